This is an optimization exercise on Yosys and OpenROAD, whose aim is small area, a short achievable clock period and few clock cycles per item, not a production implementation. At most, simulation tests tie the RTL to the original design; equivalence was not proved. Order is by start time. A run may have started before the one above it ended, and the first run may already hold edits. The series may have gaps, and a smaller design here may also do less where the tests do not look. The RTL of runs 2 to 4 was laid out without a check of its function.

File: design/flow/run.sh
#!/bin/bash
# synth_recipe.tcl (not shown) runs the flow's synth.tcl, then flattens the netlist and writes it again
# the make line also repeats each setting of config.mk as NAME=value (left out here)
make -C /OpenROAD-flow-scripts/flow DESIGN_CONFIG=/design/flow/config.mk WORK_HOME=/design/flow/orfs CLKGATE_MAP_FILE= SYNTH_SCRIPT=/design/flow/synth_recipe.tcl finish
File: design/flow/design.v
`timescale 1ns /1 ns
module control_path(
    input logic clk,
    input logic reset, 
    input logic run, 
    input logic [15:0] INSTRin,
    output logic R0in, R1in, Ain, Rin, IRin, 
    output logic [1:0] select, ALUOP,
    output logic done
); 
parameter mv = 2'b00, add = 2'b01, sub = 2'b10, mult = 2'b11;
logic [1:0] II;
logic M, rX, rY;
assign II = INSTRin[15:14];
assign M =  INSTRin[13];
assign rX = INSTRin[12];
assign rY = INSTRin[0];
typedef enum logic[1:0]
{
    C0 = 'd0,
    C1 = 'd1, 
    C2 = 'd2, 
    C3 = 'd3
} statetype;
statetype current_state, next_state;
always_comb begin
    case(current_state)
	C0: next_state = run? C1:C0;
        C1: next_state = done? C0:C2;
        C2: next_state = C3;
        C3: next_state = C0;
    endcase
end
always_comb begin
    R0in = 1'b0; R1in = 1'b0;
    Ain = 1'b0; Rin = 1'b0; IRin = 1'b0;
    select = 2'bxx; 
    ALUOP = 2'bxx;
    done = 1'b0;
    case(current_state)
        C0: IRin = 1;
        C1: 
        begin 
            case(II)
                mv: 
                    begin 
                        if (M == 1)
                            select = 2'b11;
                        else
                            select = rY ? 2'b10 : 2'b01;
                    R0in = !rX;
                    R1in = rX;
                    done = 1;
                    end
                add:
                    begin
                    select = rX ? 2'b10 : 2'b01;
                    Ain = 1;
                    end
                sub:
                    begin
                    select = rX ? 2'b10 : 2'b01;
                    Ain = 1;
                    end
                mult:
                    begin
                    select = rX ? 2'b10 : 2'b01;
                    Ain = 1;
                    end
                default: done = 1;
            endcase
        end
        C2: 
        begin
            case(II)
                add:
                    begin
                    Rin = 1;
                    if (M == 1)
                        select = 2'b11;
                    else
                        select = rY ? 2'b10 : 2'b01;
                    ALUOP = 2'b00;
                    end
                sub:
                    begin
                    Rin = 1;
                    if (M == 1)
                        select = 2'b11;
                    else
                        select = rY ? 2'b10 : 2'b01;
                    ALUOP = 2'b01;
                    end
                mult:
                    begin
                    Rin = 1;
                    if (M == 1)
                        select = 2'b11;
                    else
                        select = rY ? 2'b10 : 2'b01;
                    ALUOP = 2'b10;
                    end
                default: done = 1;
            endcase
        end
        C3: 
        begin
            case(II)
                add:
                    begin
                    select = 0;
                    R0in = !rX;
                    R1in = rX;
                    done = 1;
                    end
                sub:
                    begin
                    select = 0;
                    R0in = !rX;
                    R1in = rX;
                    done = 1;
                    end
                mult:
                    begin
                    select = 0;
                    R0in = !rX;
                    R1in = rX;
                    done = 1;
                    end
            endcase
        end
    endcase 
end
always_ff @(posedge clk) begin
    if(reset)
        current_state <= C0;
    else
       current_state <= next_state;
end
endmodule
module datapath(
    input logic clk, 
    input logic reset,
    input logic [15:0] INSTRin,
    input logic IRin, R0in, R1in, Ain, Rin,
    input logic [1:0] select, ALUOP,
    output logic [15:0] r0, r1, a, r  
);
    logic [15:0] ir, MUXout, ALUout;
    FF IR (clk, reset, IRin, INSTRin, ir); 
    FF R0 (clk, reset, R0in, MUXout, r0);
    FF R1 (clk, reset, R1in, MUXout, r1);
    logic [15:0] ir1;
    assign ir1 = {ir[11], ir[11], ir[11], ir[11], ir[11:0]};
    mux MUX (r, r0, r1, ir1, select, MUXout);
    FF A (clk, reset, Ain, MUXout, a);
    ALU ALU (a, MUXout, ALUOP, ALUout);
    FF R (clk, reset, Rin, ALUout, r);
endmodule
module ALU(input logic [15:0] A, B, input logic [1:0] choose, output logic [15:0] out);
    always_comb
        begin
            case(choose)
                0: out = A + B;
                1: out = A - B;
                2: out = A * B;
                default: out = 16'b0000000000000000;
            endcase
        end
endmodule
module FF(input logic clk, reset, enable, input logic [15:0] D, output logic [15:0] Q);
    always_ff @ (posedge clk)
        begin
        if (reset == 1)
            Q <= 16'b0;
        if (enable == 1)
            Q <= D;
        end
endmodule
module mux(input logic [15:0] a, b, c, d, input logic [1:0] choose, output logic [15:0] out);
    always_comb
    begin
        case(choose)
            0: out = a;
            1: out = b;
            2: out = c;
            3: out = d;
            default: out = 16'b0000000000000000;
        endcase
    end
endmodule
module processor(
    input logic [15:0] INSTRin,
    input logic reset, 
    input logic clk,
    input logic run,
    output logic done,
    output logic[15:0] r0_out,r1_out, a_out, r_out
);
logic r0in, r1in, ain, rin, irin;
logic[1:0] select, aluop;
control_path control(
   .clk(clk),
   .reset(reset), 
   .run(run), 
   .INSTRin(INSTRin),
   .R0in(r0in), 
   .R1in(r1in), 
   .Ain(ain), 
   .Rin(rin), 
   .IRin(irin), 
   .select(select), 
   .ALUOP(aluop),
   .done(done)
);
datapath data(
    .clk(clk), 
    .reset(reset),
    .INSTRin(INSTRin),
    .IRin(irin), 
    .R0in(r0in),
    .R1in(r1in), 
    .Ain(ain),
    .Rin(rin),
    .select(select), 
    .ALUOP(aluop),
    .r0(r0_out), 
    .r1(r1_out),
    .a(a_out),
    .r(r_out)
);
endmodule
File: design/flow/constraint.sdc
create_clock -name core_clock -period 8.0 [get_ports {clk}]
set_input_delay 1.6000 -clock core_clock [delete_from_list [all_inputs] [get_ports {clk}]]
set_output_delay 1.6000 -clock core_clock [all_outputs]
set_load 0.01 [all_outputs]
File: design/flow/config.mk
export PLATFORM = sky130hd
export DESIGN_NAME = processor
export DESIGN_NICKNAME = processor
export VERILOG_FILES = /design/flow/design.v
export SDC_FILE = /design/flow/constraint.sdc
export NUM_CORES = 4
export LEC_CHECK = 0
export CAP_MARGIN = 20
export CORE_MARGIN = 2
export CORE_UTILIZATION = 40
export SLEW_MARGIN = 20
==> results.json, run 1 <==
{
  "synth_nets": 1097,
  "fin_tns_setup_ns": 0,
  "fin_skew_ns": 0.00957,
  "maxCapViolCount": 0,
  "slew_headroom_pct": 33.8,
  "numCtsBuffers": 9,
  "crit_arrival_ns": 7.90,
  "cp_common_cell": "fa_1",
  "fin_crit_ns": 7.72,
  "crit_fanout": 9,
  "critPathMaxStageDelay_ns": 0.52,
  "ys_seq_area_share_pct": 26.8,
  "max_freq_mhz": 130,
  "yosysWarnings": 4,
  "async_reset_ff_share_pct": 0,
  "pin_count": 84,
  "cts_tree": "built",
  "final_cells": 1374,
  "rows": 53,
  "drt_iter0_markers": 521,
  "avgViaCountPerCell": 5.20,
  "port_buffers": 83,
  "cts_buffer_depth": 2,
  "critPathSlowestCell": "or4b_4",
  "nNetsFinal": 1264,
  "timing.final.ws_setup_ns": 0.279,
  "clkTransAtPathRegs_ns": 0.06,
  "hold_viol_final": 0,
  "crit_type": "primary input to flop",
  "synth_top_flop_cell": "edfxtp_1",
  "syn_area_um2": 8680,
  "dieArea_um2": 22900,
  "place_congestion": 0.920,
  "ys_types": 55,
  "grt_pass1_vias": 7193,
  "hold_depth": 3,
  "coreArea_um2": 21200,
  "synth_edf_count": 76,
  "worstRegToRegCells": 27,
  "root_buffer": "clkbuf_16",
  "antenna_found_initial": 0,
  "drive_above_1_share_pct": 14.1,
  "first_pass_iters": 5,
  "fin_hold_ws_ns": 0.637,
  "grt_setup_unrepaired": "false",
  "synth.area.top_cells": "edfxtp_1, fa_1, ha_1, inv_1, xnor2_1",
  "ys_ff_latch": 78,
  "drc": 0,
  "avgSynthCellArea_um2": 9.36,
  "worstHoldPathType": "flop to flop",
  "synth_largest_area_cell": "edfxtp_1",
  "startpoint_type": "primary input",
  "synth_cells": 927,
  "synth_top_area_share_pct": 26.3,
  "n_antenna_cell": 0,
  "worst_pin_slew_ns": 0.993,
  "worstSkewPairLatency_ns": 0.34,
  "ant_nets": 0,
  "setup_violations": 0,
  "cp.required_ns": 8.18,
  "fillers": 2028,
  "post-route-period-util_pct": 96.5,
  "dp_hpwl_mm": 21.6,
  "die_x_um": 151,
  "status": "no timing/DRC/antenna violations",
  "grt_usage_pct": 24.2,
  "grt_max_degree": 27,
  "vias": 7140,
  "initial_utilization_pct": 41.0,
  "grt_pass1_wl_mm": 41.2,
  "drv_slew": 0,
  "cts_sinks": 78,
  "drt-total-wl_mm": 27.2,
  "grt_overflow": 0,
  "area.growth.synth_to_final_pct": 26.0,
  "die-height_um": 151,
  "htree_num_levels": 3,
  "dpl_worst_slack_ns": -0.526,
  "cp-end-kind": "flop",
  "dp_cells": 1353,
  "wl_per_cell_um": 19.8
}
final timing paths:
path | end | slack, ns | start
max | data.R.Q[15] | 0.28 | INSTRin[14]
min | flop | 0.64 | control.current_state[0]
max reg2reg | data.R.Q[15] | 0.90 | control.current_state[0]
min reg2reg | flop | 0.64 | control.current_state[0]
worst max-delay path, delay by kind of cell:
| kind | cells | cell delay, ns |
|---|---|---|
| xor gates and xnor gates | 7 | 1.36 |
| and+or+nand+nor | 5 | 0.87 |
| adders and majority gates | 6 | 2.83 |
| AOI/OAI and AO/OA | 2 | 0.31 |
| buffers and inverters | 7 | 0.92 |
layout make-up:
type	count	area, µm²	area share (%)
Tap cell	275	344	3.15
Inverter	128	480	4.40
Clock inverter	7	96.3	0.882
Sequential cell	78	2320	21.2
Multi-Input combinational cell	686	5810	53.1
Timing Repair Buffer	191	1660	15.1
Clock buffer	9	225	2.06
placed cells by master (no fill, tap or decap), types with 9 or more instances in the layout:
| cell type | instances |
|---|---|
| nor3_1 | 11 |
| and3_1 | 22 |
| nand2_1 | 100 |
| nor2_1 | 87 |
| nand3_1 | 25 |
| nand2b_1 | 9 |
| fa_1 | 80 |
| buf_4 | 106 |
| a21oi_1 | 30 |
| xnor2_1 | 45 |
| o21ai_0 | 21 |
| and2_1 | 52 |
| edfxtp_1 | 76 |
| ha_1 | 70 |
| inv_1 | 127 |
| mux2i_1 | 24 |
| clkbuf_16 | 9 |
| clkdlybuf4s50_1 | 78 |
| o22ai_1 | 9 |
flip-flops by register name (all words and copies together), names as in the netlist, named ones only:
signal                 cells
data.R0.Q                 16
data.R1.Q                 16
data.A.Q                  16
data.R.Q                  16
data.IR.Q                 12
control.current_state      1
cell usage after synthesis (all sizes together) (2+ instances only):
cell type / number
o22a: 4
o211ai: 7
or2: 2
o31ai: 4
a21o: 3
a31oi: 2
nand3: 25
xnor2: 46
a21oi: 30
ha: 70
a22oi: 2
or3: 6
mux2i: 28
nand4: 2
and2: 54
nor2: 90
xor2: 7
o21a: 6
clkbuf: 24
a211oi: 6
nand2b: 10
dfxtp: 2
o41ai: 3
o21ai: 25
nor2b: 5
fa: 81
nor3: 12
mux2: 3
o22ai: 10
inv: 128
and3: 22
xnor3: 5
buf: 11
o21bai: 6
edfxtp: 76
nand2: 102
cell families after synthesis:
group	synth area share (%)
AND/OR/NAND/NOR	18.4
XOR/XNOR	6.65
adder cells (fa/ha/maj)	28.8
buffers and inverters	7.31
AO/OA/AOI/OAI	8.39
flip-flops	26.8
multiplexers	3.66
per-stage QoR:
step                area (µm²)  utilization (%)
floorplan                 8700                -
global placement         10500             49.6
detailed placement       10500             49.6
CTS                      10800             51.1
global route             10900             51.7
finish                   10900             51.7
metal layers:
metal / part of all wire [%] / vias up / track usage, %
li1: - / 3387 / -
met2: 47 / 227 / 39.1
met4: 1.4 / 0 / 4.49
met1: 45 / 3498 / 34.7
met5: 0 / - / 0
met3: 6.5 / 28 / 4.01
what timing repair did:
item / 4_1_cts / 5_1_grt
hold buffers: 0 / 0
endpoints found under the setup margin: 4 / 4
pin swaps: 0 / 16
buffers inserted: 0 / 5
hold endpoints to repair: 0 / 0
resized for setup: 4 / 27
Testbench counts, summed over its fixed seeds: cycles 16,754, instructions 4,800.
Power of run 1 is not shown: the default activity estimate is doubtful for this run.
==> inputs of run 2 (changes only) <==
==> design/flow/design.v (replaced) <==
`timescale 1ns /1 ns
module processor(
    input logic [15:0] INSTRin,
    input logic reset,
    input logic clk,
    input logic run,
    output logic done,
    output logic [15:0] r0_out, r1_out, a_out, r_out
);
    logic [1:0]  II;
    logic        M, X, Y;
    logic [15:0] rx, op2, res;
    assign II = INSTRin[15:14];
    assign M  = INSTRin[13];
    assign X  = INSTRin[12];
    assign Y  = INSTRin[0];
    assign rx  = X ? r1_out : r0_out;
    assign op2 = M ? {{4{INSTRin[11]}}, INSTRin[11:0]} : (Y ? r1_out : r0_out);
    always_comb begin
        case (II)
            2'b00: res = op2;
            2'b01: res = rx + op2;
            2'b10: res = rx - op2;
            default: res = rx * op2;
        endcase
    end
    assign done = run;
    always_ff @(posedge clk) begin
        if (reset) begin
            r0_out <= 16'h0;
            r1_out <= 16'h0;
            a_out  <= 16'h0;
            r_out  <= 16'h0;
        end else if (run) begin
            if (X) r1_out <= res; else r0_out <= res;
            if (II != 2'b00) begin
                a_out <= rx;
                r_out <= res;
            end
        end
    end
endmodule
==> run 2 against run 1 <==
Against the previous run: die area decreased by 6.3%; critical path depth decreased by 3; core utilization decreased by 0.72 points; first-iteration DRC count decreased by 10%; setup slack improved by 0.0096 ns; final cell count increased by 3.6%; critical endpoint is now r_out[15]; highest routed layer unchanged.
==> results.json, run 2 <==
{
  "synth_nets": 1164,
  "worstRegToRegCells": 22,
  "rows": 52,
  "slew_headroom_pct": 32.1,
  "avgSynthCellArea_um2": 8.15,
  "initial_utilization_pct": 40.5,
  "max_freq_mhz": 130,
  "grt_pass1_wl_mm": 43.0,
  "synth_cells": 995,
  "numCtsBuffers": 9,
  "post-route-period-util_pct": 96.4,
  "fin_skew_ns": 0.00672,
  "crit_arrival_ns": 7.90,
  "worst_pin_slew_ns": 1.02,
  "die-height_um": 146,
  "first_pass_iters": 5,
  "dieArea_um2": 21400,
  "crit_type": "primary input to flop",
  "layout_commonest_cell": "nand2_1",
  "synth_common_cells": "nand2_1, inv_1, nor2_1",
  "placed_cell_area_um2": 9910,
  "cp-end-kind": "flop",
  "avgViaCountPerCell": 5.25,
  "synth_top_flop_cell": "dfxtp_1",
  "dp_hpwl_mm": 22.5,
  "cp.required_ns": 8.18,
  "grt_max_degree": 72,
  "yosys.cell_count.top_type": "nand2_1",
  "die_x_um": 146,
  "timing.final.ws_setup_ns": 0.289,
  "vias": 7474,
  "grt_usage_pct": 26.1,
  "worstHoldPathType": "flop to flop",
  "place_congestion": 1.01,
  "dpl_worst_slack_ns": -0.153,
  "fin_crit_ns": 7.71,
  "hold_depth": 2,
  "layout_common_cells": "nand2_1, inv_1, nor2_1",
  "final_core_util_pct": 50.9,
  "cts_buffer_depth": 2,
  "grt_overflow": 0,
  "cts_sinks": 64,
  "pin_count": 84,
  "nNetsFinal": 1318,
  "cts_tree": "built",
  "startpoint_type": "primary input",
  "drv_slew": 0,
  "synth.area.top_cells": "fa_1, dfxtp_1, ha_1, nand2_1, inv_1",
  "wl_per_cell_um": 19.3,
  "grt_setup_unrepaired": "false",
  "n_antenna_cell": 0,
  "ant_nets": 0,
  "hold_viol_final": 0,
  "clkTransAtPathRegs_ns": 0.06,
  "drt-total-wl_mm": 27.5,
  "area.growth.synth_to_final_pct": 25.8,
  "maxCapViolCount": 0,
  "crit_fanout": 21,
  "worstSkewPairLatency_ns": 0.33,
  "port_buffers": 83,
  "htree_num_levels": 3,
  "ys_types": 71,
  "ys_ff_latch": 64,
  "drive_above_1_share_pct": 14.4,
  "drc": 0,
  "setup_violations": 0,
  "synth_edf_count": 0,
  "fin_area_um2": 10200,
  "antenna_found_initial": 0,
  "ys_seq_area_share_pct": 15.8,
  "status": "no timing/DRC/antenna violations",
  "syn_area_um2": 8110,
  "fin_hold_ws_ns": 0.454,
  "yosysWarnings": 1,
  "synth_top_area_share_pct": 20.0,
  "coreArea_um2": 20000,
  "fillers": 2003,
  "drt_iter0_markers": 469,
  "root_buffer": "clkbuf_16",
  "grt_pass1_vias": 7383,
  "async_reset_ff_share_pct": 0,
  "synth_largest_area_cell": "fa_1"
}
## run 2: cell count changes in the layout (fill, tap and decap cells not counted), sizes merged, moves of 7 or more
cell    previous run  this run
a211oi             6        25
a21oi             30        56
and2              54         7
and3              22         1
dfxtp              2        64
edfxtp            76         0
mux2               3        14
mux2i             28        21
nand2            102       141
nand3             25         5
nand3b             0        11
nor2              90       119
o22ai             10         2
## run 2: path summary, 6_finish.rpt
path	start	to	slack, ns
setup / recovery	INSTRin[12]	r_out[15]	0.29
hold / removal	r_out[11]	r_out[11]	0.45
setup reg to reg	r1_out[1]	r_out[15]	1.76
hold reg to reg	r_out[11]	r_out[11]	0.45
## run 2: repair_timing
action                                  in CTS  in global routing
endpoints found under the setup margin       0                  6
hold buffers                                 0                  0
setup buffers                                0                  0
resized for setup                            0                  3
## run 2: area by class of cell
class	instances	area, µm²	share of cell area (%)
multi-input cells	748	6110	59.9
repair buffers	190	1680	16.4
flip-flops and latches	64	1280	12.6
inverters	136	510	5.00
well taps	270	338	3.31
clock buffers	10	229	2.24
clock inverters	6	60.1	0.588
## run 2: cells by family (layout without fill, tap and decap cells)
kind of cell               count (synthesis)  after routing  synth area share, %
DFF                                       64             64                 15.8
muxes                                     35             35                 5.10
buffers and inverters                    183            342                 9.05
AOI/OAI and AO/OA                        179            179                 14.8
adders and majority gates                150            150                 30.6
and+or+nand+nor                          327            327                 17.6
xor gates and xnor gates                  57             57                 7.11
## run 2: critical path: stages
cell,delay (ns)
clkdlybuf4s50_1,0.50
buf_12,0.19
buf_4,0.15
mux2i_1,0.18
buf_4,0.18
nor2_1,0.07
fa_1,0.50
inv_1,0.06
fa_1,0.54
inv_1,0.05
fa_1,0.50
fa_1,0.55
inv_1,0.05
fa_1,0.45
fa_1,0.39
xor2_1,0.16
xnor2_1,0.20
xnor2_1,0.16
xnor2_1,0.14
xnor3_1,0.42
xnor3_1,0.41
xnor2_2,0.17
o211ai_1,0.18
a21oi_1,0.09
## run 2: per-layer routing
| layer | vias up | GRT usage, % | share of wire [%] |
|---|---|---|---|
| li1 | 3564 | - | - |
| met1 | 3586 | 37.3 | 46 |
| met5 | - | 0 | 0 |
| met2 | 289 | 40.6 | 45 |
| met3 | 35 | 5.38 | 7.4 |
| met4 | 0 | 6.75 | 2.4 |
## run 2: stage by stage
step | cells | setup TNS, ns
2_1_floorplan | 995 | 0
3_3_place_gp | 1408 | -0.511
3_5_place_dp | 1408 | -0.806
4_1_cts | 1424 | 0
5_1_grt | 1424 | 0
6_report | 1424 | 0
Power of run 2 is not shown: the default activity estimate is doubtful for this run.
==> inputs of run 3 (changes only) <==
==> design/flow/design.v (replaced) <==
`timescale 1ns /1 ns
module processor #(parameter int K = 8) (
    input logic [15:0] INSTRin,
    input logic reset,
    input logic clk,
    input logic run,
    output logic done,
    output logic [15:0] r0_out, r1_out, a_out, r_out
);
    localparam int N  = 16 / K;
    localparam int CW = (N > 1) ? $clog2(N) : 1;
    logic [1:0]  II;
    logic        M, X, Y, is_mul, last;
    logic [15:0] rx, op2, t, sum;
    logic [K-1:0] chunk;
    logic [CW-1:0] cnt;
    assign II = INSTRin[15:14];
    assign M  = INSTRin[13];
    assign X  = INSTRin[12];
    assign Y  = INSTRin[0];
    assign is_mul = II == 2'b11;
    assign rx  = X ? r1_out : r0_out;
    assign op2 = M ? {{4{INSTRin[11]}}, INSTRin[11:0]} : (Y ? r1_out : r0_out);
    generate if (N > 1) begin : g_cnt
        assign last  = cnt == CW'(N - 1);
        assign chunk = op2[15 - K*cnt -: K];
    end else begin : g_nocnt
        assign last  = 1'b1;
        assign chunk = op2;
    end endgenerate
    always_comb begin
        if (is_mul) t = (cnt == '0) ? 16'h0 : (r_out << K);
        else if (II == 2'b00) t = 16'h0;
        else t = rx;
    end
    always_comb begin
        sum = t;
        if (is_mul) begin
            for (int i = 0; i < K; i++)
                sum = sum + ((rx & {16{chunk[i]}}) << i);
        end else if (II == 2'b10) begin
            sum = sum + ~op2 + 16'd1;
        end else begin
            sum = sum + op2;
        end
    end
    assign done = run & (~is_mul | last);
    always_ff @(posedge clk) begin
        if (reset) begin
            r0_out <= 16'h0;
            r1_out <= 16'h0;
            a_out  <= 16'h0;
            r_out  <= 16'h0;
            cnt    <= '0;
        end else if (run) begin
            if (done) begin
                if (X) r1_out <= sum; else r0_out <= sum;
                cnt <= '0;
            end else begin
                cnt <= cnt + 1'b1;
            end
            if (II != 2'b00) begin
                a_out <= rx;
                r_out <= sum;
            end
        end
    end
endmodule
--- a/design/flow/config.mk
+++ b/design/flow/config.mk
@@ -8,4 +8,5 @@
 export CAP_MARGIN = 20
 export CORE_MARGIN = 2
-export CORE_UTILIZATION = 40
+export CORE_UTILIZATION = 60
+export SETUP_SLACK_MARGIN = 2.5
 export SLEW_MARGIN = 20
==> run 3 against run 2 <==
Against the previous run: still clean; core utilization increased by 29 points; die area decreased by 36%; register-to-register slack improved by 0.31 ns; sequential share of layout area up 0.41 points; final cell count fell by 12%; area after synthesis is 5.2% lower; count of clock-buffer cells in the layout shrank 1; final area down 1.7%; critical path type unchanged; largest cell class unchanged.
==> results.json, run 3 <==
{
  "status": "no timing/DRC/antenna violations",
  "synth_cells": 958,
  "critPathMaxStageDelay_ns": 0.56,
  "cp_common_cell": "fa_1",
  "htree_num_levels": 3,
  "root_buffer": "clkbuf_16",
  "drv_slew": 0,
  "place_congestion": 0.950,
  "die-height_um": 117,
  "cts_hold_buf": 0,
  "crit_arrival_ns": 6.98,
  "grt_max_degree": 70,
  "cts_sinks": 65,
  "dp_hpwl_mm": 19.7,
  "vias": 7802,
  "post-route-period-util_pct": 84.0,
  "avgSynthCellArea_um2": 8.03,
  "path_delay_family": "adder cells",
  "crit_chain": "buf_12 > bufbuf_16 > mux2i_2 > o21a_1 > mux2_4 > nand2b_4 > fa_1 > inv_2 > fa_2 > fa_1 > fa_1 > ha_4 > o21ai_2 > nor2_2 > o31a_1 > o311a_1 > nor4_2 > or2_4 > xor2_2 > mux2i_2 > a211oi_1",
  "grt.met2_usage_pct": 64.4,
  "drive_above_1_share_pct": 19.4,
  "worstSkewPairLatency_ns": 0.35,
  "synthAdderAreaFrac_pct": 28.5,
  "synth_nets": 1106,
  "nNetsFinal": 1218,
  "drc": 0,
  "initial_utilization_pct": 61.2,
  "crit_type": "primary input to flop",
  "pin_count": 84,
  "use_met3_pct": 11.3,
  "drt-total-wl_mm": 27.8,
  "ys_types": 55,
  "clkTransAtPathRegs_ns": 0.06,
  "synth_common_cells": "nor2_1, inv_1, nand2_1",
  "synth_top_flop_cell": "dfxtp_1",
  "cp-end-kind": "flop",
  "yosys.cell_count.top_type": "nor2_1",
  "first_pass_iters": 8,
  "yosysWarnings": 1,
  "startpoint_type": "primary input",
  "dp_cells": 1193,
  "synth.area.top_cells": "fa_1, dfxtp_1, ha_1, nor2_1, inv_1",
  "hold_viol_final": 0,
  "avgViaCountPerCell": 6.25,
  "drt_iter0_markers": 1059,
  "maxCapViolCount": 0,
  "numCtsBuffers": 9,
  "synth_top_family_by_area": "adder cells",
  "layout_common_cells": "nor2_1, inv_1, nand2_1",
  "port_buffers": 83,
  "layout_commonest_cell": "nor2_1",
  "die_x_um": 117,
  "met1_usage_pct": 50.2,
  "grt_setup_unrepaired": "true",
  "final_cells": 1248,
  "fin_skew_ns": 0.00783,
  "critPathSlowestCell": "fa_1",
  "antenna_found_initial": 1,
  "synth_compound_area_share_pct": 16.0,
  "max_freq_mhz": 149,
  "synth-simple-area-share_pct": 17.2,
  "ys_seq_area_share_pct": 16.9,
  "worstHoldPathType": "flop to flop",
  "yosys.area_share.xor_xnor_pct": 5.14,
  "grt_usage_pct": 40.6,
  "setup_violations": 0,
  "grt_pass1_wl_mm": 41.6,
  "cts_buffer_depth": 2,
  "worst_pin_slew_ns": 0.944,
  "ys_ff_latch": 65,
  "syn_area_um2": 7690,
  "synth.area.mux_share_pct": 8.07,
  "grt_pass1_vias": 7815,
  "fin_tns_setup_ns": 0,
  "dpl_worst_slack_ns": 0.0179,
  "dieArea_um2": 13700,
  "coreArea_um2": 12600,
  "rows": 41,
  "grt_overflow": 0,
  "synth_top_area_share_pct": 20.0,
  "cp.required_ns": 8.26,
  "busiest_layer": "met2",
  "cp_num_buf_inv": 3,
  "fillers": 835,
  "wl_per_cell_um": 22.3,
  "timing.final.ws_setup_ns": 1.28,
  "area.growth.synth_to_final_pct": 30.5,
  "async_reset_ff_share_pct": 0,
  "synth_edf_count": 0,
  "cts_tree": "built",
  "ant_nets": 0,
  "slew_headroom_pct": 36.3,
  "synth_largest_area_cell": "fa_1",
  "crit_fanout": 8,
  "fin_crit_ns": 6.72
}
run 3: changes by cell type in the layout (fill, tap and decap cells not counted), moves of 13 or more:
cell,before,now
buf_4,103,50
nand2_1,141,95
ha_1,69,43
inv_1,132,111
xnor2_1,44,27
nor2_1,118,131
run 3: final timing paths:
| path | startpoint | endpoint | slack (ns) | cells after the start |
|---|---|---|---|---|
| min reg2reg | r_out[5] | r_out[5] | 0.48 | 2 |
| min | r_out[5] | r_out[5] | 0.48 | 2 |
| max reg2reg | cnt | r_out[15] | 2.07 | 17 |
| max | INSTRin[0] | r_out[15] | 1.28 | 21 |
run 3: area by class of cell:
| class | instances | area, µm² | share of cell area (%) |
|---|---|---|---|
| clock inverters | 7 | 77.6 | 0.773 |
| inverters | 115 | 437 | 4.35 |
| multi-input cells | 732 | 6380 | 63.5 |
| well taps | 172 | 215 | 2.14 |
| repair buffers | 147 | 1400 | 14.0 |
| flip-flops and latches | 65 | 1300 | 13.0 |
| clock buffers | 9 | 225 | 2.24 |
| diodes | 1 | 2.50 | 0.0249 |
run 3: routing by layer:
metal  part of all wire (%)  wire, µm
met1                     36     10200
met2                     47     13100
met3                     10      2920
met4                    5.9      1650
met5                      0         0
run 3: repair_timing:
action,4_1_cts,5_1_grt
setup endpoints to repair,42,34
pin swaps,44,28
gates cloned,1,0
gates resized for setup,114,43
buffers inserted,30,7
run 3: worst register-to-register path: stages (launching register included):
cell,delay (ns)
dfxtp_1,0.82
mux4_2,0.68
buf_6,0.16
nor2_2,0.13
fa_1,0.47
fa_1,0.51
fa_1,0.46
fa_1,0.56
ha_4,0.23
o21ai_2,0.14
nor2_2,0.07
o31a_1,0.29
o311a_1,0.35
nor4_2,0.30
or2_4,0.17
xor2_2,0.15
mux2i_2,0.12
a211oi_1,0.24
run 3: per-stage QoR:
| stage | cell area (µm²) | util (%) | hold slack [ns] |
|---|---|---|---|
| global placement | 8850 | 70.4 | 0.449 |
| global route | 10000 | 79.9 | 0.499 |
| detailed placement | 8850 | 70.4 | 0.456 |
| CTS | 9800 | 78.0 | 0.462 |
| finish | 10000 | 79.9 | 0.478 |
| floorplan | 7840 | - | 0.481 |
run 3: cells by family after synthesis:
logic type                 after synthesis
and+or+nand+nor                        312
AOI/OAI and AO/OA                      194
buffers and inverters                  161
adders and majority gates              129
DFF                                     65
muxes                                   55
xor gates and xnor gates                42
Power of run 3 is not shown: the default activity estimate is doubtful for this run.
==> inputs of run 4 (changes only) <==
==> design/flow/design.v (replaced) <==
`timescale 1ns /1 ns
module processor(
    input logic [15:0] INSTRin,
    input logic reset,
    input logic clk,
    input logic run,
    output logic done,
    output logic [15:0] r0_out, r1_out, a_out, r_out
);
    logic [1:0]  II;
    logic        M, X, Y;
    logic [15:0] rx, op2, res;
    assign II = INSTRin[15:14];
    assign M  = INSTRin[13];
    assign X  = INSTRin[12];
    assign Y  = INSTRin[0];
    assign rx  = X ? r1_out : r0_out;
    assign op2 = M ? {{4{INSTRin[11]}}, INSTRin[11:0]} : (Y ? r1_out : r0_out);
    always_comb begin
        case (II)
            2'b00: res = op2;
            2'b01: res = rx + op2;
            2'b10: res = rx - op2;
            default: res = rx * op2;
        endcase
    end
    assign done = run;
    always_ff @(posedge clk) begin
        if (reset) begin
            r0_out <= 16'h0;
            r1_out <= 16'h0;
            a_out  <= 16'h0;
            r_out  <= 16'h0;
        end else if (run) begin
            if (X) r1_out <= res; else r0_out <= res;
            if (II != 2'b00) begin
                a_out <= rx;
                r_out <= res;
            end
        end
    end
endmodule
==> run 4 against run 3 <==
Against the previous run: area after synthesis increased by 5.5%; clock skew decreased by 0.00079 ns; via count increased by 3.2%; global-route usage decreased by 0.46 points; sequential share of layout area decreased by 1.3 points; highest routed layer unchanged; critical endpoint is now r1_out[14].
==> results.json, run 4 <==
{
  "status": "no timing/DRC/antenna violations",
  "worstRegToRegCells": 21,
  "post-route-period-util_pct": 89.3,
  "fin_skew_ns": 0.00704,
  "syn_area_um2": 8110,
  "worst_pin_slew_ns": 1.05,
  "ant_nets": 0,
  "drc": 0,
  "cp_num_buf_inv": 7,
  "grt_usage_pct": 40.2,
  "ys_ff_latch": 64,
  "antenna_found_initial": 0,
  "cp_num_cells": 23,
  "fin_tns_setup_ns": 0,
  "startpoint_type": "primary input",
  "port_buffers": 83,
  "grt_pass1_vias": 7916,
  "numCtsBuffers": 9,
  "grt_setup_unrepaired": "true",
  "drt_iter0_markers": 743,
  "synth_nets": 1164,
  "drv_slew": 0,
  "vias": 8049,
  "root_buffer": "clkbuf_16",
  "initial_utilization_pct": 61.3,
  "rows": 42,
  "setup_violations": 0,
  "cts_tree": "built",
  "grt_overflow": 0,
  "dieArea_um2": 14500,
  "crit_arrival_ns": 7.39,
  "register_area_um2": 1280,
  "layout_common_cells": "nand2_1, inv_1, nor2_1",
  "avgViaCountPerCell": 6.07,
  "cts_sinks": 64,
  "drive_above_1_share_pct": 24.7,
  "clkTransAtPathRegs_ns": 0.06,
  "timing.final.ws_setup_ns": 0.853,
  "hold_viol_final": 0,
  "synth_common_cells": "nand2_1, inv_1, nor2_1",
  "drt-total-wl_mm": 28.9,
  "grt_pass1_wl_mm": 43.9,
  "fin_crit_ns": 7.15,
  "fillers": 843,
  "coreArea_um2": 13200,
  "n_antenna_cell": 0,
  "max_freq_mhz": 140,
  "area.growth.synth_to_final_pct": 35.5,
  "cp-end-kind": "flop",
  "htree_num_levels": 3,
  "wl_per_cell_um": 21.8,
  "holdCritStartpoint": "r_out[3]",
  "crit_type": "primary input to flop",
  "die_x_um": 120,
  "slew_headroom_pct": 30.2,
  "grt_max_degree": 72,
  "synth_largest_area_cell": "fa_1",
  "yosysWarnings": 1,
  "die-height_um": 120,
  "critPathSlowestCell": "fa_1",
  "startpoint": "INSTRin[0]",
  "dpl_worst_slack_ns": -0.0231,
  "layout_commonest_cell": "nand2_1",
  "maxCapViolCount": 0,
  "r2r_slack_ns": 1.98,
  "hold_depth": 2,
  "crit_fanout": 7,
  "avgSynthCellArea_um2": 8.15,
  "worstSkewPairLatency_ns": 0.34,
  "nNetsFinal": 1314,
  "synth_top_flop_cell": "dfxtp_1",
  "fin_hold_ws_ns": 0.452,
  "synth.area.top_cells": "fa_1, dfxtp_1, ha_1, nand2_1, inv_1",
  "cp.required_ns": 8.24,
  "path_delay_family": "adder cells",
  "ys_seq_area_share_pct": 15.8,
  "cts_buffer_depth": 2,
  "worstHoldPathType": "flop to flop",
  "async_reset_ff_share_pct": 0,
  "synth_edf_count": 0,
  "dp_hpwl_mm": 20.8,
  "synth_cells": 995,
  "yosys.cell_count.top_type": "nand2_1",
  "synth_top_area_share_pct": 20.0,
  "critPathMaxStageDelay_ns": 0.55,
  "pin_count": 84,
  "crit_chain": "buf_6 > buf_12 > mux2_4 > o21ai_4 > buf_6 > nor2_1 > fa_1 > inv_2 > fa_1 > inv_1 > fa_1 > fa_2 > fa_1 > inv_1 > fa_1 > inv_2 > ha_4 > or3_4 > a2111oi_4 > nor3_2 > xnor2_2 > or2_4 > a311oi_2",
  "place_congestion": 1.03,
  "multiInputGateArea_um2": 6840,
  "ys_types": 71,
  "r2r-start": "r0_out[4]",
  "first_pass_iters": 5,
  "cp_common_cell": "fa_1"
}
run 4: cell types whose count changed in the layout (fill, tap and decap cells not counted), sizes merged, moves of 15 or more:
cell	previous run	this run
buf	67	105
ha	52	69
inv	117	134
mux2i	38	21
nand2	100	141
nor2	153	119
o21ai	46	31
run 4: tightest hold or removal path, cell delays in order, from the launching register on:
cell and delay (ns):
dfxtp_1 0.30, nand2_1 0.05, a21oi_1 0.05
run 4: stage by stage:
stage / utilization [%] / area (µm²) / instances
detailed placement: 72.0 / 9530 / 1252
finish: 83.0 / 11000 / 1326
global route: 83.0 / 11000 / 1326
global placement: 72.0 / 9530 / 1252
CTS: 80.3 / 10600 / 1304
floorplan: - / 8440 / 995
run 4: cell families (layout without fill, tap and decap cells):
logic type      after synthesis  in the layout  synth area share [%]
buf+inv                     183            338                  9.05
mux                          35             35                  5.10
simple gates                327            327                  17.6
xor+xnor                     57             57                  7.11
fa+ha+maj                   150            150                  30.6
flops                        64             64                  15.8
compound gates              179            179                  14.8
run 4: per-layer routing:
layer | wire (µm) | global-route usage (%) | vias up
met2 | 13100 | 62.9 | 521
met4 | 1870 | 19.8 | 0
li1 | - | - | 3554
met3 | 2940 | 10.3 | 157
met1 | 11000 | 51.8 | 3817
met5 | 0 | 0 | -
run 4: cell type report:
cell class / instances / area share, %
Clock buffer: 12 / 2.33
Clock inverter: 4 / 0.694
Inverter: 136 / 4.77
Multi-Input combinational cell: 748 / 62.2
Sequential cell: 64 / 11.7
Tap cell: 176 / 2.00
Timing Repair Buffer: 186 / 16.3
run 4: timing repair:
| action | CTS | global route |
|---|---|---|
| cloned | 2 | 0 |
| gates resized for setup | 98 | 54 |
| endpoints found under the setup margin | 36 | 33 |
| buffers inserted | 34 | 22 |
| pin swaps | 49 | 66 |
| hold buffers | 0 | 0 |
run 4: worst paths after layout:
| kind | to |
|---|---|
| setup / recovery | r1_out[14] |
| hold / removal | r_out[3] |
| setup reg to reg | r1_out[14] |
| hold reg to reg | r_out[3] |
Power of run 4 is not shown: the default activity estimate is doubtful for this run.
==> inputs of run 5 (changes only) <==
==> design/flow/design.v (replaced) <==
`timescale 1ns /1 ns
module processor(
    input logic [15:0] INSTRin,
    input logic reset,
    input logic clk,
    input logic run,
    output logic done,
    output logic [15:0] r0_out, r1_out, a_out, r_out
);
    logic [1:0]  II;
    logic        M, X, Y, is_mul, is_sub, is_as;
    logic [15:0] rx, op2, b, sum;
    logic [7:0]  one, two, neg;
    assign II = INSTRin[15:14];
    assign M  = INSTRin[13];
    assign X  = INSTRin[12];
    assign Y  = INSTRin[0];
    assign is_mul = II == 2'b11;
    assign is_sub = II == 2'b10;
    assign is_as  = II == 2'b01 || II == 2'b10;
    assign rx  = X ? r1_out : r0_out;
    assign op2 = M ? {{4{INSTRin[11]}}, INSTRin[11:0]} : (Y ? r1_out : r0_out);
    assign b   = is_as ? rx : 16'h0;
    logic [7:0] one0, two0, neg0, one1, two1, neg1;
    logic [16:0] r0e, r1e;
    assign r0e = {r0_out, 1'b0};
    assign r1e = {r1_out, 1'b0};
    always_comb begin
        for (int j = 0; j < 8; j++) begin
            one0[j] = r0e[2*j+1] ^ r0e[2*j];
            two0[j] = (r0e[2*j+2] & ~r0e[2*j+1] & ~r0e[2*j]) | (~r0e[2*j+2] & r0e[2*j+1] & r0e[2*j]);
            neg0[j] = r0e[2*j+2];
            one1[j] = r1e[2*j+1] ^ r1e[2*j];
            two1[j] = (r1e[2*j+2] & ~r1e[2*j+1] & ~r1e[2*j]) | (~r1e[2*j+2] & r1e[2*j+1] & r1e[2*j]);
            neg1[j] = r1e[2*j+2];
            if (is_mul) begin
                one[j] = X ? one1[j] : one0[j];
                two[j] = X ? two1[j] : two0[j];
                neg[j] = X ? neg1[j] : neg0[j];
            end else begin
                one[j] = (j == 0);
                two[j] = 1'b0;
                neg[j] = (j == 0) & is_sub;
            end
        end
    end
    logic c10;
    logic c100;
    logic c102;
    logic c104;
    logic c106;
    logic c108;
    logic c12;
    logic c14;
    logic c16;
    logic c18;
    logic c2;
    logic c23;
    logic c25;
    logic c27;
    logic c29;
    logic c31;
    logic c33;
    logic c35;
    logic c37;
    logic c39;
    logic c4;
    logic c41;
    logic c43;
    logic c45;
    logic c47;
    logic c49;
    logic c51;
    logic c53;
    logic c57;
    logic c59;
    logic c6;
    logic c61;
    logic c63;
    logic c65;
    logic c67;
    logic c69;
    logic c71;
    logic c73;
    logic c75;
    logic c77;
    logic c8;
    logic c80;
    logic c82;
    logic c84;
    logic c86;
    logic c88;
    logic c90;
    logic c92;
    logic c94;
    logic c96;
    logic c98;
    logic pp0_0;
    logic pp0_1;
    logic pp0_10;
    logic pp0_11;
    logic pp0_12;
    logic pp0_13;
    logic pp0_14;
    logic pp0_15;
    logic pp0_2;
    logic pp0_3;
    logic pp0_4;
    logic pp0_5;
    logic pp0_6;
    logic pp0_7;
    logic pp0_8;
    logic pp0_9;
    logic pp1_10;
    logic pp1_11;
    logic pp1_12;
    logic pp1_13;
    logic pp1_14;
    logic pp1_15;
    logic pp1_2;
    logic pp1_3;
    logic pp1_4;
    logic pp1_5;
    logic pp1_6;
    logic pp1_7;
    logic pp1_8;
    logic pp1_9;
    logic pp2_10;
    logic pp2_11;
    logic pp2_12;
    logic pp2_13;
    logic pp2_14;
    logic pp2_15;
    logic pp2_4;
    logic pp2_5;
    logic pp2_6;
    logic pp2_7;
    logic pp2_8;
    logic pp2_9;
    logic pp3_10;
    logic pp3_11;
    logic pp3_12;
    logic pp3_13;
    logic pp3_14;
    logic pp3_15;
    logic pp3_6;
    logic pp3_7;
    logic pp3_8;
    logic pp3_9;
    logic pp4_10;
    logic pp4_11;
    logic pp4_12;
    logic pp4_13;
    logic pp4_14;
    logic pp4_15;
    logic pp4_8;
    logic pp4_9;
    logic pp5_10;
    logic pp5_11;
    logic pp5_12;
    logic pp5_13;
    logic pp5_14;
    logic pp5_15;
    logic pp6_12;
    logic pp6_13;
    logic pp6_14;
    logic pp6_15;
    logic pp7_14;
    logic pp7_15;
    logic s1;
    logic s101;
    logic s103;
    logic s105;
    logic s107;
    logic s109;
    logic s11;
    logic s13;
    logic s15;
    logic s17;
    logic s19;
    logic s20;
    logic s21;
    logic s22;
    logic s24;
    logic s26;
    logic s28;
    logic s3;
    logic s30;
    logic s32;
    logic s34;
    logic s36;
    logic s38;
    logic s40;
    logic s42;
    logic s44;
    logic s46;
    logic s48;
    logic s5;
    logic s50;
    logic s52;
    logic s54;
    logic s55;
    logic s56;
    logic s58;
    logic s60;
    logic s62;
    logic s64;
    logic s66;
    logic s68;
    logic s7;
    logic s70;
    logic s72;
    logic s74;
    logic s76;
    logic s78;
    logic s79;
    logic s81;
    logic s83;
    logic s85;
    logic s87;
    logic s89;
    logic s9;
    logic s91;
    logic s93;
    logic s95;
    logic s97;
    logic s99;
    assign pp0_0 = ((one[0] & op2[0])) ^ neg[0];
    assign pp0_1 = ((one[0] & op2[1]) | (two[0] & op2[0])) ^ neg[0];
    assign pp0_2 = ((one[0] & op2[2]) | (two[0] & op2[1])) ^ neg[0];
    assign pp0_3 = ((one[0] & op2[3]) | (two[0] & op2[2])) ^ neg[0];
    assign pp0_4 = ((one[0] & op2[4]) | (two[0] & op2[3])) ^ neg[0];
    assign pp0_5 = ((one[0] & op2[5]) | (two[0] & op2[4])) ^ neg[0];
    assign pp0_6 = ((one[0] & op2[6]) | (two[0] & op2[5])) ^ neg[0];
    assign pp0_7 = ((one[0] & op2[7]) | (two[0] & op2[6])) ^ neg[0];
    assign pp0_8 = ((one[0] & op2[8]) | (two[0] & op2[7])) ^ neg[0];
    assign pp0_9 = ((one[0] & op2[9]) | (two[0] & op2[8])) ^ neg[0];
    assign pp0_10 = ((one[0] & op2[10]) | (two[0] & op2[9])) ^ neg[0];
    assign pp0_11 = ((one[0] & op2[11]) | (two[0] & op2[10])) ^ neg[0];
    assign pp0_12 = ((one[0] & op2[12]) | (two[0] & op2[11])) ^ neg[0];
    assign pp0_13 = ((one[0] & op2[13]) | (two[0] & op2[12])) ^ neg[0];
    assign pp0_14 = ((one[0] & op2[14]) | (two[0] & op2[13])) ^ neg[0];
    assign pp0_15 = ((one[0] & op2[15]) | (two[0] & op2[14])) ^ neg[0];
    assign pp1_2 = (((one[1] & op2[0])) ^ neg[1]) | b[2];
    assign pp1_3 = (((one[1] & op2[1]) | (two[1] & op2[0])) ^ neg[1]) | b[3];
    assign pp1_4 = (((one[1] & op2[2]) | (two[1] & op2[1])) ^ neg[1]) | b[4];
    assign pp1_5 = (((one[1] & op2[3]) | (two[1] & op2[2])) ^ neg[1]) | b[5];
    assign pp1_6 = (((one[1] & op2[4]) | (two[1] & op2[3])) ^ neg[1]) | b[6];
    assign pp1_7 = (((one[1] & op2[5]) | (two[1] & op2[4])) ^ neg[1]) | b[7];
    assign pp1_8 = (((one[1] & op2[6]) | (two[1] & op2[5])) ^ neg[1]) | b[8];
    assign pp1_9 = (((one[1] & op2[7]) | (two[1] & op2[6])) ^ neg[1]) | b[9];
    assign pp1_10 = (((one[1] & op2[8]) | (two[1] & op2[7])) ^ neg[1]) | b[10];
    assign pp1_11 = (((one[1] & op2[9]) | (two[1] & op2[8])) ^ neg[1]) | b[11];
    assign pp1_12 = (((one[1] & op2[10]) | (two[1] & op2[9])) ^ neg[1]) | b[12];
    assign pp1_13 = (((one[1] & op2[11]) | (two[1] & op2[10])) ^ neg[1]) | b[13];
    assign pp1_14 = (((one[1] & op2[12]) | (two[1] & op2[11])) ^ neg[1]) | b[14];
    assign pp1_15 = (((one[1] & op2[13]) | (two[1] & op2[12])) ^ neg[1]) | b[15];
    assign pp2_4 = ((one[2] & op2[0])) ^ neg[2];
    assign pp2_5 = ((one[2] & op2[1]) | (two[2] & op2[0])) ^ neg[2];
    assign pp2_6 = ((one[2] & op2[2]) | (two[2] & op2[1])) ^ neg[2];
    assign pp2_7 = ((one[2] & op2[3]) | (two[2] & op2[2])) ^ neg[2];
    assign pp2_8 = ((one[2] & op2[4]) | (two[2] & op2[3])) ^ neg[2];
    assign pp2_9 = ((one[2] & op2[5]) | (two[2] & op2[4])) ^ neg[2];
    assign pp2_10 = ((one[2] & op2[6]) | (two[2] & op2[5])) ^ neg[2];
    assign pp2_11 = ((one[2] & op2[7]) | (two[2] & op2[6])) ^ neg[2];
    assign pp2_12 = ((one[2] & op2[8]) | (two[2] & op2[7])) ^ neg[2];
    assign pp2_13 = ((one[2] & op2[9]) | (two[2] & op2[8])) ^ neg[2];
    assign pp2_14 = ((one[2] & op2[10]) | (two[2] & op2[9])) ^ neg[2];
    assign pp2_15 = ((one[2] & op2[11]) | (two[2] & op2[10])) ^ neg[2];
    assign pp3_6 = ((one[3] & op2[0])) ^ neg[3];
    assign pp3_7 = ((one[3] & op2[1]) | (two[3] & op2[0])) ^ neg[3];
    assign pp3_8 = ((one[3] & op2[2]) | (two[3] & op2[1])) ^ neg[3];
    assign pp3_9 = ((one[3] & op2[3]) | (two[3] & op2[2])) ^ neg[3];
    assign pp3_10 = ((one[3] & op2[4]) | (two[3] & op2[3])) ^ neg[3];
    assign pp3_11 = ((one[3] & op2[5]) | (two[3] & op2[4])) ^ neg[3];
    assign pp3_12 = ((one[3] & op2[6]) | (two[3] & op2[5])) ^ neg[3];
    assign pp3_13 = ((one[3] & op2[7]) | (two[3] & op2[6])) ^ neg[3];
    assign pp3_14 = ((one[3] & op2[8]) | (two[3] & op2[7])) ^ neg[3];
    assign pp3_15 = ((one[3] & op2[9]) | (two[3] & op2[8])) ^ neg[3];
    assign pp4_8 = ((one[4] & op2[0])) ^ neg[4];
    assign pp4_9 = ((one[4] & op2[1]) | (two[4] & op2[0])) ^ neg[4];
    assign pp4_10 = ((one[4] & op2[2]) | (two[4] & op2[1])) ^ neg[4];
    assign pp4_11 = ((one[4] & op2[3]) | (two[4] & op2[2])) ^ neg[4];
    assign pp4_12 = ((one[4] & op2[4]) | (two[4] & op2[3])) ^ neg[4];
    assign pp4_13 = ((one[4] & op2[5]) | (two[4] & op2[4])) ^ neg[4];
    assign pp4_14 = ((one[4] & op2[6]) | (two[4] & op2[5])) ^ neg[4];
    assign pp4_15 = ((one[4] & op2[7]) | (two[4] & op2[6])) ^ neg[4];
    assign pp5_10 = ((one[5] & op2[0])) ^ neg[5];
    assign pp5_11 = ((one[5] & op2[1]) | (two[5] & op2[0])) ^ neg[5];
    assign pp5_12 = ((one[5] & op2[2]) | (two[5] & op2[1])) ^ neg[5];
    assign pp5_13 = ((one[5] & op2[3]) | (two[5] & op2[2])) ^ neg[5];
    assign pp5_14 = ((one[5] & op2[4]) | (two[5] & op2[3])) ^ neg[5];
    assign pp5_15 = ((one[5] & op2[5]) | (two[5] & op2[4])) ^ neg[5];
    assign pp6_12 = ((one[6] & op2[0])) ^ neg[6];
    assign pp6_13 = ((one[6] & op2[1]) | (two[6] & op2[0])) ^ neg[6];
    assign pp6_14 = ((one[6] & op2[2]) | (two[6] & op2[1])) ^ neg[6];
    assign pp6_15 = ((one[6] & op2[3]) | (two[6] & op2[2])) ^ neg[6];
    assign pp7_14 = ((one[7] & op2[0])) ^ neg[7];
    assign pp7_15 = ((one[7] & op2[1]) | (two[7] & op2[0])) ^ neg[7];
    assign s1 = pp0_10 ^ pp1_10;
    assign c2 = pp0_10 & pp1_10;
    assign s3 = pp0_11 ^ pp1_11;
    assign c4 = pp0_11 & pp1_11;
    assign s5 = pp0_12 ^ pp1_12 ^ pp2_12;
    assign c6 = (pp0_12 & pp1_12) | (pp0_12 & pp2_12) | (pp1_12 & pp2_12);
    assign s7 = pp3_12 ^ pp4_12;
    assign c8 = pp3_12 & pp4_12;
    assign s9 = pp0_13 ^ pp1_13 ^ pp2_13;
    assign c10 = (pp0_13 & pp1_13) | (pp0_13 & pp2_13) | (pp1_13 & pp2_13);
    assign s11 = pp3_13 ^ pp4_13;
    assign c12 = pp3_13 & pp4_13;
    assign s13 = pp0_14 ^ pp1_14 ^ pp2_14;
    assign c14 = (pp0_14 & pp1_14) | (pp0_14 & pp2_14) | (pp1_14 & pp2_14);
    assign s15 = pp3_14 ^ pp4_14 ^ pp5_14;
    assign c16 = (pp3_14 & pp4_14) | (pp3_14 & pp5_14) | (pp4_14 & pp5_14);
    assign s17 = pp6_14 ^ pp7_14;
    assign c18 = pp6_14 & pp7_14;
    assign s19 = pp0_15 ^ pp1_15 ^ pp2_15;
    assign s20 = pp3_15 ^ pp4_15 ^ pp5_15;
    assign s21 = pp6_15 ^ pp7_15;
    assign s22 = pp0_6 ^ pp1_6;
    assign c23 = pp0_6 & pp1_6;
    assign s24 = pp0_7 ^ pp1_7;
    assign c25 = pp0_7 & pp1_7;
    assign s26 = pp0_8 ^ pp1_8 ^ pp2_8;
    assign c27 = (pp0_8 & pp1_8) | (pp0_8 & pp2_8) | (pp1_8 & pp2_8);
    assign s28 = pp3_8 ^ pp4_8;
    assign c29 = pp3_8 & pp4_8;
    assign s30 = pp0_9 ^ pp1_9 ^ pp2_9;
    assign c31 = (pp0_9 & pp1_9) | (pp0_9 & pp2_9) | (pp1_9 & pp2_9);
    assign s32 = pp3_9 ^ pp4_9;
    assign c33 = pp3_9 & pp4_9;
    assign s34 = pp2_10 ^ pp3_10 ^ pp4_10;
    assign c35 = (pp2_10 & pp3_10) | (pp2_10 & pp4_10) | (pp3_10 & pp4_10);
    assign s36 = pp5_10 ^ neg[5] ^ s1;
    assign c37 = (pp5_10 & neg[5]) | (pp5_10 & s1) | (neg[5] & s1);
    assign s38 = pp2_11 ^ pp3_11 ^ pp4_11;
    assign c39 = (pp2_11 & pp3_11) | (pp2_11 & pp4_11) | (pp3_11 & pp4_11);
    assign s40 = pp5_11 ^ s3 ^ c2;
    assign c41 = (pp5_11 & s3) | (pp5_11 & c2) | (s3 & c2);
    assign s42 = pp5_12 ^ pp6_12 ^ neg[6];
    assign c43 = (pp5_12 & pp6_12) | (pp5_12 & neg[6]) | (pp6_12 & neg[6]);
    assign s44 = s5 ^ s7 ^ c4;
    assign c45 = (s5 & s7) | (s5 & c4) | (s7 & c4);
    assign s46 = pp5_13 ^ pp6_13 ^ s9;
    assign c47 = (pp5_13 & pp6_13) | (pp5_13 & s9) | (pp6_13 & s9);
    assign s48 = s11 ^ c6 ^ c8;
    assign c49 = (s11 & c6) | (s11 & c8) | (c6 & c8);
    assign s50 = neg[7] ^ s13 ^ s15;
    assign c51 = (neg[7] & s13) | (neg[7] & s15) | (s13 & s15);
    assign s52 = s17 ^ c10 ^ c12;
    assign c53 = (s17 & c10) | (s17 & c12) | (c10 & c12);
    assign s54 = s19 ^ s20 ^ s21;
    assign s55 = c14 ^ c16 ^ c18;
    assign s56 = pp0_4 ^ pp1_4;
    assign c57 = pp0_4 & pp1_4;
    assign s58 = pp0_5 ^ pp1_5;
    assign c59 = pp0_5 & pp1_5;
    assign s60 = pp2_6 ^ pp3_6 ^ neg[3];
    assign c61 = (pp2_6 & pp3_6) | (pp2_6 & neg[3]) | (pp3_6 & neg[3]);
    assign s62 = pp2_7 ^ pp3_7 ^ s24;
    assign c63 = (pp2_7 & pp3_7) | (pp2_7 & s24) | (pp3_7 & s24);
    assign s64 = neg[4] ^ s26 ^ s28;
    assign c65 = (neg[4] & s26) | (neg[4] & s28) | (s26 & s28);
    assign s66 = s30 ^ s32 ^ c27;
    assign c67 = (s30 & s32) | (s30 & c27) | (s32 & c27);
    assign s68 = s34 ^ s36 ^ c31;
    assign c69 = (s34 & s36) | (s34 & c31) | (s36 & c31);
    assign s70 = s38 ^ s40 ^ c35;
    assign c71 = (s38 & s40) | (s38 & c35) | (s40 & c35);
    assign s72 = s42 ^ s44 ^ c39;
    assign c73 = (s42 & s44) | (s42 & c39) | (s44 & c39);
    assign s74 = s46 ^ s48 ^ c43;
    assign c75 = (s46 & s48) | (s46 & c43) | (s48 & c43);
    assign s76 = s50 ^ s52 ^ c47;
    assign c77 = (s50 & s52) | (s50 & c47) | (s52 & c47);
    assign s78 = s54 ^ s55 ^ c51;
    assign s79 = pp0_0 ^ neg[0];
    assign c80 = pp0_0 & neg[0];
    assign s81 = pp0_1 ^ b[1];
    assign c82 = pp0_1 & b[1];
    assign s83 = pp0_2 ^ pp1_2 ^ neg[1];
    assign c84 = (pp0_2 & pp1_2) | (pp0_2 & neg[1]) | (pp1_2 & neg[1]);
    assign s85 = pp0_3 ^ pp1_3;
    assign c86 = pp0_3 & pp1_3;
    assign s87 = pp2_4 ^ neg[2] ^ s56;
    assign c88 = (pp2_4 & neg[2]) | (pp2_4 & s56) | (neg[2] & s56);
    assign s89 = pp2_5 ^ s58 ^ c57;
    assign c90 = (pp2_5 & s58) | (pp2_5 & c57) | (s58 & c57);
    assign s91 = s22 ^ s60 ^ c59;
    assign c92 = (s22 & s60) | (s22 & c59) | (s60 & c59);
    assign s93 = c23 ^ s62 ^ c61;
    assign c94 = (c23 & s62) | (c23 & c61) | (s62 & c61);
    assign s95 = c25 ^ s64 ^ c63;
    assign c96 = (c25 & s64) | (c25 & c63) | (s64 & c63);
    assign s97 = c29 ^ s66 ^ c65;
    assign c98 = (c29 & s66) | (c29 & c65) | (s66 & c65);
    assign s99 = c33 ^ s68 ^ c67;
    assign c100 = (c33 & s68) | (c33 & c67) | (s68 & c67);
    assign s101 = c37 ^ s70 ^ c69;
    assign c102 = (c37 & s70) | (c37 & c69) | (s70 & c69);
    assign s103 = c41 ^ s72 ^ c71;
    assign c104 = (c41 & s72) | (c41 & c71) | (s72 & c71);
    assign s105 = c45 ^ s74 ^ c73;
    assign c106 = (c45 & s74) | (c45 & c73) | (s74 & c73);
    assign s107 = c49 ^ s76 ^ c75;
    assign c108 = (c49 & s76) | (c49 & c75) | (s76 & c75);
    assign s109 = c53 ^ s78 ^ c77;
    assign sum = {s109, s107, s105, s103, s101, s99, s97, s95, s93, s91, s89, s87, s85, s83, s81, b[0]}
               + {c108, c106, c104, c102, c100, c98, c96, c94, c92, c90, c88, c86, c84, c82, c80, s79};
    assign done = run;
    always_ff @(posedge clk) begin
        if (reset) begin
            r0_out <= 16'h0;
            r1_out <= 16'h0;
            a_out  <= 16'h0;
            r_out  <= 16'h0;
        end else if (run) begin
            if (X) r1_out <= sum; else r0_out <= sum;
            if (II != 2'b00) begin
                a_out <= rx;
                r_out <= sum;
            end
        end
    end
endmodule
--- a/design/flow/config.mk
+++ b/design/flow/config.mk
@@ -9,4 +9,4 @@
 export CORE_MARGIN = 2
 export CORE_UTILIZATION = 60
-export SETUP_SLACK_MARGIN = 2.5
+export SETUP_SLACK_MARGIN = 1.5
 export SLEW_MARGIN = 20
==> run 5 against run 4 <==
Against the previous run: still clean on timing, DRC and antenna; worst hold slack improved by 0.0069 ns; first-iteration DRC count shrank 11%; area after synthesis is 21% lower; critical path depth unchanged; count of clock-buffer cells in the layout did not move; highest routed layer unchanged.
==> results.json, run 5 <==
{
  "status": "no timing/DRC/antenna violations",
  "drv_slew": 0,
  "synth_cells": 815,
  "port_buffers": 83,
  "first_pass_iters": 5,
  "grt_setup_unrepaired": "false",
  "worst_pin_slew_ns": 0.764,
  "grt_overflow": 0,
  "vias": 6462,
  "synth_edf_count": 0,
  "synth_top_flop_cell": "dfxtp_1",
  "grt_pass1_wl_mm": 33.5,
  "fin_hold_ws_ns": 0.459,
  "cts_sinks": 64,
  "synth.area.mux_share_pct": 5.29,
  "layout_commonest_cell": "nand2_1",
  "drt_iter0_markers": 658,
  "yosys.area_share.xor_xnor_pct": 16.0,
  "synth_top_area_share_pct": 19.9,
  "initial_utilization_pct": 62.0,
  "grt_pass1_vias": 6243,
  "synth_common_cells": "nand2_1, xnor2_1, o22ai_1",
  "syn_area_um2": 6430,
  "synth-simple-area-share_pct": 15.4,
  "grt_usage_pct": 37.5,
  "async_reset_ff_share_pct": 0,
  "holdCritStartpoint": "r_out[1]",
  "die-height_um": 108,
  "drive_above_1_share_pct": 14.5,
  "synthAdderAreaFrac_pct": 16.8,
  "final_core_util_pct": 77.1,
  "wl_met1_mm": 8.67,
  "crit_fanout": 13,
  "n_antenna_cell": 0,
  "avgSynthCellArea_um2": 7.89,
  "dp_hpwl_mm": 15.9,
  "post-route-period-util_pct": 79.5,
  "place_congestion": 1.02,
  "slew_headroom_pct": 49.0,
  "root_buffer": "clkbuf_8",
  "die_x_um": 108,
  "avgViaCountPerCell": 6.24,
  "r2r_slack_ns": 2.65,
  "fin_skew_ns": 0.00523,
  "clkTransAtPathRegs_ns": 0.07,
  "maxCapViolCount": 0,
  "yosysWarnings": 1,
  "ys_types": 47,
  "wl_met2_mm": 10.3,
  "fin_tns_setup_ns": 0,
  "area.growth.synth_to_final_pct": 24.4,
  "setup_violations": 0,
  "worstHoldPathType": "flop to flop",
  "synth_nets": 900,
  "cp_common_cell": "xnor2_1",
  "critPathSlowestCell": "fa_1",
  "pin_count": 84,
  "coreArea_um2": 10400,
  "cp-end-kind": "flop",
  "layout_common_cells": "nand2_1, clkdlybuf4s50_1, xnor2_1",
  "ant_nets": 0,
  "startpoint_type": "primary input",
  "ys_ff_latch": 64,
  "nNetsFinal": 979,
  "worstRegToRegCells": 17,
  "final_cells": 1035,
  "numCtsBuffers": 9,
  "hold_viol_final": 0,
  "wl_per_cell_um": 20.8,
  "synth_top_family_by_area": "compound AO/OA/AOI/OAI gates",
  "cts_buffer_depth": 2,
  "antenna_found_initial": 0,
  "cts_tree": "built",
  "yosys.cell_count.top_type": "nand2_1",
  "synth_compound_area_share_pct": 19.8,
  "dieArea_um2": 11600,
  "synth.area.top_cells": "dfxtp_1, xnor2_1, fa_1, o22ai_1, nand2_1",
  "ys_seq_area_share_pct": 19.9,
  "min_to": "r_out[1]",
  "reg2reg_to": "r1_out[15]",
  "crit_chain": "buf_2 > buf_12 > mux2i_1 > nor2_1 > a21oi_1 > buf_4 > o22ai_2 > xnor2_2 > fa_1 > inv_1 > fa_1 > inv_1 > fa_1 > fa_2 > xor2_1 > xnor2_1 > xnor2_1 > xnor2_1 > xnor2_1 > xnor2_1 > xnor3_1 > xor3_2 > o31ai_1",
  "hold_depth": 2,
  "max_freq_mhz": 157,
  "crit_type": "primary input to flop",
  "crit_arrival_ns": 6.61,
  "topRoutingLayerUsed": "met4",
  "rows": 37,
  "drt-total-wl_mm": 21.5,
  "dp_cells": 992,
  "fin_crit_ns": 6.36,
  "cts_hold_buf": 0,
  "fillers": 772,
  "worstSkewPairLatency_ns": 0.34,
  "critPathMaxStageDelay_ns": 0.53,
  "grt_max_degree": 69,
  "wl_met3_mm": 1.92,
  "cp.required_ns": 8.25,
  "r2r-start": "r1_out[5]",
  "drc": 0,
  "synth_largest_area_cell": "dfxtp_1",
  "htree_num_levels": 3
}
## run 5: cell count changes in the layout (fill, tap and decap cells not counted), sizes merged, moves of 33 or more
cell,before,now
buf,105,49
xnor2,45,78
ha,69,32
o22ai,2,71
nor2,119,61
inv,134,42
fa,81,34
## run 5: cells by family after synthesis
group | after synthesis
AO/OA/AOI/OAI | 205
XOR/XNOR | 114
adder cells (fa/ha/maj) | 66
buffers and inverters | 105
flip-flops | 64
multiplexers | 32
AND/OR/NAND/NOR | 229
## run 5: timing repair
action | 4_1_cts | 5_1_grt
setup endpoints to repair | 18 | 9
buffers inserted | 20 | 6
gates cloned | 1 | 0
resized for setup | 56 | 20
pin swaps | 14 | 16
## run 5: how the worst max path moves through the flow
stage | cells after the start | from | to | slack (ns)
6_report | 23 | INSTRin[0] | r1_out[15] | 1.64
5_1_grt | 23 | INSTRin[0] | r1_out[15] | 1.47
4_1_cts | 23 | INSTRin[15] | r_out[15] | 1.53
3_5_place_dp | 17 | INSTRin[15] | r_out[15] | 0.45
3_3_place_gp | 19 | INSTRin[13] | r_out[15] | 0.60
2_1_floorplan | 24 | INSTRin[12] | r0_out[15] | 1.53
## run 5: routing by layer
metal / vias up / track usage, %
met2: 355 / 64.3
met3: 54 / 6.96
li1: 2943 / -
met1: 3110 / 47.4
met4: 0 / 12.2
met5: - / 0
## run 5: layout make-up
type                       instances  area [µm²]  share of cell area [%]
timing repair buffer             131        1230                    15.4
tap                              136         170                    2.13
clock buffer                      12         165                    2.06
multi-input combinational        646        4920                    61.5
inverter                          42         158                    1.97
sequential                        64        1280                    16.0
clock inverter                     4        75.1                   0.938
## run 5: metrics by stage
stage | instance area [µm²] | setup slack [ns]
4_1_cts | 7870 | 1.53
3_3_place_gp | 7310 | 0.595
3_5_place_dp | 7320 | 0.454
5_1_grt | 8000 | 1.47
2_1_floorplan | 6450 | 1.53
6_report | 8000 | 1.64
## run 5: worst max-delay path: cells and delay by family
family | cells | cell delay [ns]
and+or+nand+nor | 1 | 0.06
AOI/OAI and AO/OA | 3 | 0.53
xor gates and xnor gates | 9 | 1.66
muxes | 1 | 0.20
buffers and inverters | 5 | 0.70
adders and majority gates | 4 | 1.85
Testbench counts for the RTL of run 5, summed over its fixed seeds: cycles 4,800, instructions 4,800.
Power of run 5 is not shown: the default activity estimate is doubtful for this run.
==> inputs of run 6 (changes only) <==
==> design/flow/flow/run.sh (new file) <==
#!/bin/bash
# The standard layout (standard.sh, with its standard synthesis), except
# that the port buffers are inserted as sky130_fd_sc_hd__buf_1 cells.
set -euo pipefail
export BUFFER_PORTS_ARGS="-buffer_cell sky130_fd_sc_hd__buf_1"
bash standard.sh > standard_flow.log 2>&1
==> design/flow/standard.sh (new file) <==
#!/bin/bash
# synth_recipe.tcl (not shown) runs the flow's synth.tcl, then flattens the netlist and writes it again
# the make line also repeats each setting of config.mk as NAME=value (left out here)
make -C /OpenROAD-flow-scripts/flow DESIGN_CONFIG=/design/flow/config.mk WORK_HOME=/design/flow/orfs CLKGATE_MAP_FILE= SYNTH_SCRIPT=/design/flow/synth_recipe.tcl "${@:-finish}"
--- a/design/flow/config.mk
+++ b/design/flow/config.mk
@@ -9,4 +9,5 @@
 export CORE_MARGIN = 2
 export CORE_UTILIZATION = 60
+export CTS_BUF_LIST = sky130_fd_sc_hd__clkbuf_4
 export SETUP_SLACK_MARGIN = 1.5
 export SLEW_MARGIN = 20
removed: design/flow/run.sh
==> run 6 against run 5 <==
Against the previous run: still clean on timing, DRC and antenna; sequential cell count unchanged; global-route usage decreased by 3.4 points; sequential share of layout area increased by 1.5 points; routed wire length decreased by 8.6%; register-to-register slack got worse by 0.11 ns; area after synthesis unchanged; critical endpoint is now r_out[15].
==> results.json, run 6 <==
{
  "synth.area.mux_share_pct": 5.29,
  "yosys.cell_count.top_type": "nand2_1",
  "synthAdderAreaFrac_pct": 16.8,
  "hold_depth": 2,
  "fillers": 880,
  "crit_type": "primary input to flop",
  "worst_pin_slew_ns": 1.11,
  "ys_types": 47,
  "syn_area_um2": 6430,
  "status": "no timing/DRC/antenna violations",
  "layout_common_cells": "nand2_1, buf_1, xnor2_1",
  "die_x_um": 108,
  "ant_nets": 0,
  "synth_largest_area_cell": "dfxtp_1",
  "synth_edf_count": 0,
  "drt_iter0_markers": 537,
  "dp_hpwl_mm": 14.8,
  "coreArea_um2": 10400,
  "setup_violations": 0,
  "grt_max_degree": 69,
  "place_congestion": 0.969,
  "startpoint_type": "primary input",
  "avgSynthCellArea_um2": 7.89,
  "grt_pass1_vias": 5911,
  "synth_nets": 900,
  "slew_headroom_pct": 26.2,
  "root_buffer": "clkbuf_4",
  "drv_slew": 0,
  "n_antenna_cell": 0,
  "hold_viol_final": 0,
  "ys_seq_area_share_pct": 19.9,
  "wl_per_cell_um": 18.9,
  "port_buffers": 83,
  "layout_commonest_cell": "nand2_1",
  "nNetsFinal": 984,
  "worstHoldPathType": "flop to flop",
  "r2r-start": "r1_out[3]",
  "avgViaCountPerCell": 6.03,
  "synth_cells": 815,
  "drc": 0,
  "yosys.area_share.xor_xnor_pct": 16.0,
  "cts_tree": "built",
  "fin_skew_ns": 0.0115,
  "die-height_um": 108,
  "dieArea_um2": 11600,
  "drive_above_1_share_pct": 12.7,
  "max_freq_mhz": 158,
  "cts_sinks": 64,
  "grt_overflow": 0,
  "r2r_slack_ns": 2.54,
  "cts_hold_buf": 0,
  "path_delay_family": "adder cells",
  "worstRegToRegCells": 18,
  "yosysWarnings": 1,
  "cp_common_cell": "fa_1",
  "ys_ff_latch": 64,
  "htree_num_levels": 3,
  "synth_top_area_share_pct": 19.9,
  "vias": 6274,
  "synth.area.top_cells": "dfxtp_1, xnor2_1, fa_1, o22ai_1, nand2_1",
  "critPathMaxStageDelay_ns": 0.55,
  "post-route-period-util_pct": 79.0,
  "synth-simple-area-share_pct": 15.4,
  "min_to": "r_out[11]",
  "drt-total-wl_mm": 19.7,
  "grt_pass1_wl_mm": 30.7,
  "rows": 37,
  "holdCritStartpoint": "r_out[11]",
  "maxCapViolCount": 0,
  "crit_chain": "buf_4 > buf_12 > mux2_2 > nand2_2 > xor2_1 > fa_1 > fa_1 > inv_1 > fa_1 > fa_1 > ha_1 > a21oi_1 > o21ai_2 > a31oi_2 > xor3_1 > o31ai_2",
  "fin_crit_ns": 6.32,
  "cp.required_ns": 8.32,
  "critPathSlowestCell": "fa_1",
  "grt_usage_pct": 34.1,
  "area.growth.synth_to_final_pct": 13.9,
  "crit_arrival_ns": 6.64,
  "synth_top_family_by_area": "compound AO/OA/AOI/OAI gates",
  "initial_utilization_pct": 62.0,
  "synth_compound_area_share_pct": 19.8,
  "crit_fanout": 18,
  "grt_setup_unrepaired": "false",
  "synth_common_cells": "nand2_1, xnor2_1, o22ai_1",
  "synth_top_flop_cell": "dfxtp_1",
  "pin_count": 84,
  "worstSkewPairLatency_ns": 0.41,
  "antenna_found_initial": 0,
  "cp-end-kind": "flop",
  "reg2reg_to": "r_out[15]",
  "cp_num_buf_inv": 3,
  "numCtsBuffers": 9,
  "fin_tns_setup_ns": 0,
  "first_pass_iters": 5,
  "cts_buffer_depth": 2,
  "clkTransAtPathRegs_ns": 0.10,
  "async_reset_ff_share_pct": 0
}
==> run 6: cell type report <==
class / count / area, µm² / area share (%)
clock buffers: 9 / 67.6 / 0.923
multi-input cells: 646 / 4850 / 66.2
inverters: 42 / 161 / 2.20
flip-flops and latches: 64 / 1280 / 17.5
clock inverters: 7 / 38.8 / 0.530
well taps: 136 / 170 / 2.32
repair buffers: 136 / 756 / 10.3
==> run 6: layer usage <==
layer	vias to the layer above	part of all wire, %	GRT usage [%]
met5	-	0	0
met3	32	6.5	4.60
met2	252	47	54.4
met1	3031	44	47.7
li1	2959	-	-
met4	0	2.5	10.9
==> run 6: worst max path at each step <==
stage / cells past startpoint / end / start / slack [ns]
global route: 22 / r_out[15] / INSTRin[12] / 1.48
detailed placement: 18 / r0_out[15] / INSTRin[15] / 0.59
finish: 16 / r_out[15] / INSTRin[12] / 1.68
CTS: 21 / r0_out[15] / INSTRin[0] / 1.52
floorplan: 24 / r0_out[15] / INSTRin[12] / 1.53
global placement: 18 / r_out[15] / INSTRin[15] / 0.80
==> run 6: worst reg2reg max path: cells and delay by family (launching register included) <==
family | cells | cell delay, ns
compound gates | 8 | 1.56
xor+xnor | 2 | 0.50
fa+ha+maj | 5 | 2.35
buf+inv | 2 | 0.23
flops | 1 | 0.61
simple gates | 1 | 0.11
==> run 6: timing repair <==
item,in CTS,in global routing
endpoints found under the setup margin,14,15
gates cloned,0,1
buffers inserted,3,30
pin swaps,1,6
gates resized for setup,19,24
==> run 6: cells by family (layout without fill, tap and decap cells) <==
group,Yosys count,in the layout
buf+inv,105,194
simple gates,229,229
flops,64,64
xor+xnor,114,114
compound gates,205,205
mux,32,32
fa+ha+maj,66,66
==> run 6: through the flow <==
| step | utilization, % | cell area (µm²) | setup slack (ns) | cells | hold slack (ns) |
|---|---|---|---|---|---|
| after floorplan | - | 6450 | 1.53 | 815 | 0.481 |
| after global placement | 65.4 | 6790 | 0.803 | 990 | 0.442 |
| after detailed placement | 65.5 | 6790 | 0.593 | 990 | 0.448 |
| after CTS | 67.4 | 6990 | 1.52 | 1009 | 0.463 |
| after global routing | 70.6 | 7320 | 1.48 | 1040 | 0.489 |
| final | 70.6 | 7320 | 1.68 | 1040 | 0.465 |
Power of run 6 is not shown: the default activity estimate is doubtful for this run.
==> inputs of run 7 (changes only) <==
--- a/design/flow/design.v
+++ b/design/flow/design.v
@@ -298,115 +298,110 @@
     assign pp7_14 = ((one[7] & op2[0])) ^ neg[7];
     assign pp7_15 = ((one[7] & op2[1]) | (two[7] & op2[0])) ^ neg[7];
-    assign s1 = pp0_10 ^ pp1_10;
-    assign c2 = pp0_10 & pp1_10;
-    assign s3 = pp0_11 ^ pp1_11;
-    assign c4 = pp0_11 & pp1_11;
-    assign s5 = pp0_12 ^ pp1_12 ^ pp2_12;
-    assign c6 = (pp0_12 & pp1_12) | (pp0_12 & pp2_12) | (pp1_12 & pp2_12);
-    assign s7 = pp3_12 ^ pp4_12;
-    assign c8 = pp3_12 & pp4_12;
-    assign s9 = pp0_13 ^ pp1_13 ^ pp2_13;
-    assign c10 = (pp0_13 & pp1_13) | (pp0_13 & pp2_13) | (pp1_13 & pp2_13);
-    assign s11 = pp3_13 ^ pp4_13;
-    assign c12 = pp3_13 & pp4_13;
-    assign s13 = pp0_14 ^ pp1_14 ^ pp2_14;
-    assign c14 = (pp0_14 & pp1_14) | (pp0_14 & pp2_14) | (pp1_14 & pp2_14);
-    assign s15 = pp3_14 ^ pp4_14 ^ pp5_14;
-    assign c16 = (pp3_14 & pp4_14) | (pp3_14 & pp5_14) | (pp4_14 & pp5_14);
-    assign s17 = pp6_14 ^ pp7_14;
-    assign c18 = pp6_14 & pp7_14;
-    assign s19 = pp0_15 ^ pp1_15 ^ pp2_15;
-    assign s20 = pp3_15 ^ pp4_15 ^ pp5_15;
+    add2 u_s1 (pp0_10, pp1_10, s1, c2);
+    add2 u_s3 (pp0_11, pp1_11, s3, c4);
+    add3 u_s5 (pp0_12, pp1_12, pp2_12, s5, c6);
+    add2 u_s7 (pp3_12, pp4_12, s7, c8);
+    add3 u_s9 (pp0_13, pp1_13, pp2_13, s9, c10);
+    add2 u_s11 (pp3_13, pp4_13, s11, c12);
+    add3 u_s13 (pp0_14, pp1_14, pp2_14, s13, c14);
+    add3 u_s15 (pp3_14, pp4_14, pp5_14, s15, c16);
+    add2 u_s17 (pp6_14, pp7_14, s17, c18);
+    xor3m u_s19 (pp0_15, pp1_15, pp2_15, s19);
+    xor3m u_s20 (pp3_15, pp4_15, pp5_15, s20);
     assign s21 = pp6_15 ^ pp7_15;
-    assign s22 = pp0_6 ^ pp1_6;
-    assign c23 = pp0_6 & pp1_6;
-    assign s24 = pp0_7 ^ pp1_7;
-    assign c25 = pp0_7 & pp1_7;
-    assign s26 = pp0_8 ^ pp1_8 ^ pp2_8;
-    assign c27 = (pp0_8 & pp1_8) | (pp0_8 & pp2_8) | (pp1_8 & pp2_8);
-    assign s28 = pp3_8 ^ pp4_8;
-    assign c29 = pp3_8 & pp4_8;
-    assign s30 = pp0_9 ^ pp1_9 ^ pp2_9;
-    assign c31 = (pp0_9 & pp1_9) | (pp0_9 & pp2_9) | (pp1_9 & pp2_9);
-    assign s32 = pp3_9 ^ pp4_9;
-    assign c33 = pp3_9 & pp4_9;
-    assign s34 = pp2_10 ^ pp3_10 ^ pp4_10;
-    assign c35 = (pp2_10 & pp3_10) | (pp2_10 & pp4_10) | (pp3_10 & pp4_10);
-    assign s36 = pp5_10 ^ neg[5] ^ s1;
-    assign c37 = (pp5_10 & neg[5]) | (pp5_10 & s1) | (neg[5] & s1);
-    assign s38 = pp2_11 ^ pp3_11 ^ pp4_11;
-    assign c39 = (pp2_11 & pp3_11) | (pp2_11 & pp4_11) | (pp3_11 & pp4_11);
-    assign s40 = pp5_11 ^ s3 ^ c2;
-    assign c41 = (pp5_11 & s3) | (pp5_11 & c2) | (s3 & c2);
-    assign s42 = pp5_12 ^ pp6_12 ^ neg[6];
-    assign c43 = (pp5_12 & pp6_12) | (pp5_12 & neg[6]) | (pp6_12 & neg[6]);
-    assign s44 = s5 ^ s7 ^ c4;
-    assign c45 = (s5 & s7) | (s5 & c4) | (s7 & c4);
-    assign s46 = pp5_13 ^ pp6_13 ^ s9;
-    assign c47 = (pp5_13 & pp6_13) | (pp5_13 & s9) | (pp6_13 & s9);
-    assign s48 = s11 ^ c6 ^ c8;
-    assign c49 = (s11 & c6) | (s11 & c8) | (c6 & c8);
-    assign s50 = neg[7] ^ s13 ^ s15;
-    assign c51 = (neg[7] & s13) | (neg[7] & s15) | (s13 & s15);
-    assign s52 = s17 ^ c10 ^ c12;
-    assign c53 = (s17 & c10) | (s17 & c12) | (c10 & c12);
-    assign s54 = s19 ^ s20 ^ s21;
-    assign s55 = c14 ^ c16 ^ c18;
-    assign s56 = pp0_4 ^ pp1_4;
-    assign c57 = pp0_4 & pp1_4;
-    assign s58 = pp0_5 ^ pp1_5;
-    assign c59 = pp0_5 & pp1_5;
-    assign s60 = pp2_6 ^ pp3_6 ^ neg[3];
-    assign c61 = (pp2_6 & pp3_6) | (pp2_6 & neg[3]) | (pp3_6 & neg[3]);
-    assign s62 = pp2_7 ^ pp3_7 ^ s24;
-    assign c63 = (pp2_7 & pp3_7) | (pp2_7 & s24) | (pp3_7 & s24);
-    assign s64 = neg[4] ^ s26 ^ s28;
-    assign c65 = (neg[4] & s26) | (neg[4] & s28) | (s26 & s28);
-    assign s66 = s30 ^ s32 ^ c27;
-    assign c67 = (s30 & s32) | (s30 & c27) | (s32 & c27);
-    assign s68 = s34 ^ s36 ^ c31;
-    assign c69 = (s34 & s36) | (s34 & c31) | (s36 & c31);
-    assign s70 = s38 ^ s40 ^ c35;
-    assign c71 = (s38 & s40) | (s38 & c35) | (s40 & c35);
-    assign s72 = s42 ^ s44 ^ c39;
-    assign c73 = (s42 & s44) | (s42 & c39) | (s44 & c39);
-    assign s74 = s46 ^ s48 ^ c43;
-    assign c75 = (s46 & s48) | (s46 & c43) | (s48 & c43);
-    assign s76 = s50 ^ s52 ^ c47;
-    assign c77 = (s50 & s52) | (s50 & c47) | (s52 & c47);
-    assign s78 = s54 ^ s55 ^ c51;
-    assign s79 = pp0_0 ^ neg[0];
-    assign c80 = pp0_0 & neg[0];
-    assign s81 = pp0_1 ^ b[1];
-    assign c82 = pp0_1 & b[1];
-    assign s83 = pp0_2 ^ pp1_2 ^ neg[1];
-    assign c84 = (pp0_2 & pp1_2) | (pp0_2 & neg[1]) | (pp1_2 & neg[1]);
-    assign s85 = pp0_3 ^ pp1_3;
-    assign c86 = pp0_3 & pp1_3;
-    assign s87 = pp2_4 ^ neg[2] ^ s56;
-    assign c88 = (pp2_4 & neg[2]) | (pp2_4 & s56) | (neg[2] & s56);
-    assign s89 = pp2_5 ^ s58 ^ c57;
-    assign c90 = (pp2_5 & s58) | (pp2_5 & c57) | (s58 & c57);
-    assign s91 = s22 ^ s60 ^ c59;
-    assign c92 = (s22 & s60) | (s22 & c59) | (s60 & c59);
-    assign s93 = c23 ^ s62 ^ c61;
-    assign c94 = (c23 & s62) | (c23 & c61) | (s62 & c61);
-    assign s95 = c25 ^ s64 ^ c63;
-    assign c96 = (c25 & s64) | (c25 & c63) | (s64 & c63);
-    assign s97 = c29 ^ s66 ^ c65;
-    assign c98 = (c29 & s66) | (c29 & c65) | (s66 & c65);
-    assign s99 = c33 ^ s68 ^ c67;
-    assign c100 = (c33 & s68) | (c33 & c67) | (s68 & c67);
-    assign s101 = c37 ^ s70 ^ c69;
-    assign c102 = (c37 & s70) | (c37 & c69) | (s70 & c69);
-    assign s103 = c41 ^ s72 ^ c71;
-    assign c104 = (c41 & s72) | (c41 & c71) | (s72 & c71);
-    assign s105 = c45 ^ s74 ^ c73;
-    assign c106 = (c45 & s74) | (c45 & c73) | (s74 & c73);
-    assign s107 = c49 ^ s76 ^ c75;
-    assign c108 = (c49 & s76) | (c49 & c75) | (s76 & c75);
-    assign s109 = c53 ^ s78 ^ c77;
-    assign sum = {s109, s107, s105, s103, s101, s99, s97, s95, s93, s91, s89, s87, s85, s83, s81, b[0]}
-               + {c108, c106, c104, c102, c100, c98, c96, c94, c92, c90, c88, c86, c84, c82, c80, s79};
+    add2 u_s22 (pp0_6, pp1_6, s22, c23);
+    add2 u_s24 (pp0_7, pp1_7, s24, c25);
+    add3 u_s26 (pp0_8, pp1_8, pp2_8, s26, c27);
+    add2 u_s28 (pp3_8, pp4_8, s28, c29);
+    add3 u_s30 (pp0_9, pp1_9, pp2_9, s30, c31);
+    add2 u_s32 (pp3_9, pp4_9, s32, c33);
+    add3 u_s34 (pp2_10, pp3_10, pp4_10, s34, c35);
+    add3 u_s36 (pp5_10, neg[5], s1, s36, c37);
+    add3 u_s38 (pp2_11, pp3_11, pp4_11, s38, c39);
+    add3 u_s40 (pp5_11, s3, c2, s40, c41);
+    add3 u_s42 (pp5_12, pp6_12, neg[6], s42, c43);
+    add3 u_s44 (s5, s7, c4, s44, c45);
+    add3 u_s46 (pp5_13, pp6_13, s9, s46, c47);
+    add3 u_s48 (s11, c6, c8, s48, c49);
+    add3 u_s50 (neg[7], s13, s15, s50, c51);
+    add3 u_s52 (s17, c10, c12, s52, c53);
+    xor3m u_s54 (s19, s20, s21, s54);
+    xor3m u_s55 (c14, c16, c18, s55);
+    add2 u_s56 (pp0_4, pp1_4, s56, c57);
+    add2 u_s58 (pp0_5, pp1_5, s58, c59);
+    add3 u_s60 (pp2_6, pp3_6, neg[3], s60, c61);
+    add3 u_s62 (pp2_7, pp3_7, s24, s62, c63);
+    add3 u_s64 (neg[4], s26, s28, s64, c65);
+    add3 u_s66 (s30, s32, c27, s66, c67);
+    add3 u_s68 (s34, s36, c31, s68, c69);
+    add3 u_s70 (s38, s40, c35, s70, c71);
+    add3 u_s72 (s42, s44, c39, s72, c73);
+    add3 u_s74 (s46, s48, c43, s74, c75);
+    add3 u_s76 (s50, s52, c47, s76, c77);
+    xor3m u_s78 (s54, s55, c51, s78);
+    add2 u_s79 (pp0_0, neg[0], s79, c80);
+    add2 u_s81 (pp0_1, b[1], s81, c82);
+    add3 u_s83 (pp0_2, pp1_2, neg[1], s83, c84);
+    add2 u_s85 (pp0_3, pp1_3, s85, c86);
+    add3 u_s87 (pp2_4, neg[2], s56, s87, c88);
+    add3 u_s89 (pp2_5, s58, c57, s89, c90);
+    add3 u_s91 (s22, s60, c59, s91, c92);
+    add3 u_s93 (c23, s62, c61, s93, c94);
+    add3 u_s95 (c25, s64, c63, s95, c96);
+    add3 u_s97 (c29, s66, c65, s97, c98);
+    add3 u_s99 (c33, s68, c67, s99, c100);
+    add3 u_s101 (c37, s70, c69, s101, c102);
+    add3 u_s103 (c41, s72, c71, s103, c104);
+    add3 u_s105 (c45, s74, c73, s105, c106);
+    add3 u_s107 (c49, s76, c75, s107, c108);
+    xor3m u_s109 (c53, s78, c77, s109);
+    logic [15:0] g, p, c;
+    add2 u_gp0 (b[0], s79, p[0], g[0]);
+    add2 u_gp1 (s81, c80, p[1], g[1]);
+    add2 u_gp2 (s83, c82, p[2], g[2]);
+    add2 u_gp3 (s85, c84, p[3], g[3]);
+    add2 u_gp4 (s87, c86, p[4], g[4]);
+    add2 u_gp5 (s89, c88, p[5], g[5]);
+    add2 u_gp6 (s91, c90, p[6], g[6]);
+    add2 u_gp7 (s93, c92, p[7], g[7]);
+    add2 u_gp8 (s95, c94, p[8], g[8]);
+    add2 u_gp9 (s97, c96, p[9], g[9]);
+    add2 u_gp10 (s99, c98, p[10], g[10]);
+    add2 u_gp11 (s101, c100, p[11], g[11]);
+    add2 u_gp12 (s103, c102, p[12], g[12]);
+    add2 u_gp13 (s105, c104, p[13], g[13]);
+    add2 u_gp14 (s107, c106, p[14], g[14]);
+    add2 u_gp15 (s109, c108, p[15], g[15]);
+    assign c[0] = 1'b0;
+    assign c[1] = g[0];
+    logic [15:0] gg, pp2;
+    ao21 u_gg2 (g[1], p[1], g[0], gg[2]);
+    assign c[2] = gg[2];
+    ao21 u_c3 (g[2], p[2], c[2], c[3]);
+    ao21 u_gg4 (g[3], p[3], g[2], gg[4]);
+    assign pp2[4] = p[3] & p[2];
+    ao21 u_c4 (gg[4], pp2[4], c[2], c[4]);
+    ao21 u_c5 (g[4], p[4], c[4], c[5]);
+    ao21 u_gg6 (g[5], p[5], g[4], gg[6]);
+    assign pp2[6] = p[5] & p[4];
+    ao21 u_c6 (gg[6], pp2[6], c[4], c[6]);
+    ao21 u_c7 (g[6], p[6], c[6], c[7]);
+    ao21 u_gg8 (g[7], p[7], g[6], gg[8]);
+    assign pp2[8] = p[7] & p[6];
+    ao21 u_c8 (gg[8], pp2[8], c[6], c[8]);
+    ao21 u_c9 (g[8], p[8], c[8], c[9]);
+    ao21 u_gg10 (g[9], p[9], g[8], gg[10]);
+    assign pp2[10] = p[9] & p[8];
+    ao21 u_c10 (gg[10], pp2[10], c[8], c[10]);
+    ao21 u_c11 (g[10], p[10], c[10], c[11]);
+    ao21 u_gg12 (g[11], p[11], g[10], gg[12]);
+    assign pp2[12] = p[11] & p[10];
+    ao21 u_c12 (gg[12], pp2[12], c[10], c[12]);
+    ao21 u_c13 (g[12], p[12], c[12], c[13]);
+    ao21 u_gg14 (g[13], p[13], g[12], gg[14]);
+    assign pp2[14] = p[13] & p[12];
+    ao21 u_c14 (gg[14], pp2[14], c[12], c[14]);
+    ao21 u_c15 (g[14], p[14], c[14], c[15]);
+    assign sum = p ^ c;
     assign done = run;
     always_ff @(posedge clk) begin
@@ -425,2 +420,19 @@
     end
 endmodule
+module add3(input logic a, b, c, output logic s, co);
+    assign s  = a ^ b ^ c;
+    assign co = (a & b) | (a & c) | (b & c);
+endmodule
+module add2(input logic a, b, output logic s, co);
+    assign s  = a ^ b;
+    assign co = a & b;
+endmodule
+module xor3m(input logic a, b, c, output logic s);
+    assign s = a ^ b ^ c;
+endmodule
+module ao21(input logic g, p, c, output logic o);
+    assign o = g | (p & c);
+endmodule
+module cpa(input logic [15:0] a, b, output logic [15:0] s);
+    assign s = a + b;
+endmodule
--- a/design/flow/config.mk
+++ b/design/flow/config.mk
@@ -9,5 +9,6 @@
 export CORE_MARGIN = 2
 export CORE_UTILIZATION = 60
-export CTS_BUF_LIST = sky130_fd_sc_hd__clkbuf_4
-export SETUP_SLACK_MARGIN = 1.5
+export SETUP_SLACK_MARGIN = 2
 export SLEW_MARGIN = 20
+export SYNTH_HIERARCHICAL = 1
+export SYNTH_MINIMUM_KEEP_SIZE = 0
==> run 7 against run 6 <==
Against the previous run: still clean; clock skew fell by 0.0043 ns; area after synthesis rose by 2.9%; routed wire length fell by 2.4%; global-route usage fell by 1.0 points; final area rose by 2.6%; sequential cell count did not move; critical endpoint unchanged; largest cell class unchanged; highest routed layer unchanged.
==> results.json, run 7 <==
{
  "wl_per_cell_um": 20.3,
  "grt_pass1_vias": 5820,
  "startpoint_type": "primary input",
  "synth_top_flop_cell": "dfxtp_1",
  "numCtsBuffers": 9,
  "fillers": 861,
  "layout_commonest_cell": "buf_1",
  "ant_nets": 0,
  "critPathMaxStageDelay_ns": 0.58,
  "synth_common_cells": "xnor2_1, nand2_1, nor2_1",
  "cp_num_cells": 16,
  "max_freq_mhz": 170,
  "worst_pin_slew_ns": 0.770,
  "grt_setup_unrepaired": "false",
  "path_delay_family": "adder cells",
  "vias": 6003,
  "dp_hpwl_mm": 14.1,
  "htree_num_levels": 3,
  "crit_fanout": 30,
  "place_congestion": 0.945,
  "syn_area_um2": 6620,
  "n_antenna_cell": 0,
  "avgViaCountPerCell": 6.36,
  "layout_common_cells": "buf_1, nand2_1, nor2_1",
  "clkTransAtPathRegs_ns": 0.07,
  "yosysWarnings": 7,
  "grt_pass1_wl_mm": 30.1,
  "grt_max_degree": 65,
  "dieArea_um2": 11900,
  "cts_sinks": 64,
  "grt_overflow": 0,
  "cp-end-kind": "flop",
  "worstRegToRegCells": 16,
  "yosys.cell_count.top_type": "xnor2_1",
  "avgSynthCellArea_um2": 8.82,
  "fin_skew_ns": 0.00724,
  "crit_type": "primary input to flop",
  "initial_utilization_pct": 61.3,
  "worstHoldPathType": "flop to flop",
  "setup_violations": 0,
  "antenna_found_initial": 0,
  "fin_crit_ns": 5.89,
  "final_cells": 944,
  "drt_iter0_markers": 414,
  "synth.area.top_cells": "dfxtp_1, fa_1, xnor2_1, ha_1, mux2i_1",
  "status": "no timing/DRC/antenna violations",
  "synth_top_area_share_pct": 19.4,
  "drv_slew": 0,
  "ys_seq_area_share_pct": 19.4,
  "register_area_um2": 1280,
  "grt_usage_pct": 33.0,
  "ys_types": 50,
  "crit_chain": "clkbuf_16 > a221o_1 > and3_4 > a22oi_1 > mux2_1 > ha_1 > fa_1 > fa_1 > fa_1 > ha_4 > and2_1 > a21o_1 > a21o_1 > a21o_1 > xnor2_2 > a211oi_1",
  "multiInputGateArea_um2": 5210,
  "maxCapViolCount": 0,
  "die-height_um": 109,
  "ys_ff_latch": 64,
  "synth_largest_area_cell": "dfxtp_1",
  "critPathSlowestCell": "fa_1",
  "coreArea_um2": 10800,
  "fin_hold_ws_ns": 0.494,
  "drc": 0,
  "rows": 38,
  "synth_nets": 839,
  "crit_arrival_ns": 6.14,
  "die_x_um": 109,
  "async_reset_ff_share_pct": 0,
  "synth_edf_count": 0,
  "fin_tns_setup_ns": 0,
  "area.growth.synth_to_final_pct": 13.6,
  "slew_headroom_pct": 48.4,
  "synth_cells": 750,
  "port_buffers": 83,
  "hold_depth": 2,
  "hold_viol_final": 0,
  "root_buffer": "clkbuf_8",
  "worstSkewPairLatency_ns": 0.34,
  "pin_count": 84,
  "cts_tree": "built",
  "cts_buffer_depth": 2,
  "nNetsFinal": 890,
  "post-route-period-util_pct": 73.6,
  "drive_above_1_share_pct": 14.1,
  "final_core_util_pct": 69.6,
  "first_pass_iters": 5,
  "cp_num_buf_inv": 1,
  "dp_cells": 914,
  "drt-total-wl_mm": 19.2,
  "cp.required_ns": 8.25
}
[run 7: changes by cell type after synthesis, sizes merged, moves of 21 or more]
cell    delta
mux2i     +21
buf       +26
a211oi    +36
clkbuf    -21
a21oi     -49
nand2     -35
inv       -31
xor2      -28
[run 7: cell families (layout without fill, tap and decap cells)]
kind of cell	after synthesis	after routing	share of synthesized area (%)
AOI/OAI and AO/OA	189	189	20.7
xor gates and xnor gates	89	89	13.1
adders and majority gates	70	70	17.4
buffers and inverters	79	132	5.88
DFF	64	64	19.4
muxes	66	66	10.6
and+or+nand+nor	193	194	12.9
[run 7: final timing paths]
| check | startpoint | endpoint | slack (ns) |
|---|---|---|---|
| worst max-delay path | INSTRin[12] | r_out[15] | 2.11 |
| worst min-delay path | a_out[6] | a_out[6] | 0.49 |
| worst min register to register | a_out[6] | a_out[6] | 0.49 |
| worst max register to register | r0_out[3] | r_out[15] | 2.84 |
[run 7: what timing repair did]
| action | in CTS | in global routing |
|---|---|---|
| setup buffers | 10 | 5 |
| hold buffers | 0 | 0 |
| gates cloned | 0 | 1 |
| setup endpoints to repair | 24 | 15 |
| pin swaps | 3 | 17 |
| resized for setup | 30 | 41 |
| endpoints found under the hold margin | 0 | 0 |
[run 7: layout make-up]
type / count / share of cell area (%)
Clock buffer: 10 / 1.83
Clock inverter: 4 / 0.933
Inverter: 11 / 0.616
Multi-Input combinational cell: 608 / 69.4
Sequential cell: 64 / 17.1
Tap cell: 140 / 2.33
Timing Repair Buffer: 107 / 7.83
[run 7: worst min-delay path, stage by stage, from the launching register on]
cell	delay (ns)
dfxtp_1	0.33
mux2i_1	0.06
nor2_1	0.07
[run 7: per-layer routing]
| layer | GRT usage [%] | wire length, µm | vias to the layer above |
|---|---|---|---|
| met5 | 0 | 0 | - |
| met1 | 40.3 | 7740 | 2929 |
| li1 | - | - | 2754 |
| met3 | 5.86 | 1140 | 69 |
| met2 | 56.0 | 9370 | 251 |
| met4 | 16.0 | 942 | 0 |
[run 7: modules after synthesis, one instance, submodules excluded]
| module | flip-flops and latches | copies in the design |
|---|---|---|
| processor | 64 | 1 |
| xor3m | 0 | 6 |
| add3 | 0 | 37 |
| add2 | 0 | 30 |
| ao21 | 0 | 20 |
[run 7: per-stage QoR]
| stage | setup slack, ns | instance area, µm² |
|---|---|---|
| finish | 2.11 | 7510 |
| global route | 1.98 | 7510 |
| CTS | 2.02 | 7240 |
| detailed placement | 0.848 | 6840 |
| global placement | 0.943 | 6840 |
| floorplan | 2.00 | 6630 |
Testbench counts for the RTL of run 7, summed over its fixed seeds: cycles 4,800, instructions 4,800.
Power of run 7 is not shown: the default activity estimate is doubtful for this run.
==> inputs of run 8 (changes only) <==
--- a/design/flow/config.mk
+++ b/design/flow/config.mk
@@ -9,6 +9,7 @@
 export CORE_MARGIN = 2
 export CORE_UTILIZATION = 60
-export SETUP_SLACK_MARGIN = 2
+export SETUP_SLACK_MARGIN = 2.5
 export SLEW_MARGIN = 20
 export SYNTH_HIERARCHICAL = 1
 export SYNTH_MINIMUM_KEEP_SIZE = 0
+export TNS_END_PERCENT = 0
==> run 8 against run 7 <==
Against the previous run: setup slack improved by 0.078 ns; final cell count increased by 0.53%; register-to-register slack got worse by 0.02 ns; routed wire length increased by 1.6%; first-iteration DRC count decreased by 15%; critical path depth unchanged; largest cell class unchanged.
==> results.json, run 8 <==
{
  "status": "no timing/DRC/antenna violations",
  "hold_viol_final": 0,
  "startpoint_type": "primary input",
  "clkTransAtPathRegs_ns": 0.08,
  "drt_iter0_markers": 351,
  "grt_pass1_wl_mm": 29.4,
  "synth_compound_area_share_pct": 20.7,
  "fin_tns_setup_ns": 0,
  "area.growth.synth_to_final_pct": 13.7,
  "crit_type": "primary input to flop",
  "avgSynthCellArea_um2": 8.82,
  "synth.area.mux_share_pct": 10.6,
  "rows": 38,
  "numCtsBuffers": 9,
  "yosys.cell_count.top_type": "xnor2_1",
  "max_freq_mhz": 172,
  "cts_sinks": 64,
  "cts_hold_buf": 0,
  "ant_nets": 0,
  "synth.area.top_cells": "dfxtp_1, fa_1, xnor2_1, ha_1, mux2i_1",
  "synthAdderAreaFrac_pct": 17.4,
  "avgViaCountPerCell": 6.19,
  "synth_edf_count": 0,
  "grt_max_degree": 65,
  "die_x_um": 109,
  "yosys.area_share.xor_xnor_pct": 13.1,
  "yosysWarnings": 7,
  "post-route-period-util_pct": 72.6,
  "synth_top_flop_cell": "dfxtp_1",
  "layout_common_cells": "buf_1, xnor2_1, nor2_1",
  "root_buffer": "clkbuf_8",
  "wl_per_cell_um": 20.5,
  "vias": 5872,
  "drv_slew": 0,
  "fillers": 890,
  "grt_pass1_vias": 5549,
  "setup_violations": 0,
  "worst_pin_slew_ns": 0.783,
  "synth_top_area_share_pct": 19.4,
  "worstSkewPairLatency_ns": 0.38,
  "syn_area_um2": 6620,
  "fin_crit_ns": 5.81,
  "synth_largest_area_cell": "dfxtp_1",
  "port_buffers": 83,
  "cp.required_ns": 8.22,
  "slew_headroom_pct": 47.6,
  "pin_count": 84,
  "initial_utilization_pct": 61.3,
  "place_congestion": 0.910,
  "cp-end-kind": "flop",
  "dp_hpwl_mm": 13.9,
  "dieArea_um2": 11900,
  "htree_num_levels": 3,
  "nNetsFinal": 893,
  "antenna_found_initial": 0,
  "worstHoldPathType": "flop to flop",
  "synth_common_cells": "xnor2_1, nand2_1, nor2_1",
  "cts_tree": "built",
  "grt_usage_pct": 33.0,
  "crit_arrival_ns": 6.03,
  "grt_overflow": 0,
  "fin_skew_ns": 0.0151,
  "synth_nets": 839,
  "drc": 0,
  "layout_commonest_cell": "buf_1",
  "cts_buffer_depth": 2,
  "ys_seq_area_share_pct": 19.4,
  "synth-simple-area-share_pct": 12.9,
  "async_reset_ff_share_pct": 0,
  "maxCapViolCount": 0,
  "drt-total-wl_mm": 19.5,
  "first_pass_iters": 6,
  "coreArea_um2": 10800,
  "drive_above_1_share_pct": 15.8,
  "die-height_um": 109,
  "grt_setup_unrepaired": "true",
  "ys_types": 50,
  "crit_fanout": 7,
  "synth_top_family_by_area": "compound AO/OA/AOI/OAI gates",
  "ys_ff_latch": 64,
  "n_antenna_cell": 0,
  "synth_cells": 750
}
[run 8: cell counts after synthesis]
No cell type changed its count.
[run 8: worst paths after layout]
check / from / to / slack [ns] / cells after the start
setup / recovery: INSTRin[12] / r_out[12] / 2.19 / 16
hold / removal: r_out[4] / r_out[4] / 0.50 / 2
setup reg to reg: r0_out[3] / r_out[12] / 2.82 / 16
hold reg to reg: r_out[4] / r_out[4] / 0.50 / 2
[run 8: critical path: stages]
cell	delay, ns
clkbuf_16	0.14
a221o_1	0.27
and3_4	0.20
buf_6	0.15
a22oi_2	0.17
mux2_4	0.34
ha_4	0.25
fa_1	0.49
fa_1	0.52
fa_1	0.60
ha_4	0.22
and2_4	0.13
a21o_1	0.22
buf_4	0.15
xnor2_1	0.42
a211oi_1	0.15
[run 8: final cells by class]
cell class | count | area [µm²] | share of cell area [%]
multi-input cells | 607 | 5250 | 69.7
flip-flops and latches | 64 | 1280 | 17.0
repair buffers | 111 | 596 | 7.92
well taps | 140 | 175 | 2.33
clock buffers | 10 | 138 | 1.83
inverters | 11 | 43.8 | 0.582
clock inverters | 6 | 42.5 | 0.566
[run 8: kinds of logic after synthesis]
family | count (synthesis)
XOR/XNOR | 89
AND/OR/NAND/NOR | 193
flip-flops | 64
buffers and inverters | 79
AO/OA/AOI/OAI | 189
adder cells (fa/ha/maj) | 70
multiplexers | 66
[run 8: per-stage QoR]
stage	worst slack [ns]	hold slack, ns	std cells	area (µm²)	utilization [%]
floorplan	2.29	0.520	750	6820	-
global placement	1.25	0.471	914	6990	64.8
global route	2.06	0.525	949	7520	69.7
detailed placement	1.22	0.479	914	6990	64.8
CTS	2.22	0.500	938	7330	67.9
finish	2.19	0.501	949	7520	69.7
[run 8: per-module statistics from Yosys (local to each module, per instance)]
module     copies in the design  area, µm²  cells
xor3m                         6       23.8      1
ao21                         20       7.51      1
processor                     1       5210    657
add3                         37       20.0      1
add2                         30       12.5      1
[run 8: timing repair]
| item | 4_1_cts | 5_1_grt |
|---|---|---|
| gates resized for setup | 31 | 27 |
| buffers inserted | 8 | 10 |
| pin swaps | 2 | 19 |
| cloned | 0 | 1 |
| endpoints found under the setup margin | 27 | 24 |
[run 8: layer usage]
| metal | share of wire (%) | vias up | routed length [µm] | GRT usage, % |
|---|---|---|---|---|
| li1 | - | 2766 | - | - |
| met5 | 0 | - | 0 | 0 |
| met3 | 7.5 | 41 | 1460 | 6.40 |
| met2 | 45 | 246 | 8860 | 50.8 |
| met4 | 2.3 | 0 | 445 | 10.7 |
| met1 | 45 | 2819 | 8740 | 46.6 |
Power of run 8 is not shown: the default activity estimate is doubtful for this run.
==> inputs of run 9 (changes only) <==
--- a/design/flow/design.v
+++ b/design/flow/design.v
@@ -22,20 +22,12 @@
     assign op2 = M ? {{4{INSTRin[11]}}, INSTRin[11:0]} : (Y ? r1_out : r0_out);
     assign b   = is_as ? rx : 16'h0;
-    logic [7:0] one0, two0, neg0, one1, two1, neg1;
-    logic [16:0] r0e, r1e;
-    assign r0e = {r0_out, 1'b0};
-    assign r1e = {r1_out, 1'b0};
+    logic [16:0] rxe;
+    assign rxe = {rx, 1'b0};
     always_comb begin
         for (int j = 0; j < 8; j++) begin
-            one0[j] = r0e[2*j+1] ^ r0e[2*j];
-            two0[j] = (r0e[2*j+2] & ~r0e[2*j+1] & ~r0e[2*j]) | (~r0e[2*j+2] & r0e[2*j+1] & r0e[2*j]);
-            neg0[j] = r0e[2*j+2];
-            one1[j] = r1e[2*j+1] ^ r1e[2*j];
-            two1[j] = (r1e[2*j+2] & ~r1e[2*j+1] & ~r1e[2*j]) | (~r1e[2*j+2] & r1e[2*j+1] & r1e[2*j]);
-            neg1[j] = r1e[2*j+2];
             if (is_mul) begin
-                one[j] = X ? one1[j] : one0[j];
-                two[j] = X ? two1[j] : two0[j];
-                neg[j] = X ? neg1[j] : neg0[j];
+                one[j] = rxe[2*j+1] ^ rxe[2*j];
+                two[j] = (rxe[2*j+2] & ~rxe[2*j+1] & ~rxe[2*j]) | (~rxe[2*j+2] & rxe[2*j+1] & rxe[2*j]);
+                neg[j] = rxe[2*j+2];
             end else begin
                 one[j] = (j == 0);
@@ -431,4 +423,10 @@
     assign s = a ^ b ^ c;
 endmodule
+module aoi21(input logic a, b, c, output logic o);
+    assign o = ~(a | (b & c));
+endmodule
+module oai21(input logic a, b, c, output logic o);
+    assign o = ~(a & (b | c));
+endmodule
 module ao21(input logic g, p, c, output logic o);
     assign o = g | (p & c);
==> run 9 against run 8 <==
Against the previous run: still clean; global-route usage fell by 0.53 points; core utilization rose by 2.2 points; fmax fell by 3.1%; worst hold slack got worse by 0.0011 ns; final cell count fell by 8.1%; register-to-register slack improved by 0.29 ns; routed wire length fell by 8.3%; setup slack got worse by 0.18 ns; non-clock buffer count fell by 7; first-iteration DRC count rose by 21%; sequential cell count did not move; critical path type unchanged.
==> results.json, run 9 <==
{
  "status": "no timing/DRC/antenna violations",
  "fin_area_um2": 7090,
  "n_antenna_cell": 0,
  "synth_nets": 759,
  "drc": 0,
  "worstSkewPairLatency_ns": 0.33,
  "crit_fanout": 13,
  "startpoint_type": "primary input",
  "syn_area_um2": 6130,
  "vias": 5473,
  "grt_pass1_vias": 5301,
  "holdCritStartpoint": "r_out[4]",
  "avgViaCountPerCell": 6.28,
  "reg2reg_to": "r_out[15]",
  "dieArea_um2": 11000,
  "yosys.cell_count.top_type": "nor2_1",
  "synth_edf_count": 0,
  "crit_type": "primary input to flop",
  "worstHoldPathType": "flop to flop",
  "synth_common_cells": "nor2_1, xnor2_1, dfxtp_1",
  "yosysWarnings": 7,
  "antenna_found_initial": 0,
  "port_buffers": 83,
  "ys_types": 50,
  "area.growth.synth_to_final_pct": 15.7,
  "worstRegToRegCells": 15,
  "max_freq_mhz": 167,
  "maxCapViolCount": 0,
  "initial_utilization_pct": 62.1,
  "layout_commonest_cell": "nor2_1",
  "synth_cells": 670,
  "coreArea_um2": 9860,
  "min_to": "r_out[4]",
  "dp_hpwl_mm": 13.4,
  "post-route-period-util_pct": 74.9,
  "die-height_um": 105,
  "setup_violations": 0,
  "clkTransAtPathRegs_ns": 0.07,
  "synth_largest_area_cell": "dfxtp_1",
  "critPathMaxStageDelay_ns": 0.55,
  "drive_above_1_share_pct": 16.0,
  "cts_tree": "built",
  "synth_top_area_share_pct": 20.9,
  "drt-total-wl_mm": 17.9,
  "multiInputGateArea_um2": 4860,
  "drt_iter0_markers": 423,
  "root_buffer": "clkbuf_8",
  "fillers": 784,
  "fin_tns_setup_ns": 0,
  "grt_overflow": 0,
  "register_area_um2": 1280,
  "hold_viol_final": 0,
  "wl_per_cell_um": 20.5,
  "cts_buffer_depth": 2,
  "ys_seq_area_share_pct": 20.9,
  "critPathSlowestCell": "fa_1",
  "grt_pass1_wl_mm": 28.3,
  "grt_setup_unrepaired": "true",
  "nNetsFinal": 823,
  "placed_cell_area_um2": 6600,
  "worst_pin_slew_ns": 0.713,
  "crit_arrival_ns": 6.18,
  "synth_top_flop_cell": "dfxtp_1",
  "slew_headroom_pct": 51.1,
  "crit_chain": "buf_4 > mux2_2 > o21ai_0 > o22ai_1 > xnor2_1 > fa_2 > fa_1 > fa_1 > fa_1 > ha_4 > and2_1 > a21o_1 > a21o_1 > xnor2_4 > a211oi_1",
  "place_congestion": 0.904,
  "cts_sinks": 64,
  "fin_crit_ns": 5.99,
  "grt_usage_pct": 32.5,
  "async_reset_ff_share_pct": 0,
  "grt_max_degree": 65,
  "first_pass_iters": 6,
  "r2r-start": "r0_out[3]",
  "fin_hold_ws_ns": 0.500,
  "ys_ff_latch": 64,
  "hold_depth": 2,
  "synth.area.top_cells": "dfxtp_1, fa_1, xnor2_1, a211oi_1, ha_1",
  "r2r_slack_ns": 3.11,
  "numCtsBuffers": 9,
  "fin_skew_ns": 0.00846,
  "avgSynthCellArea_um2": 9.14,
  "ant_nets": 0,
  "htree_num_levels": 3,
  "cp-end-kind": "flop",
  "die_x_um": 105,
  "cp.required_ns": 8.19,
  "rows": 36,
  "drv_slew": 0,
  "layout_common_cells": "nor2_1, xnor2_1, buf_1",
  "cp_common_cell": "fa_1",
  "pin_count": 84
}
==> run 9: cell count changes in the layout (fill, tap and decap cells not counted), sizes merged, moves of 8 or more <==
cell,change
a21oi,+10
o21ai,+17
nand2,-63
a22oi,-11
o211ai,-9
nand2b,-11
mux2,-14
mux2i,-8
nor2,+22
a211oi,+14
==> run 9: per-stage QoR <==
stage               utilization [%]  instances  setup WS, ns
finish                         71.9        872          2.01
global placement               66.9        850          1.05
floorplan                         -        670          2.09
detailed placement             66.9        850         0.959
CTS                            71.1        871          1.99
global route                   71.9        872          1.87
==> run 9: repair_timing <==
item | in CTS | in global routing
pin swaps | 10 | 14
buffers inserted | 4 | 1
hold buffers | 0 | 0
cloned | 1 | 0
resized for setup | 38 | 20
setup endpoints to repair | 30 | 27
==> run 9: area by class of cell <==
class / instances / share of cell area (%)
repair buffers: 104 / 7.57
inverters: 11 / 0.653
clock inverters: 6 / 0.829
multi-input cells: 544 / 68.6
well taps: 133 / 2.35
flip-flops and latches: 64 / 18.1
clock buffers: 10 / 1.94
==> run 9: logic make-up after synthesis <==
kind of cell,synth area share (%)
buffers and inverters,5.11
and+or+nand+nor,9.54
adders and majority gates,18.8
muxes,8.47
xor gates and xnor gates,14.6
AOI/OAI and AO/OA,22.5
DFF,20.9
==> run 9: worst max-delay path by stage <==
stage / from / endpoint / slack, ns / depth (start not counted)
after floorplan: INSTRin[12] / r0_out[15] / 2.09 / 18
after detailed placement: INSTRin[12] / r1_out[14] / 0.96 / 18
final: INSTRin[0] / r_out[15] / 2.01 / 15
after CTS: INSTRin[12] / r1_out[15] / 1.99 / 19
after global routing: INSTRin[12] / r_out[15] / 1.87 / 19
after global placement: INSTRin[12] / r1_out[15] / 1.05 / 17
==> run 9: per-layer routing <==
layer / up-vias / routed length (µm) / global-route usage (%)
li1: 2545 / - / -
met2: 274 / 8720 / 53.2
met4: 0 / 544 / 12.0
met5: - / 0 / 0
met1: 2620 / 7240 / 42.8
met3: 34 / 1370 / 5.93
==> run 9: critical path, delay by kind of cell <==
kind            cells  cell delay (ns)
compound gates      5             1.20
simple gates        1             0.15
xor+xnor            2             0.47
buf+inv             1             0.22
fa+ha+maj           5             2.19
mux                 1             0.35
==> run 9: Yosys stat by module, one instance, submodules excluded <==
module     times used  cells inside  flip-flops and latches  cell area (µm²)
ao21               20             1                       0             7.51
add2               30             1                       0             12.5
add3               37             1                       0             20.0
processor           1           577                      64             4720
xor3m               6             1                       0             23.8
Testbench counts for the RTL of run 9, summed over its fixed seeds: cycles 4,800, instructions 4,800.
Power of run 9 is not shown: the default activity estimate is doubtful for this run.

==> afterwards: timing with drivers on the ports <==
Ports are ideal in the flow. The routed layouts listed here were re-timed in OpenROAD. Step 1: set_driving_cell puts a clkbuf_16 on clk and a buf_2 on each other input, an assumption about the parent block. Step 2 times the ports against the registers' clock, not the clock port: input delays grow and output delays shrink by t, the midpoint of the rising clock arrivals with the driver on. Slacks: no drivers / after step 1 / after step 2; pairs: no drivers / after step 1.
run	shift t [ns]	slack for setup (ns)	worst hold slack (ns)	cell pins on the clock port's net
run 1	0.371	0.279 / 0.291 / -0.080	0.637 / 0.637 / 0.637	1
run 2	0.363	0.289 / 0.280 / -0.083	0.454 / 0.454 / 0.454	1
run 3	0.381	1.280 / 1.270 / 0.889	0.478 / 0.478 / 0.478	1
run 4	0.368	0.853 / 0.852 / 0.484	0.452 / 0.452 / 0.452	1
run 5	0.371	1.639 / 1.645 / 1.273	0.459 / 0.459 / 0.459	1
run 6	0.436	1.683 / 1.685 / 1.249	0.465 / 0.465 / 0.465	1
run 7	0.368	2.113 / 2.102 / 1.733	0.494 / 0.494 / 0.494	1
run 8	0.408	2.191 / 2.120 / 1.711	0.501 / 0.501 / 0.501	1
run 9	0.360	2.007 / 1.942 / 1.582	0.500 / 0.500 / 0.500	1
With both steps, setup timing fails in run 1 and run 2, where it was met with ideal ports. The setup slack of run 8, which loses most, moves by -0.071 ns with the drivers and by -0.480 ns with both steps.
